From an optimization exercise on the open Yosys and OpenROAD flow, aimed at small area; shortcuts taken in it are not production practice. RTL that was checked went through simulation tests only; none was proved equivalent to the original. Order is by start time. A run may have started before the one above it ended, and the first run may already hold edits. Some runs may be left out. An edit can pass the tests and still lose a function that they never use. Function not checked in run 1: the RTL went through the layout flow alone. No driver is modelled on the clock port, so clocking that relies on it looks cheaper here than on a real chip. Power figures rest on the tool's default switching activity, not on a simulated workload.

==> flow/design.v <==
module backup_buffer#(
 parameter WIDTH = 128,
 parameter WORD_WIDTH = 64
)
(
 input logic                      i_clk,
 input logic                      i_reset,
 input logic                      i_en,
 input logic  [WORD_WIDTH - 1:0]  i_word,
 output logic [WIDTH - 1:0]       o_backup_buffer
);
logic counter;
always_ff @(posedge i_clk, negedge i_reset) begin
 if(~i_reset) begin
    o_backup_buffer <= 128'd0;
    counter <= 1'b0;
 end else if (i_en) begin
    if(counter)  begin
     o_backup_buffer[WORD_WIDTH - 1:0] <= i_word;
     counter <= 1'b0; 
    end else begin 
     o_backup_buffer[WIDTH - 1 : WORD_WIDTH] <= i_word;
     counter <= 1'b1;
    end
 end
end
endmodule
module barrel_shifter_1 #(
    parameter WIDTH = 68,
    parameter SHIFT_BIT = 6 
)
(
    input  logic [WIDTH -1:0]     i_word,
    input  logic [SHIFT_BIT -1:0] i_amt,
    output logic [WIDTH -1:0]     o_word
);
    logic [WIDTH -1 :0] s0;
    logic [WIDTH -1 :0] s1;    
    logic [WIDTH -1 :0] s2;
    logic [WIDTH -1 :0] s3;
    logic [WIDTH -1 :0] s4;
    logic [WIDTH -1 :0] s5;
    assign s0 = i_amt[0]? {i_word[WIDTH - 2 : 0], 1'b0} :i_word ;
    assign s1 = i_amt[1]? {s0[WIDTH - 3 : 0], 2'b00} : s0 ;
    assign s2 = i_amt[2]? {s1[WIDTH - 5 : 0], 4'h0} : s1;
    assign s3 = i_amt[3]? {s2[WIDTH - 9 : 0], 8'h0} : s2;
    assign s4 = i_amt[4]? {s3[WIDTH - 17 : 0], 16'h0} :s3;
    assign o_word = i_amt[5]? {s4[WIDTH - 33 : 0], 32'h0} : s4;
endmodule
module barrel_shifter_2 #(
    parameter TOTAL_LENGTH = 7,
    parameter WIDTH = 136
) (
    input logic [WIDTH - 1 :0]        i_word,
    input logic [TOTAL_LENGTH - 1 :0] i_amt,
    output logic [WIDTH - 1 :0] o_word
);
    logic [WIDTH -1 :0] s0;
    logic [WIDTH -1 :0] s1;    
    logic [WIDTH -1 :0] s2;
    logic [WIDTH -1 :0] s3;
    logic [WIDTH -1 :0] s4;
    logic [WIDTH -1 :0] s5;
    assign s0 = i_amt[0]? {i_word[WIDTH - 2 : 0], 1'b0} :i_word ;
    assign s1 = i_amt[1]? {s0[WIDTH - 3 : 0], 2'b00} : s0 ;
    assign s2 = i_amt[2]? {s1[WIDTH - 5 : 0], 4'h0} : s1;
    assign s3 = i_amt[3]? {s2[WIDTH - 9 : 0], 8'h0} : s2;
    assign s4 = i_amt[4]? {s3[WIDTH - 17 : 0], 16'h0} :s3;
    assign s5 = i_amt[5]? {s4[WIDTH - 33 : 0], 32'h0} : s4;
    assign o_word = i_amt[6]? {s5[WIDTH - 65 : 0], 64'h0} : s5;
endmodule
module barrel_shifter_3 #(
    parameter TOTAL_LENGTH = 7,
    parameter WIDTH = 136,
    parameter O_WIDTH = 128
) (
    input  logic [WIDTH - 1 :0]       i_word,
    input  logic [TOTAL_LENGTH - 1 :0]i_amt,
    output logic [O_WIDTH - 1 :0]     o_word
);
    logic [WIDTH -1 :0] s0;
    logic [WIDTH -1 :0] s1;    
    logic [WIDTH -1 :0] s2;
    logic [WIDTH -1 :0] s3;
    logic [WIDTH -1 :0] s4;
    logic [WIDTH -1 :0] s5;
    logic [WIDTH -1 :0] s6;
    assign s0 = i_amt[0]? {i_word[WIDTH - 2 : 0], 1'b0} : i_word ;
    assign s1 = i_amt[1]? {s0[WIDTH - 3 : 0], 2'b00} : s0 ;
    assign s2 = i_amt[2]? {s1[WIDTH - 5 : 0], 4'h0} : s1;
    assign s3 = i_amt[3]? {s2[WIDTH - 9 : 0], 8'h0} : s2;
    assign s4 = i_amt[4]? {s3[WIDTH - 17 : 0], 16'h0} :s3;
    assign s5 = i_amt[5]? {s4[WIDTH - 33 : 0], 32'h0} : s4;
    assign s6 = i_amt[6]? {s5[WIDTH - 65 : 0], 64'h0} : s5;
    assign o_word = s6[O_WIDTH - 1 : 0];
endmodule
module barrel_shifter_d2 #(
  parameter WIDTH     = 196,
  parameter I_WIDTH   = 128,
  parameter SHIFT_BIT = 7
)(
  input  logic                     i_comp_flag,
  input  logic [I_WIDTH-1 : 0]     i_word,
  input  logic [SHIFT_BIT - 1 : 0] i_amt,
  output logic [WIDTH-1 : 0]       o_word
);
  logic [WIDTH-1:0] stage [$clog2(WIDTH):0];
  logic [WIDTH-1 : 0]       pre_word;
  assign stage[0] = { {(WIDTH-I_WIDTH){1'b0}}, i_word };
  genvar i;
  generate
    for (i = 0; i < SHIFT_BIT; i++) begin : gen_shift_stage
      assign stage[i+1] = i_amt[i] ? { stage[i][WIDTH - 2**i -1 : 0], {2**i{1'b0}} } : stage[i];
    end
  endgenerate
  assign pre_word = stage[SHIFT_BIT];
  assign o_word = i_comp_flag ? pre_word : '0;
endmodule
module barrel_shifter_right #(parameter WIDTH = 196)(
    input  logic [WIDTH-1:0] i_data,
    input  logic [6:0]       i_amt,        
    output logic [WIDTH-1:0] o_data
); 
 logic [WIDTH-1:0] s0;
 logic [WIDTH-1:0] s1;
 logic [WIDTH-1:0] s2;
 logic [WIDTH-1:0] s3;
 logic [WIDTH-1:0] s4;
 logic [WIDTH-1:0] s5;
 logic [WIDTH-1:0] s6;
 logic [WIDTH-1:0] s7;
    assign s0 = i_data;
    assign s1 = i_amt[0] ? {{1'b0}, s0[WIDTH-1:1]} : s0;
    assign s2 = i_amt[1] ? {{2{1'b0}}, s1[WIDTH-1:2]} : s1;
    assign s3 = i_amt[2] ? {{4{1'b0}}, s2[WIDTH-1:4]} : s2;
    assign s4 = i_amt[3] ? {{8{1'b0}}, s3[WIDTH-1:8]}: s3;
    assign s5 = i_amt[4] ? {{16{1'b0}}, s4[WIDTH-1:16]} : s4;
    assign s6 = i_amt[5] ? {{32{1'b0}}, s5[WIDTH-1:32]} : s5;
    assign s7 = i_amt[6] ? {{64{1'b0}}, s6[WIDTH-1:64]} : s6;
    assign o_data = s7;
endmodule
module code_concatenator #(
  parameter DATA_WIDTH = 32,
  parameter TOTAL_BITS = 34,
  parameter TOTAL_WORDS = 16
)(
  input  logic [3:0]                           i_dict_idx, 
  input  logic [2:0]                           i_code,     
  input  logic [DATA_WIDTH - 1:0]              i_word,     
  output logic [TOTAL_BITS-1:0]                o_compressed_word
);
logic [TOTAL_BITS-1:0] temp;
always_comb begin
case (i_code)
    3'b000: begin  
        temp =  32'd0;
    end
    3'b001: begin  
        temp = {{(TOTAL_BITS-6){1'b0}}, i_dict_idx, 2'b10};  
    end
    3'b010: begin  
        temp = {{(TOTAL_BITS-12){1'b0}}, i_word[7:0], 4'b0111};  
    end
    3'b011: begin  
        temp = {{(TOTAL_BITS-16){1'b0}},  i_word[7:0], i_dict_idx, 4'b1011};  
    end
    3'b100: begin  
        temp = {{(TOTAL_BITS-24){1'b0}},  i_word[15:0], i_dict_idx, 4'b0011 };
    end
    3'b101: begin  
        temp = {i_word, 2'b01}; 
    end
    default: begin
        temp = {TOTAL_BITS{1'b0}};
    end
endcase
end
assign o_compressed_word = temp;
endmodule
module comparator_array1 #(
    parameter WIDTH = 32
)(
    input  logic                         i_reset,
    input  logic [WIDTH -1:0]            i_word,
    output logic                         o_type_matched,
    output logic                         o_match_s,
    output logic [11:0]                  o_code   
);
 logic match_zzzz;
 logic MSB_24_match;
 assign match_zzzz = ~(|i_word);
 assign MSB_24_match = ~(|i_word[31:8]);
always_comb begin
    if(i_reset) begin
       if (match_zzzz) begin
           o_code = 12'b0000_00000000;
           o_match_s = 1'b1;
		   o_type_matched = 1'b1;
       end else if (MSB_24_match) begin
           o_code = {4'b1101, i_word[7:0]};
           o_match_s = 1'b1;
		   o_type_matched = 1'b0;
       end else begin
           o_code = 12'b0;
           o_match_s = 1'b0;
		   o_type_matched = 1'b0;
       end
    end else begin
        o_code = 12'b0000_00000000;
        o_match_s = 1'b1;
		o_type_matched = 1'b1;
    end
end
endmodule
module comparator_array2#(parameter INPUT_WORD = 32, DICT_ENTRY = 16, DICT_WORD = 32)(
    input  logic                                   i_reset,
    input  logic [INPUT_WORD - 1 : 0]              i_input,
    input  logic [INPUT_WORD * DICT_ENTRY - 1 : 0] i_dict,
    output logic [1:0]                             o_type_matched,  
    output logic                                   o_align,
    output logic [$clog2(DICT_ENTRY) - 1 : 0]      o_location
);
localparam WIDTH_MATCH_BYTE = 2;
logic [DICT_ENTRY * 2 - 1 : 0] no_match;
logic [DICT_ENTRY - 1: 0] align;
logic [1:0]               pre_type_matched;
generate
 genvar i;
  for (i = 0; i < 16; i = i + 1) begin : gen_compare
   word_comparator #(.INPUT_WORD(INPUT_WORD),
                .COMPARE_WORD(DICT_WORD)) comparator_inst (
                .i_input(i_input),
                .i_dict(i_dict[(i+1)*DICT_WORD - 1 : i*DICT_WORD]),
                .o_no_match(no_match[(i+1)*2 - 1: i*2]),
                .o_align(align[i])
               );
  end
endgenerate
  max_selector #(.WIDTH_MATCH_BYTE(WIDTH_MATCH_BYTE), .NO_WORD(DICT_ENTRY)) max_selector (
        .i_no_byte_matched(no_match),
        .i_align(align),
        .max_val(pre_type_matched),
        .max_idx(o_location),
        .max_align(o_align)
    );
always_comb begin
   if(~i_reset) o_type_matched = 2'b11;
   else o_type_matched = pre_type_matched;
end
endmodule
module comparator_array4#(parameter INPUT_WORD = 32, DICT_ENTRY = 16, DICT_WORD = 32)(
    input  logic                                   i_reset,
    input  logic [INPUT_WORD - 1 : 0]              i_input,
    input  logic [INPUT_WORD - 1 : 0]              i_first_word,
    input  logic [INPUT_WORD * DICT_ENTRY - 1 : 0] i_dict,
    input  logic                                   i_match_s1,
    output logic [1:0]                             o_type_matched,
    output logic                                   o_align,
    output logic [$clog2(DICT_ENTRY) - 1 : 0]      o_location
);
localparam WIDTH_MATCH_BYTE = 2;
logic [DICT_ENTRY * 2 - 1 : 0] no_match;
logic [DICT_ENTRY - 1: 0]      align;
logic [1:0]                    first_word_no_match;
logic                          first_word_align;
logic [1:0]                    pre_type_matched, pre_type_matched2;
logic [3:0]                    pre_location;
logic                          pre_align;
word_comparator #(.INPUT_WORD(INPUT_WORD),
                .COMPARE_WORD(DICT_WORD)) comparator_first_word (
                    .i_input(i_input),
                    .i_dict(i_first_word),
                    .o_no_match(first_word_no_match),
                    .o_align(first_word_align));
generate
 genvar i;
  for (i = 0; i < 16; i = i + 1) begin : gen_compare
   word_comparator #(.INPUT_WORD(INPUT_WORD),
                .COMPARE_WORD(DICT_WORD)) comparator_inst (
                .i_input(i_input),
                .i_dict(i_dict[(i+1)*DICT_WORD - 1 : i*DICT_WORD]),
                .o_no_match(no_match[(i+1)*2 - 1: i*2]),
                .o_align(align[i]));
  end
endgenerate
max_selector #(.WIDTH_MATCH_BYTE(WIDTH_MATCH_BYTE), .NO_WORD(DICT_ENTRY)) max_selector (
        .i_no_byte_matched(no_match),
        .i_align(align),
        .max_val(pre_type_matched),
        .max_idx(pre_location),
        .max_align(pre_align));
max2_with_index m_final (
        .i_a(first_word_no_match),
        .i_b(pre_type_matched),
        .idxA(4'd0),
        .idxB(pre_location),
        .alignA(first_word_align),
        .alignB(pre_align),
        .max_out(pre_type_matched2),
        .max_idx(o_location),
        .max_align(o_align)
    );
always_comb begin
 if (~i_reset) o_type_matched = 2'b11;
 else if((&first_word_no_match) & i_match_s1) o_type_matched = 2'b00; 
 else o_type_matched = pre_type_matched2;
end
endmodule
module comparator_compress#(parameter N = 32) (
    input  logic [N -1 : 0]  input_i,
    input  logic [N - 1 : 0] compare_value_i,
    output logic             match_o
);
assign match_o = &(input_i ~^ compare_value_i);
endmodule
module comparator_decompress (
 input logic [7:0] i_len_r,
 output logic o_comp_signal
);
assign o_comp_signal = (i_len_r < 7'd68) ? 1'b1 : 1'b0;
endmodule : comparator_decompress
module compare_value#(parameter WIDTH = 3)(
    input  logic [WIDTH - 1:0] i_a,
    input  logic [WIDTH - 1:0] i_b,
    output logic       o_a_gt_b,
    output logic       o_equal
);
    logic [WIDTH -1:0] eq;
    assign eq[1] = ~(i_a[1] ^ i_b[1]);
    assign eq[0] = ~(i_a[0] ^ i_b[0]);
    assign o_equal = &eq;
    assign o_a_gt_b = o_equal ? 1'b0 : (i_a[1] & ~i_b[1]) |
                                       (eq[1] & i_a[0] & ~i_b[0]);  
endmodule
module control_signal_generator_compress (
    input  logic [1:0] i_type_matched2,
    input  logic       i_match_s1,
    input  logic       i_match_s3,
    input  logic [1:0] i_type_matched4,
    output logic [1:0] o_wr_control 
);
assign o_wr_control[0] = (~(i_type_matched2[0] | i_type_matched2[1]) & ~i_match_s1);
assign o_wr_control[1] = (~(i_type_matched4[0] | i_type_matched4[1]) & ~i_match_s3);
endmodule
module control_signal_generator_decompress(
 input  logic [1:0] i_first_code,
 input  logic [1:0] i_first_code_bak,
 input  logic [1:0] i_second_code,
 input  logic [1:0] i_second_code_bak,
 output logic [1:0] ctrl_signal
);
logic test_first_code;
logic test_second_code;
logic test_first_code_bak;
logic test_second_code_bak;
assign test_second_code = &i_second_code;
assign test_first_code = &i_first_code;
assign test_first_code_bak = ~i_first_code_bak[1] &i_first_code_bak[0];
assign test_second_code_bak = ~i_second_code_bak[1] & i_second_code_bak[0];
always_comb begin: proc_first
 ctrl_signal[0] = 1'b0; 
 if(~test_first_code) begin
  ctrl_signal[0] = 1'b0;  
 end else begin
    if (test_first_code_bak) begin
        ctrl_signal[0] = 1'b0;  
        end else begin
        ctrl_signal[0] = 1'b1;  
        end
 end
end
always_comb begin: proc_second
 ctrl_signal[1] = 1'b0; 
 if(~test_second_code) begin
  ctrl_signal[1] = 1'b0;  
 end else begin
    if (test_second_code_bak) begin
        ctrl_signal[1] = 1'b0;  
        end else begin
        ctrl_signal[1] = 1'b1;  
        end
 end
end
endmodule
module decoder #(
    parameter CODES = 2,
    parameter WORD  = 16,
    parameter WIDTH = 32,
    parameter I_WORD = 196,
    parameter I_WORD2 = 34
)(
    input  logic [CODES - 1 : 0]        i_codes,
    input  logic [CODES - 1 : 0]        i_codes_bak,
    input  logic [I_WORD - 1 : 0]       i_word, 
    input  logic [$clog2(WORD) - 1: 0]  i_idx,
    input  logic [WORD * WIDTH - 1 : 0] i_dict,
    output logic [WIDTH - 1 : 0]        o_word
);
logic [WIDTH - 1 : 0] temp_data;
assign temp_data = i_dict[i_idx * WIDTH +: WIDTH];
always_comb begin
 case(i_codes)
  2'b00: o_word = 32'd0;  
  2'b01: o_word = i_word[33:2];  
  2'b10: o_word = temp_data;  
  2'b11: begin
    case(i_codes_bak)
     2'b00: o_word = {temp_data[31:16], i_word[23:8]};  
     2'b01: o_word = {24'd0, i_word[11:4]};  
     2'b10: o_word = {temp_data[WIDTH -  1 : 8], i_word[15:8]};  
     2'b11: o_word = i_word[31:0];
    endcase
  end
 endcase
end
endmodule
module decompressor #(
 parameter WIDTH_DATA_IN = 128,
 parameter INPUT_LENGTH = 9,
 parameter WORD  = 16,
 parameter WIDTH = 32,
 parameter I_WORD = 196,
 parameter I_WORD2 = 34,
 parameter LENGTH_CODE = 2,
 parameter LENGTH = 6,
 parameter REMAIN_LENGTH = 8,
 parameter RESULT_LENGTH = 7
) 
(
 input  logic                         i_clk,
 input  logic                         i_decompressor_en,
 input  logic                         i_reset,
 input  logic                         i_update,
 input  logic                         i_comp_flag,
 input  logic [WIDTH_DATA_IN - 1 : 0] i_data,
 output logic [WIDTH_DATA_IN - 1 : 0] o_data,
 output logic [LENGTH_CODE - 1 : 0]   ctrl_signal,
 output logic [WIDTH - 1 : 0]         first_word,
 output logic [WIDTH - 1 : 0]         second_word,
 input  logic [WORD * WIDTH - 1 :0]   dictionary_data
);
logic [LENGTH_CODE - 1 : 0]  o_first_code;
logic [LENGTH_CODE - 1 : 0]  o_first_code_bak;
logic [LENGTH_CODE - 1 : 0]  o_second_code;
logic [LENGTH_CODE - 1 : 0]  o_second_code_bak;
logic [I_WORD2 - 1 : 0]      i_compressed_word1, i_compressed_word2;
logic [$clog2(WORD) - 1 :0]  o_idx1, o_idx2;
logic [LENGTH - 1 : 0]       o_first_length, o_second_length;
logic [REMAIN_LENGTH - 1 : 0]o_remain_length;
logic [REMAIN_LENGTH - 1 : 0]o_remain_length_n;
logic [RESULT_LENGTH - 1 : 0]o_len_r;
logic [RESULT_LENGTH - 1 : 0]o_mux_1;
logic [I_WORD - 1 : 0]       o_barrel_shifter2; 
logic [I_WORD - 1 : 0]       o_barrel_shifter1; 
logic [I_WORD - 1 : 0]       o_or_gate; 
logic [I_WORD - 1 : 0]       reg_array1_out; 
logic [WIDTH_DATA_IN - 1 : 0]o_reg_array3;
logic [WIDTH_DATA_IN - 1 : 0]o_latch; 
logic [I_WORD - 1 : 0]       o_mux_2; 
logic                        o_comp_signal;
logic                        latch_en;
logic [$clog2(WIDTH_DATA_IN)-1:0]    o_total_length_n;
logic [I_WORD - 1 : 0]       i_decoder2;
logic mux2_sel;
assign i_decoder2 = reg_array1_out >> o_first_length;
logic o_comp_signal_r;
always_ff @(posedge i_clk or negedge i_reset) begin
   if (~i_reset) begin
     o_comp_signal_r <= '0;
   end else begin
     o_comp_signal_r <= o_comp_signal;
   end
 end
assign mux2_sel = i_update | o_comp_signal_r;
unpacker #(
 .WIDTH(WIDTH_DATA_IN),  
 .CODE(LENGTH_CODE),  
 .WORD(WORD),  
 .LENGTH(LENGTH))  
unpacker
(
 .i_clk(i_clk),
 .i_comp_flag(i_comp_flag),
 .i_decompressor_en(i_decompressor_en),
 .i_reset(i_reset),
 .i_update(o_comp_signal_r),
 .i_data(o_mux_2),
 .o_first_code(o_first_code),
 .o_first_code_bak(o_first_code_bak),
 .o_idx1(o_idx1),
 .o_second_code(o_second_code),
 .o_second_code_bak(o_second_code_bak),
 .o_idx2(o_idx2),
 .o_first_length(o_first_length),
 .o_second_length(o_second_length),
 .o_remain_length(o_remain_length),
 .o_total_length_n(o_total_length_n),
 .o_remain_length_n(o_remain_length_n)
);
control_signal_generator_decompress control_signal_gen (
 .i_first_code(o_first_code),
 .i_first_code_bak(o_first_code_bak),
 .i_second_code(o_second_code),
 .i_second_code_bak(o_second_code_bak),
 .ctrl_signal(ctrl_signal)
);  
decoder #(
 .CODES(LENGTH_CODE),  
 .WORD(WORD),  
 .WIDTH(WIDTH),  
 .I_WORD(I_WORD),  
 .I_WORD2(I_WORD2)  
) decoder1
(
 .i_codes(o_first_code),
 .i_codes_bak(o_first_code_bak),
 .i_word(reg_array1_out),  
 .i_idx(o_idx1),
 .i_dict(dictionary_data),
 .o_word(first_word)
);
decoder #(
 .CODES(LENGTH_CODE),  
 .WORD(WORD),  
 .WIDTH(WIDTH),  
 .I_WORD(I_WORD),  
 .I_WORD2(I_WORD2)  
) decoder2
(
 .i_codes(o_second_code),
 .i_codes_bak(o_second_code_bak),
 .i_word(i_decoder2), 
 .i_idx(o_idx2),
 .i_dict(dictionary_data),
 .o_word(second_word)
);
reg_out #(
 .WIDTH(WIDTH),  
 .O_WIDTH(WIDTH_DATA_IN)  
)register_array3(
 .i_clk(i_clk),
 .i_reset(i_reset),
 .i_word1(first_word),
 .i_word2(second_word),
 .o_word(o_reg_array3),
 .o_count(latch_en)
);
latch_module_decompress #(
 .WIDTH(WIDTH_DATA_IN)  
) latch_module
(
 .i_clk(i_clk),
 .i_reset(i_reset),
 .i_enable(latch_en),
 .i_word(o_reg_array3),
 .o_word(o_latch)
);
three_input_carry_save_adder #(
 .WORD_LENGTH(LENGTH),  
 .REMAIN_LENGTH(REMAIN_LENGTH),  
 .RESULT_LENGTH(RESULT_LENGTH)  
) carry_save_adder
(
 .i_first_len(o_first_length),
 .i_second_len(o_second_length),
 .i_remain_len(o_remain_length),  
 .o_len_r(o_len_r)
);
comparator_decompress substracter(
 .i_len_r(o_remain_length_n),
 .o_comp_signal(o_comp_signal)  
);
mux2_1 #(
 .N(RESULT_LENGTH))  
mux1 (
 .i_option(o_comp_signal_r),
 .i_a(7'd0),
 .i_b(o_remain_length),
 .o_word(o_mux_1)
);
barrel_shifter_d2 #(
 .WIDTH(I_WORD),  
 .I_WIDTH(WIDTH_DATA_IN),  
 .SHIFT_BIT(RESULT_LENGTH)  
) barrel_shifter2 (
 .i_comp_flag(i_comp_flag),
 .i_word(i_data),
 .i_amt(o_mux_1),
 .o_word(o_barrel_shifter2)
);
or_gate_d #(
 .WIDTH(I_WORD))  
 or_gate( 
 .i_first_word(o_barrel_shifter2),
 .i_second_word(o_barrel_shifter1), 
 .o_word(o_or_gate)
);
mux2_1 #(
 .N(I_WORD))
mux2 (   
 .i_option(mux2_sel),
 .i_a(o_barrel_shifter1),
 .i_b(o_or_gate),
 .o_word(o_mux_2)
);
barrel_shifter_right #(
 .WIDTH(I_WORD)
) barrel_shifter1
(
 .i_data(reg_array1_out),
 .i_amt(o_total_length_n),        
 .o_data(o_barrel_shifter1)
); 
register_array #(
 .TOTAL_WIDTH(I_WORD))
register_array1 (
 .i_clk(i_clk),
 .i_reset(i_reset),  
 .i_en(1'b1),
 .i_word(o_mux_2),
 .o_word(reg_array1_out)
);
mux2_1 #(
 .N(WIDTH_DATA_IN))  
mux_out (   
 .i_option(i_comp_flag),
 .i_a(i_data),
 .i_b(o_latch),
 .o_word(o_data)
);
endmodule
module fifo_dict #(
  parameter DATA_WIDTH = 32,
  parameter TOTAL_WORDS = 16,  
  parameter SIZE = 8           
)(
  input  logic i_clk,
  input  logic i_reset,  
  input  logic wr,     
  input  logic wr2,  
  input  logic wr3,     
  input  logic wr4,    
  input  logic [DATA_WIDTH-1:0] w_data,  
  input  logic [DATA_WIDTH-1:0] w_data2,  
  input  logic [DATA_WIDTH-1:0] w_data3,  
  input  logic [DATA_WIDTH-1:0] w_data4,  
  output logic [TOTAL_WORDS*DATA_WIDTH-1:0] o_data 
);
  logic [DATA_WIDTH - 1 :0] real_write2, real_write;
  logic [$clog2(SIZE)-1:0] wr_addr, wr_addr2;
  fifo_ptr_gen #(.SIZE(SIZE)) ptr_gen (
    .i_clk(i_clk),
    .i_reset(i_reset),
    .wr(wr),
    .wr2(wr2),
    .wr3(wr3),
    .wr4(wr4),
    .wr_addr(wr_addr),
    .wr_addr2(wr_addr2)
  );
  reg_file_dual #(.DATA_N(DATA_WIDTH), .SIZE(SIZE), .TOTAL_WORDS(TOTAL_WORDS))
    rf_dual (
      .clk_i(i_clk),
      .i_reset(i_reset),
      .wr(wr),
      .wr2(wr2),
      .wr3(wr3),
      .wr4(wr4),
      .wr_addr(wr_addr),
      .wr_addr2(wr_addr2),
      .w_data(w_data),
      .w_data2(w_data2),
      .w_data3(w_data3),
      .w_data4(w_data4),
      .o_data(o_data)
    );
endmodule
module fifo_ptr_gen #(
  parameter SIZE = 8
)(
  input  logic i_clk,
  input  logic i_reset, 
  input  logic wr,     
  input  logic wr2,  
  input  logic wr3,     
  input  logic wr4,   
  output logic [$clog2(SIZE)-1:0] wr_addr,
  output logic [$clog2(SIZE)-1:0] wr_addr2
);
  logic [$clog2(SIZE)-1:0] current_ptr;
  logic [$clog2(SIZE)-1:0] current_ptr2;
  always_ff @(posedge i_clk or negedge i_reset) begin
    if (!i_reset) begin
      current_ptr  <= 0;
      current_ptr2 <= 0;
    end else begin
      if (wr | wr3) begin
        if (current_ptr < SIZE - 1)
          current_ptr <= current_ptr + 1'b1;
        else
          current_ptr <= 0;
      end
      if (wr2 | wr4) begin
        if (current_ptr2 < SIZE - 1)
          current_ptr2 <= current_ptr2 + 1'b1;
        else
          current_ptr2 <= 0;
      end
    end
  end
  assign wr_addr  = current_ptr;
  assign wr_addr2 = current_ptr2;
endmodule
module reg_file_dual #(
    parameter DATA_N = 32,
    parameter SIZE = 8,
    parameter TOTAL_WORDS = 16
)(
    input  logic              clk_i,
    input  logic              i_reset,
    input  logic              wr,       
    input  logic              wr2,  
    input  logic              wr3,       
    input  logic              wr4,      
    input  logic [$clog2(SIZE)-1:0] wr_addr,
    input  logic [$clog2(SIZE)-1:0] wr_addr2,
    input  logic [DATA_N-1:0] w_data,     
    input  logic [DATA_N-1:0] w_data2,    
    input  logic [DATA_N-1:0] w_data3,  
    input  logic [DATA_N-1:0] w_data4,  
    output logic [TOTAL_WORDS * DATA_N -1:0] o_data
);
logic [DATA_N-1:0] regs1 [0:SIZE-1];
logic [DATA_N-1:0] regs2 [0:SIZE-1];
always_ff @(posedge clk_i) begin
if (~i_reset) begin
 for (integer i = 0; i < SIZE; i = i + 1) begin
  regs1[i] <= 32'd0;
  regs2[i] <= 32'd0;
end
end else begin
 if(wr & wr2) begin
  regs2[wr_addr2] <= w_data2;
  regs1[wr_addr] <= w_data;
 end else if (wr) regs1[wr_addr] <= w_data;
 else if (wr2) regs2[wr_addr2] <= w_data2;
 else if (wr3) regs1[wr_addr] <= w_data3;
 else if (wr4) regs1[wr_addr] <= w_data4;
 else begin
  regs2[wr_addr2] <=  regs2[wr_addr2];
  regs1[wr_addr] <=  regs1[wr_addr];
  end
end
end
always @(*) begin
   o_data = {regs2[SIZE-1], regs1[SIZE-1], regs2[SIZE-2], regs1[SIZE-2],
                 regs2[SIZE-3], regs1[SIZE-3], regs2[SIZE-4], regs1[SIZE-4],
                 regs2[SIZE-5], regs1[SIZE-5], regs2[SIZE-6], regs1[SIZE-6],
                 regs2[SIZE-7], regs1[SIZE-7], regs2[0], regs1[0]};
end
endmodule
module latch_module_compress #(
    parameter WIDTH = 128
)
(
    input  logic                i_clk,
    input  logic                i_reset,
    input  logic                i_enable,
    input  logic [WIDTH - 1 :0] i_word,
    output logic [WIDTH - 1 :0] o_word
);
logic [WIDTH - 1 :0] hold_q;
always_ff @(posedge i_clk, negedge i_reset) begin
    if(~i_reset) hold_q <= '0;
    else if (i_enable) hold_q <= i_word;
end
assign o_word = (~i_reset) ? '0 : (i_enable ? i_word : hold_q);
endmodule
module latch_module_decompress #(
    parameter WIDTH = 128
)
(
    input  logic                i_clk,
    input  logic                i_reset,
    input  logic                i_enable,
    input  logic [WIDTH - 1 :0] i_word,
    output logic [WIDTH - 1 :0] o_word
);
logic [WIDTH - 1 :0] hold_q;
always_ff @(posedge i_clk, negedge i_reset) begin
    if(~i_reset) hold_q <= '0;
    else if (i_enable) hold_q <= i_word;
end
assign o_word = (~i_reset) ? '0 : (i_enable ? i_word : hold_q);
endmodule
module length_accumulator #(
  parameter CACHE_LINE = 128,
  parameter WORD_SIZE  = 64    
)(
  input  logic         i_clk,
  input  logic         i_reset,      
  input  logic [6:0]   i_total_length, 
  output logic         o_store_flag,   
  output logic [7:0]   o_shift_amount,  
  output logic         o_fill_flag,    
  output logic         o_output_flag,  
  output logic         o_fill_ctrl,   
  output logic         o_stop_flag,     
  output logic         o_done_flag,
  output logic         o_finish_final,
  output logic         o_compressed_flag,
  output logic         o_push_flag
);
logic [7:0] sum_partial_reg;  
logic [7:0] sum_total_reg;  
logic [7:0] sum64_reg;
logic [7:0] next_sum64;
logic [7:0] next_sum_partial;
logic [7:0] next_sum_total;
logic o_full_flag, push_flag_n, push_flag_n2;
assign o_done_flag = o_full_flag || o_stop_flag;
always_comb begin
  if(~i_reset) begin
      next_sum_partial = 0;
      next_sum_total   = 0;
      next_sum64       = 0;
		push_flag_n = 1'b0;
  end else begin
    push_flag_n = 1'b0;
    next_sum_partial = sum_partial_reg + i_total_length;
    next_sum_total   = sum_total_reg   + i_total_length;
    next_sum64       = sum64_reg + i_total_length;
    if(i_total_length >= WORD_SIZE) begin
      if(sum_total_reg <= WORD_SIZE - 4) begin
      next_sum64 = next_sum_total;
      push_flag_n = 1'b1;
      end else begin
      push_flag_n = 1'b0;
      end
    end else begin
      next_sum_partial = sum_partial_reg + i_total_length;
      next_sum_total   = sum_total_reg   + i_total_length;
      if (push_flag_n2) next_sum64 = sum64_reg - 8'd64 + i_total_length;
      else next_sum64 = sum64_reg + i_total_length;
    end
  end
end
always_ff @(posedge i_clk or negedge i_reset) begin
  if (~i_reset) begin
    sum_partial_reg <= 0;
    sum_total_reg   <= 0;
    sum64_reg <=0;
    o_push_flag <= 1'b0;
    push_flag_n2 <= 1'b0;
  end else begin
    push_flag_n2 <= push_flag_n;
    o_push_flag  <= push_flag_n2;
    if (o_store_flag) begin
      sum_partial_reg <= next_sum_partial - next_sum_partial;
      if(push_flag_n2) 
        if (o_stop_flag)sum64_reg <= sum64_reg - sum64_reg + i_total_length;
        else sum64_reg <= sum64_reg - WORD_SIZE + i_total_length;
      else sum64_reg <= sum64_reg - sum64_reg + i_total_length;
    end
    else begin 
      sum_partial_reg <= next_sum_partial;
      sum64_reg <= next_sum64;
    end
    if (o_full_flag)  sum_total_reg <= next_sum_total - next_sum_total + i_total_length;
    else if (o_stop_flag)  sum_total_reg <= next_sum_total - next_sum_total;
    else sum_total_reg   <= next_sum_total;
  end
end
always_comb begin 
 o_store_flag   = (sum64_reg >= WORD_SIZE) ? 1'b1 : 1'b0;
 o_shift_amount = sum64_reg;
 o_output_flag = (sum_total_reg >= CACHE_LINE) ? 1'b1 : 1'b0;
 o_stop_flag  = o_full_flag ? 1'b0 : (next_sum_total > CACHE_LINE) ? 1'b1 : 1'b0;
 o_compressed_flag = o_stop_flag ? 1'b0 : 1'b1;
end
always_ff @(posedge i_clk) begin
 o_fill_flag <= (sum_partial_reg < WORD_SIZE) ? 1'b1 : 1'b0;
 o_fill_ctrl <= (sum_partial_reg < WORD_SIZE && sum_total_reg + sum_partial_reg >= CACHE_LINE) ? 1'b1 : 1'b0;
 o_full_flag <= (next_sum_total == CACHE_LINE) ? 1'b1 : 1'b0;
 o_finish_final <= o_done_flag ? 1'b1 : 1'b0;
end
endmodule
module length_generation #(parameter CACHE_LINE = 128, WORD_SIZE = 64)
(
 input  logic         i_clk,
 input  logic         i_reset,
 input  logic [3:0]   i_type_matched2,
 input  logic [1:0]   i_type_matched1,
 input  logic [1:0]   i_match_s,
 output logic         o_store_flag,  
 output logic [7:0]   o_shift_amount,
 output logic [2:0]   o_encoded1,
 output logic [2:0]   o_encoded2,
 output logic [5:0]   o_length1,
 output logic [5:0]   o_length2,
 output logic [6:0]   o_total_length,
 output logic         o_fill_flag,    
 output logic         o_output_flag,  
 output logic         o_fill_ctrl,   
 output logic         o_stop_flag,     
 output logic         o_done_flag,
 output logic         o_push_flag,   
 output logic         o_compressed_flag,
 output logic         o_finish_final
);
logic [1:0] i_type_matched21, i_type_matched22;
logic       i_type_matched11, i_type_matched12;
logic       i_match_s1, i_match_s2;
assign i_type_matched21 = i_type_matched2[1:0];
assign i_type_matched22 = i_type_matched2[3:2];
assign i_type_matched11 = i_type_matched1[0];
assign i_type_matched12 = i_type_matched1[1];
assign i_match_s1 = i_match_s[0];
assign i_match_s2 = i_match_s[1];
length_accumulator #(
.CACHE_LINE(CACHE_LINE),
.WORD_SIZE(WORD_SIZE)    
) length_accumulator (
.i_clk(i_clk),
.i_reset(i_reset),      
.i_total_length(o_total_length), 
.o_store_flag(o_store_flag),  
.o_shift_amount(o_shift_amount),
.o_fill_flag(o_fill_flag),    
.o_output_flag(o_output_flag),  
.o_fill_ctrl(o_fill_ctrl),   
.o_stop_flag(o_stop_flag),     
.o_done_flag(o_done_flag),
.o_push_flag(o_push_flag),
.o_compressed_flag(o_compressed_flag),
.o_finish_final(o_finish_final)
);
total_length_generator total_length_generator(
.i_word1_length(o_length1),
.i_word2_length(o_length2),
.o_total_length(o_total_length)
);
word_length_genetator word_length_generator1(
.i_reset(i_reset),
.i_type_matched1(i_type_matched11),
.i_match_s1(i_match_s1),
.i_type_matched2(i_type_matched21),
.o_length(o_length1),
.o_encoded(o_encoded1)
);
word_length_genetator word_length_generator2(
.i_reset(i_reset),
.i_type_matched1(i_type_matched12),
.i_match_s1(i_match_s2),
.i_type_matched2(i_type_matched22),
.o_length(o_length2),
.o_encoded(o_encoded2)
);
endmodule
module length_generator#(
 parameter CODE = 2,
 parameter LENGTH = 6
)(
 input  logic                i_reset,
 input  logic [CODE - 1 : 0] i_codes,
 input  logic [CODE - 1 : 0] i_codes_bak,
 output logic [LENGTH -  1 : 0] o_length1
);
always_comb begin : proc_length_1
if(~i_reset) o_length1 = '0;
else
 case(i_codes)
  2'b00: o_length1 = 6'd2;  
  2'b01: o_length1 = 6'd34;  
  2'b10: o_length1 = 6'd6;  
  2'b11: begin
    case(i_codes_bak)
     2'b00: o_length1 = 5'd24;  
     2'b01: o_length1 = 6'd12;  
     2'b10: o_length1 = 6'd16;  
     2'b11: o_length1 = 6'd32;  
    endcase
  end
 endcase
end
endmodule
module length_packing_reg#(
 parameter WIDTH = 64
)(
 input  logic               i_clk,
 input  logic               i_reset,
 input  logic               i_store_flag,
 input  logic               i_done_flag,  
 input  logic               i_finish_final,
 input  logic               i_compressed_flag,
 input  logic [7:0]         i_shift_amount,
 input  logic [2:0]         i_encoded1,
 input  logic [2:0]         i_encoded2,
 input  logic [5:0]         i_length1,
 input  logic [5:0]         i_length2,
 input  logic [3:0]         i_location2,
 input  logic [3:0]         i_location4,
 input  logic [6:0]         i_total_length,
 input  logic               i_fill_flag,    
 input  logic               i_output_flag,  
 input  logic               i_fill_ctrl,   
 input  logic               i_push_flag,
 input  logic               i_stop_flag,     
 input  logic [WIDTH - 1:0] i_word,
 output logic               o_store_flag,  
 output logic               o_compressed_flag,
 output logic               o_done_flag,
 output logic [7:0]         o_shift_amount,
 output logic [2:0]         o_encoded1,
 output logic [2:0]         o_encoded2,
 output logic [5:0]         o_length1,
 output logic [5:0]         o_length2,
 output logic [3:0]         o_location2,
 output logic [3:0]         o_location4,
 output logic [6:0]         o_total_length,
 output logic               o_fill_flag,    
 output logic               o_output_flag,  
 output logic               o_fill_ctrl,   
 output logic               o_push_flag,
 output logic               o_finish_final,
 output logic               o_stop_flag,     
 output logic [WIDTH - 1:0] o_word
);
always_ff @(posedge i_clk, negedge i_reset) begin
 if(~i_reset) begin
  o_store_flag   <= 1'b0;
  o_shift_amount <= 7'd0;
  o_encoded1     <= 3'd0;
  o_encoded2     <= 3'd0;
  o_length1      <= 6'd0;
  o_length2      <= 6'd0;
  o_total_length <= 7'd0;
  o_fill_flag    <= 1'b0;
  o_output_flag  <= 1'b0;
  o_fill_ctrl    <= 1'b0;
  o_stop_flag    <= 1'b0;
  o_word         <= 64'd0;
  o_location2    <= 4'd0;
  o_location4    <= 4'd0;
  o_finish_final  <= 1'b0;
  o_done_flag    <= 1'b0;
  o_push_flag    <= 1'b0; 
  o_compressed_flag <= 1'b0;
 end else begin
  o_compressed_flag <= i_compressed_flag;
  o_finish_final <= i_finish_final;
  o_push_flag    <= i_push_flag;
  o_done_flag    <= i_done_flag;
  o_store_flag   <= i_store_flag;
  o_shift_amount <= i_shift_amount;
  o_encoded1     <= i_encoded1;
  o_encoded2     <= i_encoded2;
  o_length1      <= i_length1;
  o_length2      <= i_length2;
  o_total_length <= i_total_length;
  o_fill_flag    <= i_fill_flag;
  o_output_flag  <= i_output_flag;
  o_fill_ctrl    <= i_fill_ctrl;
  o_stop_flag    <= i_stop_flag;
  o_word         <= i_word;
  o_location2    <= i_location2;
  o_location4    <= i_location4;
;
 end
end
endmodule
module matching_length_reg #(
 parameter WIDTH = 64
)(
 input  logic               i_clk,
 input  logic               i_reset,
 input  logic [WIDTH - 1:0] i_word,
 input  logic [3:0]         i_type_matched2,
 input  logic [1:0]         i_type_matched1,
 input  logic [3:0]         i_location2,
 input  logic [3:0]         i_location4,
 input  logic [1:0]         i_match_s,
 output logic [3:0]         o_type_matched2,
 output logic [1:0]         o_type_matched1,
 output logic [1:0]         o_match_s,
 output logic [WIDTH - 1:0] o_word,
 output logic [3:0]         o_location2,
 output logic [3:0]         o_location4
);
always_ff @(posedge i_clk, negedge i_reset) begin
 if(~i_reset) begin
  o_type_matched1 <= 2'b11;
  o_type_matched2 <= 4'b1111;
  o_match_s       <= 2'd0;
  o_location2     <= 4'd0;
  o_location4     <= 4'd0;
  o_word          <= 64'd0;
 end else begin
  o_type_matched1 <= i_type_matched1;
  o_type_matched2 <= i_type_matched2;
  o_match_s       <= i_match_s;
  o_word          <= i_word;
  o_location2     <= i_location2;
  o_location4     <= i_location4;
 end
end
endmodule
module matching_stage #(parameter WIDTH = 64, DICT_ENTRY = 16, DICT_WORD = 32, WORD = 32) (
 input  logic               i_clk,
 input  logic               i_reset,
 input  logic [WIDTH - 1:0] i_word,
 output logic [3:0]         o_location2,
 output logic [3:0]         o_location4,
 output logic [11:0]        o_codeded1,
 output logic [11:0]        o_codeded3,
 output logic               type_matched1,  
 output logic               type_matched3,  
 output logic               match_s1,  
 output logic               match_s3,  
 output logic [1:0]         type_matched2,  
 output logic [1:0]         type_matched4,  
 output logic [1:0]         fifo_wr_signal,
 output logic [31:0]        first_word,
 output logic [31:0]        second_word,
 input  logic [511:0]       dictionary_data
);
logic         align2;
logic         align4;
assign first_word  = i_word[31:0];
assign second_word = i_word[63:32];
comparator_array2 #(.INPUT_WORD(WORD), .DICT_ENTRY(DICT_ENTRY), .DICT_WORD(DICT_WORD)) comparator_array2(
                    .i_reset(i_reset),
                    .i_input(first_word),
                    .i_dict(dictionary_data),
                    .o_type_matched(type_matched2),
                    .o_align(align2),
                    .o_location(o_location2)
);
comparator_array1 #(.WIDTH(WORD)) comparator_array1 (
                    .i_reset(i_reset),
                    .i_word(first_word),
                    .o_type_matched(type_matched1),
                    .o_match_s(match_s1),
                    .o_code(o_codeded1)
);
comparator_array4 #(.INPUT_WORD(WORD), .DICT_ENTRY(DICT_ENTRY), .DICT_WORD(DICT_WORD)) comparator_array4(
                    .i_reset(i_reset),
                    .i_input(second_word),
                    .i_first_word(first_word),
                    .i_match_s1(match_s1),
                    .i_dict(dictionary_data),
                    .o_type_matched(type_matched4),
                    .o_align(align4),
                    .o_location(o_location4)
);
comparator_array1 #(.WIDTH(WORD)) comparator_array3 (
                    .i_reset(i_reset),
                    .i_word(second_word),
                    .o_type_matched(type_matched3),
                    .o_match_s(match_s3),
                    .o_code(o_codeded3)
);
control_signal_generator_compress control_signal_generator (
    .i_match_s1(match_s1),
    .i_match_s3(match_s3),
    .i_type_matched2(type_matched2),
    .i_type_matched4(type_matched4),
    .o_wr_control(fifo_wr_signal) 
);
endmodule
module max2_with_index#(parameter WIDTH = 2)(
    input  logic [WIDTH - 1 : 0] i_a,
    input  logic [WIDTH - 1 : 0] i_b,
    input  logic [3:0]           idxA,
    input  logic [3:0]           idxB,
    input  logic                 alignA,
    input  logic                 alignB,
    output logic [WIDTH - 1 : 0] max_out,
    output logic [3:0]           max_idx,
    output logic                 max_align
);
    wire a_gt_b, equal;
    compare_value #(.WIDTH(WIDTH)) comp (
        .i_a(i_a),
        .i_b(i_b),
        .o_a_gt_b(a_gt_b),
        .o_equal(equal)
    );
    always_comb begin
        if(a_gt_b) begin  
            max_out   = i_a;
            max_idx   = idxA;
            max_align = alignA;
        end else if(~a_gt_b && ~equal) begin  
            max_out   = i_b;
            max_idx   = idxB;
            max_align = alignB;
        end else begin  
            if(alignA && ~alignB) begin
                max_out   = i_a;
                max_idx   = idxA;
                max_align = alignA;
            end else if(alignB && ~alignA) begin
                max_out   = i_b;
                max_idx   = idxB;
                max_align = alignB;
            end else begin
                max_out   = i_a;
                max_idx   = idxA;
                max_align = alignA;
            end
        end
    end
endmodule
module max_selector #(parameter WIDTH_MATCH_BYTE = 2, parameter NO_WORD = 16)(
    input  logic [WIDTH_MATCH_BYTE * NO_WORD - 1 :0] i_no_byte_matched,      
    input  logic [NO_WORD - 1 :0]                    i_align,  
    output logic [WIDTH_MATCH_BYTE - 1 : 0]          max_val,
    output logic [$clog2(NO_WORD) - 1:0]             max_idx,
    output logic                                     max_align     
);
    wire [WIDTH_MATCH_BYTE - 1 : 0] v   [0: NO_WORD - 1];
    wire [$clog2(NO_WORD) -1 : 0]   idx [0: NO_WORD - 1]; 
    wire                            a   [0:15];
    genvar i;
    generate
        for(i = 0; i < 16; i = i + 1) begin : stage0
            assign v[i]   = i_no_byte_matched[(i+1)*WIDTH_MATCH_BYTE - 1 : i*WIDTH_MATCH_BYTE];  
            assign idx[i] = i[3:0];  
            assign a[i]   = i_align[i];               
        end
    endgenerate
    wire [WIDTH_MATCH_BYTE -1 : 0] s1_val  [0:7];
    wire [$clog2(NO_WORD) - 1 : 0] s1_idx  [0:7];
    wire                           s1_align[0:7];
    genvar j;
    generate
        for(j = 0; j < 8; j = j + 1) begin : stage1
            max2_with_index m_inst (
                .i_a(v[2*j]), 
                .i_b(v[2*j+1]),
                .idxA(idx[2*j]),
                .idxB(idx[2*j+1]),
                .alignA(a[2*j]),
                .alignB(a[2*j+1]),
                .max_out(s1_val[j]),
                .max_idx(s1_idx[j]),
                .max_align(s1_align[j])
            );
        end
    endgenerate
    wire [WIDTH_MATCH_BYTE - 1: 0] s2_val  [0:3];
    wire [$clog2(NO_WORD) - 1: 0]  s2_idx  [0:3];
    wire                           s2_align[0:3];
    genvar k;
    generate
        for(k = 0; k < 4; k = k + 1) begin : stage2
            max2_with_index m_inst (
                .i_a(s1_val[2*k]),
                .i_b(s1_val[2*k+1]),
                .idxA(s1_idx[2*k]),
                .idxB(s1_idx[2*k+1]),
                .alignA(s1_align[2*k]),
                .alignB(s1_align[2*k+1]),
                .max_out(s2_val[k]),
                .max_idx(s2_idx[k]),
                .max_align(s2_align[k])
            );
        end
    endgenerate
    wire [WIDTH_MATCH_BYTE - 1 : 0] s3_val  [0:1];
    wire [$clog2(NO_WORD) -1 : 0]   s3_idx  [0:1];
    wire                            s3_align[0:1];
    genvar m;
    generate
        for(m = 0; m < 2; m = m + 1) begin : stage3
            max2_with_index m_inst (
                .i_a(s2_val[2*m]),
                .i_b(s2_val[2*m+1]),
                .idxA(s2_idx[2*m]),
                .idxB(s2_idx[2*m+1]),
                .alignA(s2_align[2*m]),
                .alignB(s2_align[2*m+1]),
                .max_out(s3_val[m]),
                .max_idx(s3_idx[m]),
                .max_align(s3_align[m])
            );
        end
    endgenerate
    max2_with_index m_final (
        .i_a(s3_val[0]),
        .i_b(s3_val[1]),
        .idxA(s3_idx[0]),
        .idxB(s3_idx[1]),
        .alignA(s3_align[0]),
        .alignB(s3_align[1]),
        .max_out(max_val),
        .max_idx(max_idx),
        .max_align(max_align)
    );
endmodule
module mux2_1#(parameter N = 32)(
	input logic [N-1:0] i_a, i_b,
	input logic i_option,
	output logic [N-1:0] o_word
);
always_comb begin: Multiplexor_2_1
	if(i_option) begin 
		o_word = i_b;
		end
	else begin 
		o_word = i_a;
		end
	end
endmodule
module or_gate #(
 parameter I_WIDTH1 = 68,
 parameter I_WIDTH2 = 34,
 parameter TOTAL_WIDTH = 136
)
(
 input logic [I_WIDTH1 - 1 : 0] i_first_word,
 input logic [I_WIDTH2 - 1 : 0] i_second_word,
 input logic [TOTAL_WIDTH - 1 : 0] i_reg_array,
 output logic [TOTAL_WIDTH - 1 :0] o_word
);
assign o_word = {i_reg_array[TOTAL_WIDTH-1:68], 
                         ({i_first_word[67:34], i_second_word | i_first_word[33:0]} | i_reg_array[67:0])};
endmodule
module or_gate_d #(
 parameter WIDTH = 196
)
(
 input logic [WIDTH - 1 : 0] i_first_word,
 input logic [WIDTH - 1 : 0] i_second_word,
 output logic [WIDTH - 1 :0] o_word
);
assign o_word = i_first_word | i_second_word;
endmodule
module packing_and_shifting #(
    parameter TOTAL_WIDTH           = 136,
    parameter TOTAL_BITS_COMPRESSED = 34,
    parameter CACHE_LINE            = 64,
    parameter WORD_WIDTH            = 32,
    parameter SHIFT_WIDTH           = 68,
    parameter WORD2_LENGTH          = 6,
    parameter TOTAL_LENGTH          = 7,
    parameter DICT_WORD             = 16,
    parameter OUT_SHIFT_BIT         = 7
)
(
    input  logic                                 i_clk,
    input  logic                                 i_reset,
    input  logic                                 i_store_flag,
    input  logic                                 i_output_flag,
    input  logic                                 i_fill_flag,
    input  logic                                 i_push_flag,
    input  logic                                 i_stop_flag,  
    input  logic [2:0]                           i_code1,
    input  logic [2:0]                           i_code2,
    input  logic [TOTAL_LENGTH - 1 :  0]         i_total_length,
    input  logic [OUT_SHIFT_BIT - 1 : 0]         i_out_shift,
    input  logic [WORD2_LENGTH - 1 : 0]          i_word2_length,
    input  logic [WORD_WIDTH - 1 :0]             i_word1,
    input  logic [WORD_WIDTH - 1 :0]             i_word2,
    input  logic [CACHE_LINE * 2 - 1 :0]         i_backup_buffer,
    input  logic [$clog2(DICT_WORD) - 1 :0]      i_idx1,
    input  logic [$clog2(DICT_WORD) - 1 :0]      i_idx2,
    output logic [CACHE_LINE*2 - 1 :0]           o_mux_array2
);
logic [TOTAL_BITS_COMPRESSED - 1 :0]   o_compressed_word1;
logic [TOTAL_BITS_COMPRESSED - 1 :0]   o_compressed_word2;
logic [TOTAL_BITS_COMPRESSED*2 - 1 :0] o_shifted; 
logic [TOTAL_WIDTH - 1 :0]             o_or_gate;
logic [TOTAL_WIDTH - 1 :0]             o_reg_array1;
logic [TOTAL_WIDTH - 1 :0]             o_barrel2_shifted;
logic [CACHE_LINE*2 - 1 :0]            o_barrel3_shifted;
logic [CACHE_LINE*2 - 1 :0]            shifted_and_or;
logic [CACHE_LINE*2 - 1 :0]            o_reg_array2;
logic [CACHE_LINE*2 - 1 :0]            o_padding;
logic [CACHE_LINE*2 - 1 :0]            o_mux_array1;
logic [CACHE_LINE*2 - 1 :0]            o_mux_array3;
logic [CACHE_LINE*2 - 1 :0]            o_mux_reg_array2;
logic [CACHE_LINE*2 - 1 :0]            o_latch;
code_concatenator #(
.DATA_WIDTH(WORD_WIDTH),
.TOTAL_BITS(TOTAL_BITS_COMPRESSED),
.TOTAL_WORDS(DICT_WORD)
) code_concatenator1 (
.i_dict_idx(i_idx1), 
.i_code(i_code1),     
.i_word(i_word1),     
.o_compressed_word(o_compressed_word1)
);
code_concatenator #(
.DATA_WIDTH(WORD_WIDTH),
.TOTAL_BITS(TOTAL_BITS_COMPRESSED),
.TOTAL_WORDS(DICT_WORD)
) code_concatenator2 (
.i_dict_idx(i_idx2), 
.i_code(i_code2),     
.i_word(i_word2),     
.o_compressed_word(o_compressed_word2)
);
barrel_shifter_1 #(
.WIDTH(TOTAL_BITS_COMPRESSED * 2),
.SHIFT_BIT(WORD2_LENGTH) 
) barrel_shifter1 (
 .i_word({34'd0, o_compressed_word2}),
 .i_amt(i_word2_length),
 .o_word(o_shifted)
);
or_gate #(
.I_WIDTH1(SHIFT_WIDTH),
.I_WIDTH2(TOTAL_BITS_COMPRESSED),
.TOTAL_WIDTH(TOTAL_WIDTH)
) or_gate (
.i_first_word(o_shifted),
.i_second_word(o_compressed_word1),
.i_reg_array(o_barrel2_shifted),
.o_word(o_or_gate)
);
register_array #(
 .TOTAL_WIDTH(TOTAL_WIDTH)
) reg_array1
(
 .i_clk(i_clk),
 .i_reset(i_reset),
 .i_en(1'b1),
 .i_word(o_or_gate),  
 .o_word(o_reg_array1)
);
barrel_shifter_3 #(
 .TOTAL_LENGTH(OUT_SHIFT_BIT),
 .WIDTH(TOTAL_WIDTH),
 .O_WIDTH(CACHE_LINE * 2)
) barrel_shifter_3(
 .i_word(o_reg_array1),
 .i_amt(i_out_shift),
 .o_word(o_barrel3_shifted)
);
barrel_shifter_2 #(
 .TOTAL_LENGTH(TOTAL_LENGTH),
 .WIDTH(TOTAL_WIDTH)
) barrel_shifter_2 (
 .i_word(o_reg_array1),
 .i_amt(i_total_length),
 .o_word(o_barrel2_shifted)
);
assign shifted_and_or = o_barrel3_shifted | o_reg_array2;
mux2_1#(
 .N(CACHE_LINE * 2)
) multiplexer_array1
(
 .i_a(o_reg_array2),
 .i_b(shifted_and_or),
 .i_option(i_store_flag),  
 .o_word(o_mux_array1)
);
mux2_1#(
 .N(CACHE_LINE * 2)
) multiplexer_reg_array2
(
 .i_a(o_barrel3_shifted),
 .i_b(o_reg_array1[127:0]),  
 .i_option(i_push_flag),  
 .o_word(o_mux_reg_array2)
);
reg_array2 #(
    .TOTAL_WIDTH(CACHE_LINE * 2)
)reg_array2(
 .i_clk(i_clk),
 .i_reset(i_reset),
 .i_enable(i_store_flag),
 .i_push_flag(i_push_flag),
 .i_word(o_mux_reg_array2),
 .o_word(o_reg_array2)
);
latch_module_compress #(
 .WIDTH(CACHE_LINE * 2)
) latch_module
(
.i_clk(i_clk),
.i_reset(i_reset),
.i_enable(i_output_flag),
.i_word(o_reg_array2),
.o_word(o_latch)
);
padding_module padding_module
(
 .i_word(o_reg_array2),
 .i_reset(i_reset),
 .i_padd_amount(i_fill_flag),
 .o_word(o_padding)
);
mux2_1#(
 .N(CACHE_LINE * 2)
) multiplexer_array3
(
 .i_a(o_reg_array2),
 .i_b(128'd0),  
 .i_option(1'b0),  
 .o_word(o_mux_array3)
);
mux2_1#(
 .N(CACHE_LINE * 2)
) multiplexer_array2
(
 .i_a(o_mux_array3),
 .i_b(i_backup_buffer),  
 .i_option(i_stop_flag),  
 .o_word(o_mux_array2)
);
endmodule
module padding_module (
  input  logic [127:0] i_word,
  input  logic         i_reset,
  input  logic [7:0]   i_padd_amount,
  output logic [127:0] o_word
);
  logic [127:0] mask;
always_comb begin
 if (~i_reset) begin
	o_word = 128'd0;
	mask = 128'd0;
 end else begin
	if (i_padd_amount >= 128)
	  mask = 128'd0;   
	else
	  mask = (128'hFFFFFFFFFFFFFFFFFFFFFFFFFFFFFFFF) >> i_padd_amount;
	o_word = i_word & mask;
 end
end
endmodule
module reg_array2 #(
    parameter TOTAL_WIDTH = 128
)(
    input  logic i_clk,
    input  logic i_reset,
    input  logic i_enable,
    input  logic i_push_flag,
    input  logic [TOTAL_WIDTH-1:0] i_word,
    output logic [TOTAL_WIDTH-1:0] o_word
);
logic toggle_half;
always_ff @(posedge i_clk or negedge i_reset) begin
    if (~i_reset) begin
        o_word <= '0;
        toggle_half <= 1'b0;
    end else if (i_enable) begin
        if (!toggle_half)
            if(i_push_flag) begin
            o_word <= i_word;
            end else o_word[63:0] <= i_word[127:64];          
        else
            if(i_push_flag) begin
            o_word <= i_word;
            end else o_word[127:64] <= i_word[127:64];        
        toggle_half <= ~toggle_half;        
    end
end
endmodule
 module reg_out #(
  parameter WIDTH   = 32,
  parameter O_WIDTH = 128
)(
  input  logic                 i_clk,
  input  logic                 i_reset,
  input  logic [WIDTH - 1:0]   i_word1,
  input  logic [WIDTH - 1:0]   i_word2,
  output logic [O_WIDTH - 1:0] o_word,
  output logic                 o_count
);
logic [WIDTH-1:0] reg_array [3:0];
logic [O_WIDTH-1:0] o_word_temp;
logic               word_count_r, word_count_n;   
always_comb begin
 if(~i_reset) begin
  o_word_temp  = '0;
  o_count = '0;
  word_count_n = '0;
 end else begin
  o_count = 1'b0;
  o_word_temp  = {reg_array[3], reg_array[2], reg_array[1], reg_array[0]};
  word_count_n = ~word_count_r;
  if (word_count_r) begin
   o_count = 1'b1;
   word_count_n = '0;
  end else begin
   o_count = 1'b0;
   end
 end
end
always_ff @(posedge i_clk or negedge i_reset) begin
 if (~i_reset) begin
  reg_array[0] <= '0;
  reg_array[1] <= '0;
  reg_array[2] <= '0;
  reg_array[3] <= '0;
  word_count_r <= '0;
  end else begin
  reg_array[3] <= reg_array[1];
  reg_array[2] <= reg_array[0];
  reg_array[1] <= i_word2;
  reg_array[0] <= i_word1;
  word_count_r <= word_count_n;
  o_word <= o_word_temp;
 end
end
endmodule
module register_array #(
    parameter TOTAL_WIDTH = 128
)(
    input  logic i_clk,
    input  logic i_reset,
    input  logic i_en,
    input  logic [TOTAL_WIDTH - 1:0] i_word,
    output logic [TOTAL_WIDTH - 1:0] o_word
);
always_ff @(posedge i_clk, negedge i_reset) begin
 if(~i_reset) o_word <= '0;
 else if (i_en) o_word <= i_word;
end
endmodule
module stage1and2 #(
 parameter WIDTH = 64,
 parameter DICT_ENTRY = 16, 
 parameter DICT_WORD = 32, 
 parameter WORD = 32,
 parameter CACHE_LINE = 128
)
(
 input  logic               i_clk,
 input  logic               i_reset,
 input  logic [WIDTH - 1:0] i_word,
 output logic               o_store_flag,  
 output logic [7:0]         o_shift_amount,
 output logic [2:0]         o_encoded1,
 output logic [2:0]         o_encoded2,
 output logic [5:0]         o_length1,
 output logic [5:0]         o_length2,
 output logic [6:0]         o_total_length,
 output logic [3:0]         o_location2,
 output logic [3:0]         o_location4,
 output logic               o_fill_flag,    
 output logic               o_output_flag,  
 output logic               o_fill_ctrl,   
 output logic               o_stop_flag,     
 output logic               o_done_flag,
 output logic               o_push_flag,   
 output logic               o_finish_final,
 output logic               o_compressed_flag,
 output logic [WIDTH - 1:0] o_word,
 output logic [1:0]         fifo_wr_signal,
 output logic [31:0]        first_word,
 output logic [31:0]        second_word,
 input  logic [511:0]       dictionary_data
);
logic [3:0]         i_location2, i_location4;
logic [3:0]         i_type_matched2, o_type_matched2;
logic [11:0]        o_codeded1, o_codeded3;
logic [1:0]         i_type_matched1, o_type_matched1;
logic [1:0]         i_match_s, o_match_s;
logic               type_matched1;
logic               type_matched3;
logic               match_s1;
logic               match_s3;
logic [1:0]         type_matched2;
logic [1:0]         type_matched4;
assign i_type_matched2[1:0] = type_matched2;
assign i_type_matched2[3:2] = type_matched4;
assign i_type_matched1[0]   = type_matched1;
assign i_type_matched1[1]   = type_matched3;
assign i_match_s[0]         = match_s1;
assign i_match_s[1]         = match_s3;
matching_stage #(
 .WIDTH(WIDTH),
 .DICT_ENTRY(DICT_ENTRY), 
 .DICT_WORD(DICT_WORD),
 .WORD(WORD)) 
 stage1 (
 .i_clk(i_clk),
 .i_reset(i_reset),
 .i_word(i_word),
 .o_location2(i_location2),
 .o_location4(i_location4),
 .o_codeded1(o_codeded1),
 .o_codeded3(o_codeded3),
 .type_matched1(type_matched1),  
 .type_matched3(type_matched3),  
 .match_s1(match_s1),  
 .match_s3(match_s3),  
 .type_matched2(type_matched2),  
 .type_matched4(type_matched4),  
 .fifo_wr_signal(fifo_wr_signal),
 .first_word(first_word),
 .second_word(second_word),
 .dictionary_data(dictionary_data)
);
matching_length_reg #(
 .WIDTH(WIDTH)
) pipeline_reg(
 .i_clk(i_clk),
 .i_reset(i_reset),
 .i_word(i_word),
 .i_type_matched2(i_type_matched2),
 .i_type_matched1(i_type_matched1),
 .i_location2(i_location2),
 .i_location4(i_location4),
 .i_match_s(i_match_s),
 .o_type_matched2(o_type_matched2),
 .o_type_matched1(o_type_matched1),
 .o_match_s(o_match_s),
 .o_word(o_word),
 .o_location2(o_location2),
 .o_location4(o_location4)
);
length_generation #(
 .CACHE_LINE(CACHE_LINE),
 .WORD_SIZE(WIDTH)
)
 stage2 (
 .i_clk(i_clk),
 .i_reset(i_reset),
 .i_type_matched2(o_type_matched2),
 .i_type_matched1(o_type_matched1),
 .i_match_s(o_match_s),
 .o_store_flag(o_store_flag),  
 .o_shift_amount(o_shift_amount),
 .o_encoded1(o_encoded1),
 .o_encoded2(o_encoded2),
 .o_length1(o_length1),
 .o_length2(o_length2),
 .o_total_length(o_total_length),
 .o_fill_flag(o_fill_flag),    
 .o_output_flag(o_output_flag),  
 .o_fill_ctrl(o_fill_ctrl),   
 .o_stop_flag(o_stop_flag),     
 .o_done_flag(o_done_flag),
 .o_push_flag(o_push_flag),
 .o_compressed_flag(o_compressed_flag),
 .o_finish_final(o_finish_final)
);
endmodule
module stage1and2and3 #(
 parameter WIDTH                 = 64,
 parameter DICT_ENTRY            = 16, 
 parameter DICT_WORD             = 32, 
 parameter WORD                  = 32,
 parameter CACHE_LINE            = 128,
 parameter TOTAL_WIDTH           = 136,
 parameter TOTAL_BITS_COMPRESSED = 34,
 parameter WORD2_LENGTH          = 6,
 parameter TOTAL_LENGTH          = 7,
 parameter DICT_WORD2            = 16,
 parameter OUT_SHIFT_BIT         = 7
)
(
 input  logic                     i_clk,
 input  logic                     i_reset,
 input  logic                     i_compressor_en,
 input  logic [WIDTH - 1:0]       i_word,
 output logic [CACHE_LINE - 1 :0] o_mux_array2,
 output logic                     o_finish_final,
 output logic                     o_compressed_flag,
 output logic [1:0]               fifo_wr_signal,
 output logic [31:0]              first_word,
 output logic [31:0]              second_word,
 input  logic [512 - 1 :0]        dictionary_data
);
 logic               i_compressed_flag;
 logic               i_finish_final;
 logic               i_push_flag, o_push_flag;
 logic               o_done_flag, i_done_flag;
 logic               i_store_flag, o_store_flag; 
 logic [7:0]         i_shift_amount, o_shift_amount;
 logic [7:0]         i_push_amount, o_push_amount;
 logic [3:0]         i_location2, i_location4;
 logic [3:0]         o_location2, o_location4;
 logic               i_send_back,o_send_back;
 logic [2:0]         i_encoded1, o_encoded1;
 logic [2:0]         i_encoded2, o_encoded2;
 logic [5:0]         i_length1, o_length1;
 logic [5:0]         i_length2, o_length2;
 logic [6:0]         i_total_length, o_total_length;
 logic               i_fill_flag, o_fill_flag;    
 logic               i_output_flag, o_output_flag;  
 logic               i_fill_ctrl, o_fill_ctrl;   
 logic               i_stop_flag, o_stop_flag;     
 logic [WIDTH - 1:0] i_reg_word, o_word;
 logic [DICT_WORD - 1 : 0] i_word1, i_word2;
 logic [CACHE_LINE - 1 :0] o_backup_buffer3;
 logic [WIDTH - 1 :0] o_backup_buffer2;
 logic [WIDTH - 1 :0] o_backup_buffer;
 assign i_word1 = o_word[31:0];
 assign i_word2 = o_word[63:32];
register_array #(
 .TOTAL_WIDTH(WIDTH)
) pipeline_reg_for_backup_buffer1
(
 .i_clk(i_clk),
 .i_reset(i_reset),
 .i_en(i_compressor_en),
 .i_word(i_word),
 .o_word(o_backup_buffer)
);
register_array #(
 .TOTAL_WIDTH(WIDTH)
) pipeline_reg_for_backup_buffer2
(
 .i_clk(i_clk),
 .i_reset(i_reset),
 .i_en(i_compressor_en),
 .i_word(o_backup_buffer),
 .o_word(o_backup_buffer2)
);
backup_buffer #(
 .WIDTH(CACHE_LINE),
 .WORD_WIDTH(WIDTH)
) backup_buffer
(
 .i_clk(i_clk),
 .i_reset(i_reset),
 .i_en(i_compressor_en),
 .i_word(o_backup_buffer),
 .o_backup_buffer(o_backup_buffer3)
);
stage1and2#(
 .WIDTH(WIDTH),
 .DICT_ENTRY(DICT_ENTRY), 
 .DICT_WORD(DICT_WORD), 
 .WORD(WORD),
 .CACHE_LINE(CACHE_LINE)
) stage1and2
(
 .i_clk(i_clk),
 .i_reset(i_reset),
 .i_word(i_word),
 .o_store_flag(i_store_flag),  
 .o_shift_amount(i_shift_amount),
 .dictionary_data(dictionary_data),
 .o_encoded1(i_encoded1),
 .o_encoded2(i_encoded2),
 .o_length1(i_length1),
 .o_length2(i_length2),
 .o_total_length(i_total_length),
 .o_fill_flag(i_fill_flag),    
 .o_output_flag(i_output_flag),  
 .o_fill_ctrl(i_fill_ctrl),   
 .o_stop_flag(i_stop_flag),     
 .o_compressed_flag(i_compressed_flag),
 .o_word(i_reg_word),
 .o_done_flag(i_done_flag),
 .o_push_flag(i_push_flag),
 .o_finish_final(i_finish_final),
 .o_location2(i_location2),
 .o_location4(i_location4),
 .fifo_wr_signal(fifo_wr_signal),
 .first_word(first_word),
 .second_word(second_word)
);
length_packing_reg #(
 .WIDTH(WIDTH)
) pipeline_reg (
 .i_clk(i_clk),
 .i_reset(i_reset | i_compressor_en),
 .i_store_flag(i_store_flag),  
 .i_shift_amount(i_shift_amount),
 .i_done_flag(i_done_flag),
 .i_finish_final(i_finish_final),
 .i_compressed_flag(i_compressed_flag),
 .i_encoded1(i_encoded1),
 .i_encoded2(i_encoded2),
 .i_length1(i_length1),
 .i_length2(i_length2),
 .i_location2(i_location2),
 .i_location4(i_location4),
 .i_total_length(i_total_length),
 .i_fill_flag(i_fill_flag),    
 .i_output_flag(i_output_flag),  
 .i_fill_ctrl(i_fill_ctrl),   
 .i_push_flag(i_push_flag),
 .i_stop_flag(i_stop_flag),     
 .i_word(i_reg_word),
 .o_compressed_flag(o_compressed_flag),
 .o_store_flag(o_store_flag),  
 .o_shift_amount(o_shift_amount),
 .o_done_flag(o_done_flag),
 .o_encoded1(o_encoded1),
 .o_encoded2(o_encoded2),
 .o_length1(o_length1),
 .o_length2(o_length2),
 .o_location2(o_location2),
 .o_location4(o_location4),
 .o_total_length(o_total_length),
 .o_fill_flag(o_fill_flag),    
 .o_output_flag(o_output_flag),  
 .o_fill_ctrl(o_fill_ctrl),   
 .o_stop_flag(o_stop_flag),     
 .o_finish_final(o_finish_final),
 .o_push_flag(o_push_flag),
 .o_word(o_word)
);
packing_and_shifting #(
 .TOTAL_WIDTH(TOTAL_WIDTH) ,
 .TOTAL_BITS_COMPRESSED(TOTAL_BITS_COMPRESSED),
 .CACHE_LINE(WIDTH),
 .WORD_WIDTH(DICT_WORD),
 .SHIFT_WIDTH(TOTAL_BITS_COMPRESSED*2) ,
 .WORD2_LENGTH(WORD2_LENGTH),
 .TOTAL_LENGTH (TOTAL_LENGTH),
 .DICT_WORD(DICT_WORD2),
 .OUT_SHIFT_BIT(OUT_SHIFT_BIT)
) stage3
(
 .i_clk(i_clk),
 .i_reset(i_reset | i_compressor_en),
 .i_store_flag(o_store_flag),
 .i_output_flag(o_output_flag),
 .i_push_flag(o_push_flag),
 .i_fill_flag(o_fill_flag),
 .i_stop_flag(o_stop_flag),  
 .i_code1(o_encoded1),
 .i_code2(o_encoded2),
 .i_total_length(o_total_length),
 .i_out_shift(o_shift_amount),
 .i_word2_length(o_length1),
 .i_word1(i_word1),
 .i_word2(i_word2),
 .i_backup_buffer(o_backup_buffer3),
 .i_idx1(o_location2),
 .i_idx2(o_location4),
 .o_mux_array2(o_mux_array2)
);
endmodule
module three_input_carry_save_adder #(
    parameter WORD_LENGTH = 6,
    parameter REMAIN_LENGTH = 8,
    parameter RESULT_LENGTH = 7
)
(
 input logic [WORD_LENGTH - 1 : 0] i_first_len,
 input logic [WORD_LENGTH - 1 : 0] i_second_len,
 input logic [REMAIN_LENGTH - 1 : 0] i_remain_len,  
 output logic [RESULT_LENGTH - 1 :0] o_len_r
);
logic [REMAIN_LENGTH - 1 : 0] temp_value;
assign temp_value = i_remain_len - (i_first_len + i_second_len);
assign o_len_r = temp_value[6:0];
endmodule
module total_length_generator (
 input  logic [5:0] i_word1_length,
 input  logic [5:0] i_word2_length,
 output logic [6:0] o_total_length
);
assign o_total_length = i_word1_length + i_word2_length;
endmodule
module unpacker #(
  parameter WIDTH  = 128,
  parameter CODE   = 2,
  parameter WORD   = 16,
  parameter LENGTH = 6,
  parameter WIDTH196 = 196
)(
  input  logic                       i_clk,
  input  logic                       i_decompressor_en,
  input  logic                       i_comp_flag,
  input  logic                       i_reset,
  input  logic                       i_update,
  input  logic [WIDTH196 - 1 : 0]    i_data,
  output logic [CODE - 1 : 0]        o_first_code,
  output logic [CODE - 1 : 0]        o_first_code_bak,
  output logic [$clog2(WORD)-1 : 0]  o_idx1,
  output logic [CODE - 1 : 0]        o_second_code,
  output logic [CODE - 1 : 0]        o_second_code_bak,
  output logic [$clog2(WORD)-1 : 0]  o_idx2,
  output logic [LENGTH - 1 : 0]      o_first_length,
  output logic [LENGTH - 1 : 0]      o_second_length,
  output logic [$clog2(WIDTH) : 0]   o_remain_length,
  output logic [$clog2(WIDTH)-1:0]   o_total_length_n,
  output logic [$clog2(WIDTH) : 0]   o_remain_length_n
);
logic [WIDTH196-1:0] shifted_data_n, shifted_data_r;
logic [$clog2(WIDTH)-1:0] total_length_next;
logic [WIDTH196-1:0] second_shifted;
logic test_first_code;
logic test_second_code;
assign o_total_length_n = total_length_next;
always_comb begin
  if(~i_reset | ~i_comp_flag) begin
    shifted_data_n = '0;
    second_shifted = '0;
    total_length_next = '0;
    test_first_code = '0;
    test_second_code = '0;
    o_remain_length_n = 8'd0;
  end else begin
    if(i_decompressor_en) total_length_next = o_first_length + o_second_length;
    else total_length_next = '0;
    if(i_update) begin
    shifted_data_n = i_data;
    second_shifted = shifted_data_r >> o_first_length;
    test_first_code = &shifted_data_r[1:0];
    test_second_code = &second_shifted[1:0];
    o_remain_length_n = ~i_decompressor_en ? 1'b0 : o_remain_length - total_length_next + 8'd128;  
    end else begin
    shifted_data_n = shifted_data_r >> total_length_next;
    second_shifted = shifted_data_r >> o_first_length;
    test_first_code = &shifted_data_r[1:0];
    test_second_code = &second_shifted[1:0];
    o_remain_length_n = o_remain_length - total_length_next;
    end
  end
end
always_ff @(posedge i_clk or negedge i_reset) begin : proc_update
  if (~i_reset) begin
    shifted_data_r <= '0;
    o_remain_length <= '0;
  end else begin
    o_remain_length <= o_remain_length_n;
    shifted_data_r <= shifted_data_n;
  end
end
always_comb begin : proc_first
  if (~i_reset) begin
    o_first_code      = '0;
    o_first_code_bak  = '0;
    o_idx1            = '0;
  end else begin
    o_first_code = shifted_data_r[1:0];
    if (test_first_code) begin
      o_first_code_bak = shifted_data_r[3:2];
      o_idx1 = shifted_data_r[7:4];
    end else begin
      o_first_code_bak = '0;
      o_idx1 = shifted_data_r[5:2];
    end
  end
end
length_generator #(
  .CODE(CODE),
  .LENGTH(LENGTH)
) length_gen1 (
  .i_reset(i_reset & i_decompressor_en),
  .i_codes(o_first_code),
  .i_codes_bak(o_first_code_bak),
  .o_length1(o_first_length)
);
always_comb begin : proc_second
  if (~i_reset) begin
    o_second_code     = '0;
    o_second_code_bak = '0;
    o_idx2            = '0;
  end else begin
    o_second_code = second_shifted[1:0];
    if (test_second_code) begin
      o_second_code_bak = second_shifted[3:2];
      o_idx2 = second_shifted[7:4];
    end else begin
      o_second_code_bak = '0;
      o_idx2 = second_shifted[5:2];
    end
  end
end
length_generator #(
  .CODE(CODE),
  .LENGTH(LENGTH)
) length_gen2 (
  .i_reset(i_reset & i_decompressor_en),
  .i_codes(o_second_code),
  .i_codes_bak(o_second_code_bak),
  .o_length1(o_second_length)
);
endmodule
module word_comparator#(parameter INPUT_WORD = 32, COMPARE_WORD = 32, BYTE = 8)(
 input  logic [INPUT_WORD - 1:0]   i_input,
 input  logic [COMPARE_WORD - 1:0] i_dict,
 output logic [1:0]                o_no_match,
 output logic                      o_align
);
logic [3:0] compare_vec;
generate
 genvar i;
  for (i = 0; i < 4; i = i + 1) begin : gen_compare
   comparator_compress #(.N(BYTE)) comparator_inst (
                .input_i(i_input[(i+1)*BYTE - 1 : i*BYTE]),
                .compare_value_i(i_dict[(i+1)*BYTE - 1 : i*BYTE]),
                .match_o(compare_vec[i])
               );
  end
endgenerate
word_decoder word_decoder_inst(.i_compare_vec(compare_vec), 
                               .o_match_count(o_no_match),
                               .o_align(o_align));
endmodule
module word_decoder (
    input  logic [3:0] i_compare_vec,   
    output logic [1:0] o_match_count,   
    output logic       o_align        
);
    always_comb begin
        case (i_compare_vec)
            4'b0000: begin  
                o_match_count = 2'd0;
                o_align     = 1'b0;
            end
            4'b1100: begin  
                o_match_count = 2'd1;  
                o_align     = 1'b1;
            end
            4'b1110: begin
                o_match_count = 2'd2;  
                o_align     = 1'b1;
            end
            4'b1111: begin  
                o_match_count = 2'd3;  
                o_align     = 1'b1;
            end
            default: begin
                o_match_count = 2'd0;
                o_align     = 1'b0;
            end
        endcase
    end
endmodule
module word_length_genetator(
    input  logic        i_reset,
    input  logic        i_type_matched1,
    input  logic        i_match_s1,
    input  logic  [1:0] i_type_matched2,
    output logic  [5:0] o_length,
    output logic  [2:0] o_encoded
);
always_comb begin
    if(i_reset) begin
        o_encoded[0] = i_type_matched2[1]&i_type_matched2[0] | ~i_match_s1&(i_type_matched2[1] | ~i_type_matched2[0]);
        o_encoded[1] = ~i_match_s1 & i_type_matched2[1] & ~i_type_matched2[0] |
                        i_match_s1 & ~i_type_matched1&(~i_type_matched2[1] | ~i_type_matched2[0]) | 
                        i_match_s1 & i_type_matched1 & i_type_matched2[1] & i_type_matched2[1];
        o_encoded[2] = ~i_match_s1&~i_type_matched2[1] |  i_match_s1 & i_type_matched1 & i_type_matched2[1] & i_type_matched2[0];
    end else o_encoded =3'b111;
end
always_comb begin
 if(~i_reset) o_length = 6'd0;
 else
  case (o_encoded)
   3'b000: o_length = 6'd2;  
   3'b001: o_length = 6'd6;  
   3'b010: o_length = 6'd12;  
   3'b011: o_length = 6'd16;  
   3'b100: o_length = 6'd24;  
   3'b101: o_length = 6'd34;  
  default: o_length = 6'd0;
  endcase
end
endmodule
module compressor_decompressor #(
 parameter WIDTH                 = 64,
 parameter DICT_ENTRY            = 16, 
 parameter DICT_WORD             = 32, 
 parameter WORD                  = 32,
 parameter CACHE_LINE            = 128,
 parameter TOTAL_WIDTH           = 136,
 parameter TOTAL_BITS_COMPRESSED = 34,
 parameter WORD2_LENGTH          = 6,
 parameter TOTAL_LENGTH          = 7,
 parameter DICT_WORD2            = 16,
 parameter OUT_SHIFT_BIT         = 7,
 parameter INPUT_LENGTH          = 9,
 parameter I_WORD                = 196,
 parameter LENGTH_CODE           = 2,
 parameter REMAIN_LENGTH         = 8
) (
 input  logic i_clk,
 input  logic i_reset,
 input  logic i_update_d,
 input  logic i_decompressor_en,
 input  logic i_compressor_en,
 input  logic i_compressed_flag,
 input  logic [WIDTH - 1:0]       i_word_c,
 input  logic [CACHE_LINE - 1 : 0] i_word_d,
 output logic [CACHE_LINE - 1 : 0] o_compressed_word,
 output logic [CACHE_LINE - 1 : 0] o_decompressed_word,
 output logic                      o_compressed_flag,
 output logic                      o_finish_c_flag
);
logic [1:0]   fifo_wr_signal, fifo_wr_signal_d;
logic [31:0]  first_word, second_word, third_word, fourth_word;
logic [511:0] dictionary_data;
stage1and2and3 #(
 .WIDTH(WIDTH),
 .DICT_ENTRY(DICT_ENTRY), 
 .DICT_WORD(DICT_WORD), 
 .WORD(WORD),
 .CACHE_LINE(CACHE_LINE),
 .TOTAL_WIDTH(TOTAL_WIDTH),
 .TOTAL_BITS_COMPRESSED(TOTAL_BITS_COMPRESSED),
 .WORD2_LENGTH(WORD2_LENGTH),
 .TOTAL_LENGTH(TOTAL_LENGTH),
 .DICT_WORD2(DICT_WORD2),
 .OUT_SHIFT_BIT(OUT_SHIFT_BIT)       
) compressor
(
 .i_clk(i_clk),
 .i_reset(i_reset),
 .i_word(i_word_c),
 .i_compressor_en(i_compressor_en),
 .o_mux_array2(o_compressed_word),
 .o_finish_final(o_finish_c_flag),
 .o_compressed_flag(o_compressed_flag),
 .fifo_wr_signal(fifo_wr_signal),
 .first_word(first_word),
 .second_word(second_word),
 .dictionary_data(dictionary_data)
);
decompressor #(
  .WIDTH_DATA_IN(CACHE_LINE),
  .INPUT_LENGTH(INPUT_LENGTH),
  .WORD(DICT_ENTRY),
  .WIDTH(WORD),
  .I_WORD(I_WORD),
  .I_WORD2(TOTAL_BITS_COMPRESSED),
  .LENGTH_CODE(LENGTH_CODE),
  .LENGTH(WORD2_LENGTH),
  .REMAIN_LENGTH(REMAIN_LENGTH),
  .RESULT_LENGTH(OUT_SHIFT_BIT) 
) decompressor
(
 .i_clk(i_clk),
 .i_decompressor_en(i_decompressor_en),
 .i_reset(i_reset),
 .i_update(i_update_d),
 .i_comp_flag(i_compressed_flag),
 .i_data(i_word_d),
 .o_data(o_decompressed_word),
 .ctrl_signal(fifo_wr_signal_d),
 .first_word(third_word),
 .second_word(fourth_word),
 .dictionary_data(dictionary_data)
);
fifo_dict #(.DATA_WIDTH(WORD), .TOTAL_WORDS(DICT_ENTRY)) dictionary (
            .i_clk(i_clk),
            .i_reset(i_reset),
            .wr(fifo_wr_signal[0]),
            .wr2(fifo_wr_signal[1]),
            .wr3(fifo_wr_signal_d[0]),
            .wr4(fifo_wr_signal_d[1]),
            .w_data(first_word),
            .w_data2(second_word),
            .w_data3(third_word),
            .w_data4(fourth_word),
            .o_data(dictionary_data)
);
endmodule
==> flow/run.sh <==
#!/bin/bash
# synth_recipe.tcl (not shown) runs the flow's synth.tcl, then flattens the netlist and writes it again
# the make line also repeats each setting of config.mk as NAME=value (left out here)
make -C /OpenROAD-flow-scripts/flow DESIGN_CONFIG=/design/flow/config.mk WORK_HOME=/design/flow/orfs CLKGATE_MAP_FILE= SYNTH_SCRIPT=/design/flow/synth_recipe.tcl finish
==> flow/config.mk <==
export PLATFORM = sky130hd
export DESIGN_NAME = compressor_decompressor
export DESIGN_NICKNAME = compressor_decompressor
export VERILOG_FILES = /design/flow/design.v
export SDC_FILE = /design/flow/constraint.sdc
export NUM_CORES = 4
export LEC_CHECK = 0
export CAP_MARGIN = 20
export CORE_MARGIN = 2
export CORE_UTILIZATION = 40
export SLEW_MARGIN = 20
==> flow/constraint.sdc <==
create_clock -name core_clock -period 20.0 [get_ports {i_clk}]
set_input_delay 4.0000 -clock core_clock [delete_from_list [all_inputs] [get_ports {i_clk}]]
set_output_delay 4.0000 -clock core_clock [all_outputs]
set_load 0.01 [all_outputs]
==> report_table.html, run 1 <==
<table>
<tr><th>Metric</th><th>Value</th></tr>
<tr><th colspan="2">CTS</th></tr>
<tr><td>Clock net sink count</td><td>slightly below 2k</td></tr>
<tr><td>TritonCTS clock tree</td><td>yes</td></tr>
<tr><td>Number of gates given a new drive strength after cts</td><td>0</td></tr>
<tr><td>Clock-pin slew on the worst setup and hold paths</td><td>50 ps</td></tr>
<tr><td>H-Tree Depth</td><td>4</td></tr>
<tr><td>Count of hold-fix buffers inserted at cts</td><td>0</td></tr>
<tr><td>Clock root buffer master</td><td>clkbuf_16</td></tr>
<tr><td>Clock latency of the later-clocked register in the worst-skew pair</td><td>between 1000 and 1500 ps</td></tr>
<tr><td>Post-CTS Repair Setup Buffers</td><td>0</td></tr>
<tr><td>Maximum number of buffers from clock root to sink</td><td>4</td></tr>
<tr><td>CTS buffer count</td><td>approximately 230</td></tr>
<tr><th colspan="2">Placed design</th></tr>
<tr><td>HPWL after detailed placement</td><td>602 mm</td></tr>
<tr><td>Placer Congestion</td><td>about 1.1</td></tr>
<tr><td>Placed Cells incl. Taps</td><td>between 20k and 25k</td></tr>
<tr><td>Total of buffers placed on input and output ports</td><td>455</td></tr>
<tr><td>Dpl ws</td><td>between 3000 and 4000 ps</td></tr>
<tr><th colspan="2">Floorplan</th></tr>
<tr><td>Die Ht</td><td>about 620 um</td></tr>
<tr><td>Core Area</td><td>roughly 0.38 sq mm</td></tr>
<tr><td>Die area</td><td>0.384 sq mm</td></tr>
<tr><td>Starting density of the core</td><td>40.1%</td></tr>
<tr><td>Number of top-level pins</td><td>456</td></tr>
<tr><td>Chip width</td><td>~620 um</td></tr>
<tr><td>Number of rows created at floorplan</td><td>approximately 230</td></tr>
<tr><th colspan="2">Routing</th></tr>
<tr><td>Via/cell ratio</td><td>just under 7</td></tr>
<tr><td>Aggregate routed wire length</td><td>797 mm</td></tr>
<tr><td>Number of detailed-routing iterations run before antenna repair</td><td>10</td></tr>
<tr><td>DR DRC count</td><td>0</td></tr>
<tr><td>Vias after detailed routing</td><td>144k</td></tr>
<tr><td>Routed WL per cell</td><td>around 37 um</td></tr>
<tr><td>Iteration-0 DRC Markers</td><td>24.3k</td></tr>
<tr><td>Remaining number of nets flagged by the antenna check after routing</td><td>0</td></tr>
<tr><th colspan="2">GRT</th></tr>
<tr><td>Number of global-route vias before repair</td><td>between 100k and 150k</td></tr>
<tr><td>Routing usage on met1</td><td>about half</td></tr>
<tr><td>Wire length of the first global-routing pass</td><td>about 1100 mm</td></tr>
<tr><td>Final global-route overflow total</td><td>0</td></tr>
<tr><td>Grt peak-use layer</td><td>met2</td></tr>
<tr><td>Met3 Use GR</td><td>between 10% and 20%</td></tr>
<tr><td>Met2 Resource Use GR</td><td>~56%</td></tr>
<tr><td>Maximum number of pins on one net before global-route repair</td><td>178</td></tr>
<tr><td>Number of antenna violations at the first check in global routing</td><td>between 90 and 100</td></tr>
<tr><td>GRT Overall Usage</td><td>around two fifths</td></tr>
<tr><th colspan="2">STA</th></tr>
<tr><td>Worst hold slack across all endpoints</td><td>roughly 330 ps</td></tr>
<tr><td>Worst Skew</td><td>between 90 and 100 ps</td></tr>
<tr><td>Actual transition at the worst max-transition pin</td><td>between 1000 and 1500 ps</td></tr>
<tr><td>Share of the cycle needed by the critical path after routing</td><td>around three quarters</td></tr>
<tr><td>RSZ-0062 raised after global routing</td><td>false</td></tr>
<tr><td>Normalized max-slew margin</td><td>a little over a tenth</td></tr>
<tr><td>Post-route setup slack</td><td>between 4000 and 5000 ps</td></tr>
<tr><td>TNS Setup</td><td>0 ps</td></tr>
<tr><td>Total setup violations reported at the end of the flow</td><td>0</td></tr>
<tr><td>Final Max Slew Viols</td><td>0</td></tr>
<tr><td>F_max</td><td>~0.065 GHz</td></tr>
<tr><td>Count of final hold-check violations</td><td>0</td></tr>
<tr><td>Time the worst path needs with I/O delays and setup</td><td>15,370 ps</td></tr>
<tr><th colspan="2">Min path</th></tr>
<tr><td>Class of the most critical hold timing path</td><td>reg2reg</td></tr>
<tr><td>Cell depth of the worst hold path</td><td>0</td></tr>
<tr><th colspan="2">Logic synthesis</th></tr>
<tr><td>Most numerous cell types in the synthesized netlist</td><td>nand2_1 (2,339), mux2i_1 (2,247), nor2_1 (1,436)</td></tr>
<tr><td>Number of flops mapped to enable cells by yosys</td><td>640</td></tr>
<tr><td>Post-synth net total</td><td>16.8k</td></tr>
<tr><td>Share of Yosys cell area claimed by the top area cell type</td><td>21.6%</td></tr>
<tr><td>Gate count of the mapped netlist</td><td>~16k</td></tr>
<tr><td>Yosys warnings</td><td>36</td></tr>
<tr><td>Primary FF master, synth</td><td>dfrtp_1</td></tr>
<tr><td>Flop and latch count out of synthesis</td><td>1,954</td></tr>
<tr><td>Cell area after synthesis</td><td>0.152 sq mm</td></tr>
<tr><td>Seq/Total Area, Yosys</td><td>between 30% and 40%</td></tr>
<tr><td>Dominant cells by area after synthesis</td><td>dfrtp_1 (22%), mux2i_1 (15%), edfxtp_1 (13%), mux4_2 (5.9%), nand2_1 (5.8%)</td></tr>
<tr><td>Mean instance size in the synthesized netlist</td><td>between 9 and 10 sq um</td></tr>
<tr><td>Number of distinct standard cells referenced by the synthesized netlist</td><td>~110</td></tr>
<tr><td>Cell type with the highest aggregate area in the netlist</td><td>dfrtp_1</td></tr>
<tr><td>Most common cell in the netlist</td><td>nand2_1</td></tr>
<tr><td>Proportion of register bits with asynchronous set or reset after synthesis</td><td>about 67%</td></tr>
<tr><th colspan="2">Setup path</th></tr>
<tr><td>Category of the worst setup path capture point</td><td>flip-flop</td></tr>
<tr><td>Worst r2r path cells</td><td>34</td></tr>
<tr><td>Reg-to-reg startpoint</td><td>dictionary.rf_dual.regs2[7][21]</td></tr>
<tr><td>Arrival time reported for the critical path endpoint</td><td>roughly 16,000 ps</td></tr>
<tr><td>Reg-to-reg slack, setup</td><td>approximately 7700 ps</td></tr>
<tr><td>CP Launch Type</td><td>input port</td></tr>
<tr><td>Origin of the worst setup path</td><td>i_word_c[51]</td></tr>
<tr><td>Cell repeated most along the worst path</td><td>ha_1</td></tr>
<tr><td>Capture point of the critical path</td><td>dictionary.rf_dual.regs2[0][4]</td></tr>
<tr><td>Worst reg2reg path endpoint</td><td>dictionary.rf_dual.regs2[0][4]</td></tr>
<tr><td>Largest stage delay on the critical path</td><td>approximately 950 ps</td></tr>
<tr><td>Setup Crit Path Kind</td><td>in2reg</td></tr>
<tr><td>Largest fanout on the critical path</td><td>50</td></tr>
<tr><td>Worst endpoint required time</td><td>20,580 ps</td></tr>
<tr><td>Cell with the largest stage delay on the worst path</td><td>a211oi_4</td></tr>
<tr><th colspan="2">Final layout</th></tr>
<tr><td>Multi-input gate area</td><td>0.0936 sq mm</td></tr>
<tr><td>Count of non-filler cells in the finished layout</td><td>~21k</td></tr>
<tr><td>Final core area utilization</td><td>around 44%</td></tr>
<tr><td>NumNets Final</td><td>16.4k</td></tr>
<tr><td>Fillers</td><td>36.7k</td></tr>
<tr><td>Sequential cell area</td><td>approximately 0.052 sq mm</td></tr>
<tr><td>Layout overhead on the synthesized area</td><td>11.0%</td></tr>
<tr><td>Share of cells above drive strength 1</td><td>about an eighth</td></tr>
<tr><td>Registers with the most flip-flops</td><td>dictionary.rf_dual.regs1: 256 flops, dictionary.rf_dual.regs2: 256 flops</td></tr>
<tr><th colspan="2">Power</th></tr>
<tr><td>IR drop worst, VDD</td><td>104 uV</td></tr>
<tr><td>Total power per unit cell area</td><td>between 100 and 150 mW/mm^2</td></tr>
<tr><td>Total leakage power</td><td>roughly 73 nW</td></tr>
<tr><th colspan="2">Run</th></tr>
<tr><td>Maxcap violations</td><td>0</td></tr>
<tr><th colspan="2">Outcome</th></tr>
<tr><td>Status</td><td>no timing/DRC/antenna violations</td></tr>
</table>
[kinds of logic after synthesis]
kind of cell / count (synthesis) / share of synthesized area [%]
compound gates: 3207 / 14.1
simple gates: 5341 / 15.5
mux: 3160 / 24.6
xor+xnor: 1115 / 6.44
flops: 1954 / 34.4
buf+inv: 1631 / 4.27
fa+ha+maj: 91 / 0.806
[through the flow]
stage / power (mW) / cell area, sq um
final: 19.9 / 168000
after global routing: 20.4 / 168000
after CTS: 19.4 / 168000
after detailed placement: 14.8 / 160000
after global placement: 14.8 / 160000
after floorplan: 11.0 / 152000
[critical path, delay by kind of cell]
kind                     cells  cell delay, ps
AO/OA/AOI/OAI               10            3550
AND/OR/NAND/NOR             10            3330
buffers and inverters        7            2200
adder cells (fa/ha/maj)      5            1860
multiplexers                 2             670
XOR/XNOR                     1             150
[routing by layer]
| layer | share of wire [%] | vias up |
|---|---|---|
| li1 | - | 59500 |
| met2 | 40 | 10600 |
| met3 | 14 | 2310 |
| met1 | 38 | 71600 |
| met5 | 0.10 | - |
| met4 | 8.1 | 54 |
[report_power, final]
part / leakage, nW / internal (mW) / switching (mW)
registers: 22.3 / 5.05 / 1.73
clock network: 3.89 / 2.62 / 1.95
logic: 47.0 / 3.15 / 5.39
total: 73.2 / 10.8 / 9.07
[cells in the final DEF, fill, tap and decap left out, types with 37 or more instances in the layout]
master,Yosys,routed
a21oi_1,746,739
clkbuf_16,0,238
a211oi_1,329,328
a21o_1,47,47
clkinv_2,0,37
a22o_1,175,175
edfxtp_1,640,640
mux4_2,394,394
mux2i_1,2247,2226
xnor2_1,361,361
and3_1,191,191
nor4_1,204,198
o22ai_1,211,211
ha_1,80,80
nor2_1,1436,1423
a31oi_1,173,173
nor2b_1,170,167
a22oi_1,143,143
clkdlybuf4s50_1,0,388
o21ai_0,632,619
nand2b_1,46,45
dfrtp_1,1306,1287
a221o_1,90,90
xor2_1,754,754
o221ai_1,76,75
mux2_2,517,517
a32oi_1,38,38
inv_1,168,161
nand3_1,275,274
o211ai_1,113,113
nor3_1,294,292
buf_4,21,370
nand2_1,2339,2324
diode_2,0,72
buf_2,194,65
nand4_1,130,130
and2_1,111,102
o22a_1,47,47
a311oi_1,65,65
[final cells by class]
type | count | share of cell area [%]
Sequential cell | 1954 | 31.0
Timing Repair Buffer | 835 | 4.28
Tap cell | 5016 | 3.73
Clock inverter | 129 | 0.959
Multi-Input combinational cell | 12900 | 55.6
Inverter | 188 | 0.438
Clock buffer | 299 | 3.83
Antenna cell | 72 | 0.107
[worst min path at each step]
stage,slack [ps],endpoint,startpoint
after floorplan,320,compressor.pipeline_reg.o_finish_final,flip-flop
after global placement,320,compressor.pipeline_reg.o_finish_final,flip-flop
after detailed placement,320,compressor.pipeline_reg.o_finish_final,flip-flop
after CTS,330,compressor.pipeline_reg.o_finish_final,flip-flop
after global routing,340,compressor.pipeline_reg.o_finish_final,flip-flop
final,330,compressor.pipeline_reg.o_finish_final,flip-flop
==> run 2: changes to the inputs <==
==> flow/design.v (replaced) <==
module compressor_decompressor #(
 parameter WIDTH                 = 64,
 parameter DICT_ENTRY            = 16,
 parameter DICT_WORD             = 32,
 parameter WORD                  = 32,
 parameter CACHE_LINE            = 128,
 parameter TOTAL_WIDTH           = 136,
 parameter TOTAL_BITS_COMPRESSED = 34,
 parameter WORD2_LENGTH          = 6,
 parameter TOTAL_LENGTH          = 7,
 parameter DICT_WORD2            = 16,
 parameter OUT_SHIFT_BIT         = 7,
 parameter INPUT_LENGTH          = 9,
 parameter I_WORD                = 196,
 parameter LENGTH_CODE           = 2,
 parameter REMAIN_LENGTH         = 8
) (
 input  logic i_clk,
 input  logic i_reset,
 input  logic i_update_d,
 input  logic i_decompressor_en,
 input  logic i_compressor_en,
 input  logic i_compressed_flag,
 input  logic [WIDTH - 1:0]       i_word_c,
 input  logic [CACHE_LINE - 1 : 0] i_word_d,
 output logic [CACHE_LINE - 1 : 0] o_compressed_word,
 output logic [CACHE_LINE - 1 : 0] o_decompressed_word,
 output logic                      o_compressed_flag,
 output logic                      o_finish_c_flag
);
function automatic [1:0] match_class(input logic [31:0] a, input logic [31:0] b);
  logic [3:0] v;
  for (int k = 0; k < 4; k++) v[k] = (a[8*k +: 8] == b[8*k +: 8]);
  case (v)
    4'b1111: match_class = 2'd3;
    4'b1110: match_class = 2'd2;
    4'b1100: match_class = 2'd1;
    default: match_class = 2'd0;
  endcase
endfunction
function automatic [5:0] clen(input logic [2:0] e);
  case (e)
    3'b000: clen = 6'd2;
    3'b001: clen = 6'd6;
    3'b010: clen = 6'd12;
    3'b011: clen = 6'd16;
    3'b100: clen = 6'd24;
    3'b101: clen = 6'd34;
    default: clen = 6'd0;
  endcase
endfunction
function automatic [2:0] cenc(input logic z, input logic ms, input logic [1:0] t);
  if (!ms) begin
    case (t)
      2'd0: cenc = 3'b101;
      2'd1: cenc = 3'b100;
      2'd2: cenc = 3'b011;
      default: cenc = 3'b001;
    endcase
  end else if (!z) begin
    cenc = (t == 2'd3) ? 3'b001 : 3'b010;
  end else begin
    case (t)
      2'd2: cenc = 3'b010;
      2'd3: cenc = 3'b111;
      default: cenc = 3'b000;
    endcase
  end
endfunction
function automatic [33:0] ccode(input logic [2:0] e, input logic [3:0] idx, input logic [31:0] w);
  case (e)
    3'b001: ccode = {28'd0, idx, 2'b10};
    3'b010: ccode = {22'd0, w[7:0], 4'b0111};
    3'b011: ccode = {18'd0, w[7:0], idx, 4'b1011};
    3'b100: ccode = {10'd0, w[15:0], idx, 4'b0011};
    3'b101: ccode = {w, 2'b01};
    default: ccode = 34'd0;
  endcase
endfunction
function automatic [5:0] dlen(input logic [1:0] c, input logic [1:0] cb);
  case (c)
    2'b00: dlen = 6'd2;
    2'b01: dlen = 6'd34;
    2'b10: dlen = 6'd6;
    default:
      case (cb)
        2'b00: dlen = 6'd24;
        2'b01: dlen = 6'd12;
        2'b10: dlen = 6'd16;
        default: dlen = 6'd32;
      endcase
  endcase
endfunction
logic [31:0] bank1 [0:7];
logic [31:0] bank2 [0:7];
logic [2:0]  ptr1, ptr2;
logic [31:0] dict [0:15];
always_comb
  for (int k = 0; k < 8; k++) begin
    dict[2*k]   = bank1[k];
    dict[2*k+1] = bank2[k];
  end
logic wr, wr2, wr3, wr4;               
logic [31:0] dw1, dw2;                 
logic [31:0] cw1_in, cw2_in;
assign cw1_in = i_word_c[31:0];
assign cw2_in = i_word_c[63:32];
logic [15:0] f1_3, f1_2, f1_1, f2_3, f2_2, f2_1;
always_comb
  for (int e = 0; e < 16; e++) begin
    f1_3[e] = (match_class(cw1_in, dict[e]) == 2'd3);
    f1_2[e] = (match_class(cw1_in, dict[e]) == 2'd2);
    f1_1[e] = (match_class(cw1_in, dict[e]) == 2'd1);
    f2_3[e] = (match_class(cw2_in, dict[e]) == 2'd3);
    f2_2[e] = (match_class(cw2_in, dict[e]) == 2'd2);
    f2_1[e] = (match_class(cw2_in, dict[e]) == 2'd1);
  end
logic [1:0]  t1, pv2;
logic [3:0]  loc1, ploc2;
logic [15:0] sel1, sel2;
always_comb begin
  t1   = (|f1_3) ? 2'd3 : (|f1_2) ? 2'd2 : (|f1_1) ? 2'd1 : 2'd0;
  sel1 = (|f1_3) ? f1_3 : (|f1_2) ? f1_2 : f1_1;
  pv2  = (|f2_3) ? 2'd3 : (|f2_2) ? 2'd2 : (|f2_1) ? 2'd1 : 2'd0;
  sel2 = (|f2_3) ? f2_3 : (|f2_2) ? f2_2 : f2_1;
  loc1 = 4'd0;
  for (int e = 15; e >= 0; e--) if (sel1[e]) loc1 = e;
  ploc2 = 4'd0;
  for (int e = 15; e >= 0; e--) if (sel2[e]) ploc2 = e;
end
logic       z1, z2, ms1, ms2;
logic [1:0] fv2, t2;
logic [3:0] loc2;
always_comb begin
  z1  = ~|cw1_in;
  z2  = ~|cw2_in;
  ms1 = ~|cw1_in[31:8];
  ms2 = ~|cw2_in[31:8];
  fv2 = match_class(cw2_in, cw1_in);
  if (fv2 >= pv2) begin
    t2   = fv2;
    loc2 = 4'd0;
  end else begin
    t2   = pv2;
    loc2 = ploc2;
  end
  if (fv2 == 2'd3 && ms1) t2 = 2'd0;
  wr  = i_reset & (t1 == 2'd0) & ~ms1;
  wr2 = i_reset & (t2 == 2'd0) & ~ms2;
end
logic [2:0]  e1_s1, e2_s1;
logic [67:0] p_s1;
always_comb begin
  e1_s1 = cenc(z1, ms1, t1);
  e2_s1 = cenc(z2, ms2, t2);
  p_s1  = {34'd0, ccode(e1_s1, loc1, cw1_in)} |
          ({34'd0, ccode(e2_s1, loc2, cw2_in)} << clen(e1_s1));
end
logic [2:0]  e1_s2, e2_s2;
logic [67:0] p_s2;
always_ff @(posedge i_clk, negedge i_reset) begin
  if (~i_reset) begin
    e1_s2 <= 3'b001;
    e2_s2 <= 3'b001;
    p_s2  <= 68'h82;
  end else begin
    e1_s2 <= e1_s1;
    e2_s2 <= e2_s1;
    p_s2  <= p_s1;
  end
end
logic [6:0] tl2;
assign tl2 = clen(e1_s2) + clen(e2_s2);
logic [7:1] st, s64;
logic       pf2, opf, full, fin;
logic [7:0] st8, s648, nst, ns64, s64_nx, st_nx;
logic       pfn, store2, stop2;
always_comb begin
  st8  = {st, 1'b0};
  s648 = {s64, 1'b0};
  nst  = st8 + tl2;
  pfn  = 1'b0;
  if (tl2 >= 7'd64) begin
    if (st8 <= 8'd60) begin
      ns64 = nst;
      pfn  = 1'b1;
    end else ns64 = s648 + tl2;
  end else if (pf2) ns64 = s648 - 8'd64 + tl2;
  else ns64 = s648 + tl2;
  store2 = s648 >= 8'd64;
  stop2  = ~full & (nst > 8'd128);
  if (store2) begin
    if (pf2 & ~stop2) s64_nx = s648 - 8'd64 + tl2;
    else s64_nx = {1'b0, tl2};
  end else s64_nx = ns64;
  if (full) st_nx = {1'b0, tl2};
  else if (stop2) st_nx = 8'd0;
  else st_nx = nst;
end
logic [67:0] p_s3;
logic [6:1]  tl3;
logic [7:1]  sh3;
logic        push3, stop3, fin3;
always_ff @(posedge i_clk, negedge i_reset) begin
  if (~i_reset) begin
    st    <= '0;
    s64   <= '0;
    p_s3  <= '0;
    push3 <= 1'b0;
    fin3  <= 1'b0;
  end else begin
    st    <= st_nx[7:1];
    s64   <= s64_nx[7:1];
    p_s3  <= p_s2;
    push3 <= opf;
    fin3  <= fin;
  end
end
always_ff @(posedge i_clk) begin
  pf2   <= pfn;
  opf   <= pf2;
  full  <= (nst == 8'd128);
  fin   <= full | stop2;
  tl3   <= tl2[6:1];
  sh3   <= s64;
  stop3 <= stop2;
end
logic [127:0] ra1, ra2, bk;
logic [63:0]  bk1;
logic         tog, bk_cnt;
logic         store3;
logic [127:0] ra1_nx;
logic [63:0]  b3hi;
assign store3 = sh3[7] | sh3[6];
assign ra1_nx = (ra1 << {tl3, 1'b0}) | {60'd0, p_s3};
logic [127:0] b3;
assign b3     = ra1 << {sh3[6:1], 1'b0};
assign b3hi   = b3[127:64];
always_ff @(posedge i_clk, negedge i_reset) begin
  if (~i_reset) begin
    ra1 <= '0;
    ra2 <= '0;
    tog <= 1'b0;
  end else begin
    ra1 <= ra1_nx;
    if (store3) begin
      tog <= ~tog;
      if (push3) ra2 <= ra1;
      else if (!tog) ra2[63:0] <= b3hi;
      else ra2[127:64] <= b3hi;
    end
  end
end
always_ff @(posedge i_clk, negedge i_reset) begin
  if (~i_reset) begin
    bk1    <= '0;
    bk     <= '0;
    bk_cnt <= 1'b0;
  end else if (i_compressor_en) begin
    bk1    <= i_word_c;
    bk_cnt <= ~bk_cnt;
    if (bk_cnt) bk[63:0] <= bk1;
    else bk[127:64] <= bk1;
  end
end
assign o_compressed_word = stop3 ? bk : ra2;
assign o_compressed_flag = ~stop3;
assign o_finish_c_flag   = fin3;
logic [193:0] sreg, areg;    
logic [7:1]   rl;
logic         crl;
logic         cf, den;
assign cf  = i_compressed_flag;
assign den = i_decompressor_en;
logic [1:0]  fc, fcb, sc, scb;
logic [3:0]  idx1, idx2;
logic [5:0]  l1, l2;
logic [6:0]  tl;
logic [7:0]  ss;
logic [33:0] aw2;
always_comb begin
  fc   = sreg[1:0];
  fcb  = (cf & (&sreg[1:0])) ? sreg[3:2] : 2'b00;
  idx1 = (cf & (&sreg[1:0])) ? sreg[7:4] : sreg[5:2];
  l1   = den ? dlen(fc, fcb) : 6'd0;
  ss   = cf ? 8'(sreg >> l1) : 8'd0;
  sc   = ss[1:0];
  scb  = (&ss[1:0]) ? ss[3:2] : 2'b00;
  idx2 = (&ss[1:0]) ? ss[7:4] : ss[5:2];
  l2   = den ? dlen(sc, scb) : 6'd0;
  tl   = cf ? ({1'b0, l1} + {1'b0, l2}) : 7'd0;
  aw2  = 34'(areg >> l1);
  wr3  = i_reset & (&fc) & (fcb != 2'b01);
  wr4  = i_reset & (&sc) & (scb != 2'b01);
end
function automatic [31:0] ddec(input logic [1:0] c, input logic [1:0] cb,
                               input logic [33:0] w, input logic [31:0] d);
  case (c)
    2'b00: ddec = 32'd0;
    2'b01: ddec = w[33:2];
    2'b10: ddec = d;
    default:
      case (cb)
        2'b00: ddec = {d[31:16], w[23:8]};
        2'b01: ddec = {24'd0, w[11:4]};
        2'b10: ddec = {d[31:8], w[15:8]};
        default: ddec = w[31:0];
      endcase
  endcase
endfunction
assign dw1 = ddec(fc, fcb, areg[33:0], dict[idx1]);
assign dw2 = ddec(sc, scb, aw2, dict[idx2]);
logic [193:0] b1a, b1s, b2, mrg;
logic [7:0]   rl8, rln;
always_comb begin
  rl8 = {rl, 1'b0};
  b1a = areg >> tl;
  b1s = sreg >> tl;
  b2  = cf ? ({66'd0, i_word_d} << (crl ? rl8[6:0] : 7'd0)) : 194'd0;
  mrg = (i_update_d | crl) ? (b2 | b1a) : b1a;
  if (!cf) rln = 8'd0;
  else if (crl) rln = den ? (rl8 - {1'b0, tl} + 8'd128) : 8'd0;
  else rln = rl8 - {1'b0, tl};
end
always_ff @(posedge i_clk, negedge i_reset) begin
  if (~i_reset) begin
    areg <= '0;
    rl   <= '0;
    crl  <= 1'b0;
  end else begin
    areg <= mrg;
    rl   <= rln[7:1];
    crl  <= rln < 8'd68;
  end
end
always_ff @(posedge i_clk)
  sreg <= (cf & i_reset) ? (crl ? mrg : b1s) : 194'd0;
logic [127:0] stg, dout;
logic         wc;
always_ff @(posedge i_clk, negedge i_reset) begin
  if (~i_reset) begin
    wc         <= 1'b0;
    stg[63:0]  <= '0;
  end else begin
    wc         <= ~wc;
    stg[63:0]  <= {dw2, dw1};
  end
end
always_ff @(posedge i_clk)
  stg[127:64] <= stg[63:0];
always_ff @(posedge i_clk)
  if (~wc) dout <= stg;
assign o_decompressed_word = cf ? dout : i_word_d;
logic        we1;
logic [31:0] wd1, wd2;
always_comb begin
  we1 = wr | (~wr2 & (wr3 | wr4));
  wd1 = ~i_reset ? 32'd0 : wr ? cw1_in : wr3 ? dw1 : dw2;
  wd2 = ~i_reset ? 32'd0 : cw2_in;
end
always_ff @(posedge i_clk, negedge i_reset) begin
  if (~i_reset) begin
    ptr1 <= '0;
    ptr2 <= '0;
  end else begin
    if (wr | wr3) ptr1 <= ptr1 + 3'd1;
    if (wr2 | wr4) ptr2 <= ptr2 + 3'd1;
  end
end
always_ff @(posedge i_clk)
  for (int k = 0; k < 8; k++) begin
    if (~i_reset | (we1 & (ptr1 == k))) bank1[k] <= wd1;
    if (~i_reset | (wr2 & (ptr2 == k))) bank2[k] <= wd2;
  end
endmodule
==> flow/flow/run.sh (new file) <==
#!/bin/bash
# Layout flow: the standard flow (standard.sh: floorplan, power grid and
# tap cells as standard) with
#  - the standard synthesis but an area-oriented ABC script (flow/area.abc) (flow/synth.tcl),
#  - buf_1 port buffers instead of the default port buffer cell,
#  - CTS with clkbuf_8 buffers, larger sink clusters and no dummy loads,
#  - a power-recovery (downsizing) pass after CTS on paths with slack.
# Each tool's output stays in the ORFS logs standard.sh writes; this
# script's own output goes to run_flow.log.
exec > run_flow.log 2>&1
export AREA_ABC_SCRIPT="$PWD/flow/area.abc"
export BUFFER_PORTS_ARGS="-buffer_cell sky130_fd_sc_hd__buf_1"
export CTS_ARGS="-sink_clustering_enable -repair_clock_nets -dont_use_dummy_load -buf_list sky130_fd_sc_hd__clkbuf_8 -sink_clustering_size 20 -sink_clustering_max_diameter 80"
export POST_CTS_TCL="$PWD/flow/post_cts.tcl"
# standard.sh with its synthesis script swapped for flow/synth.tcl
sed "s#SYNTH_SCRIPT=[^ ]*#SYNTH_SCRIPT=$PWD/flow/synth.tcl#" standard.sh > standard_area_synth.sh
grep -q "SYNTH_SCRIPT=$PWD/flow/synth.tcl" standard_area_synth.sh || exit 1
bash standard_area_synth.sh finish
==> flow/flow/area.abc (new file) <==
strash
&get -n
&fraig -x
&put
dc2
strash
&get -n
&st
&syn2
&dch -f
&nf -p -R 1000
&st
&syn2
&dch -f
&nf -p -R 1000
&st
&syn2
&dch -f
&nf -p -R 1000
&st
&syn2
&dch -f
&nf -p -R 1000
&st
&syn2
&dch -f
&nf -p -R 1000
&st
&syn2
&dch -f
&nf -p -R 1000
&st
&dch -f
&nf -p -R 2000 -F 6 -A 6
&put
==> flow/flow/post_cts.tcl (new file) <==
# Downsize cells on paths with positive setup slack, then re-legalize.
estimate_parasitics -placement
repair_timing -recover_power 100 -verbose
detailed_placement
check_placement -verbose
==> flow/flow/synth.tcl (new file) <==
# The standard flow's synthesis script (synth_recipe.tcl) with one change: ORFS's abc call
# uses the area-oriented script flow/area.abc instead of ORFS's speed script.
# Everything else (yosys synth -nofsm -noshare, flip-flop mapping, flatten,
# renaming) is the standard synthesis, so the registers are the same.
proc synth {args} { yosys synth -nofsm -noshare {*}$args }
proc abc {args} {
  set i [lsearch -exact $args -script]
  if {$i >= 0} { lset args [expr {$i + 1}] $::env(AREA_ABC_SCRIPT) }
  yosys abc {*}$args
}
source $::env(SCRIPTS_DIR)/synth.tcl
# left out here: clear keep_hierarchy, flatten, clean up, hide names made inside functions, write 1_2_yosys.v
==> flow/standard.sh (new file) <==
#!/bin/bash
# synth_recipe.tcl (not shown) runs the flow's synth.tcl, then flattens the netlist and writes it again
# the make line also repeats each setting of config.mk as NAME=value (left out here)
make -C /OpenROAD-flow-scripts/flow DESIGN_CONFIG=/design/flow/config.mk WORK_HOME=/design/flow/orfs CLKGATE_MAP_FILE= SYNTH_SCRIPT=/design/flow/synth_recipe.tcl "${@:-finish}"
--- a/flow/config.mk
+++ b/flow/config.mk
@@ -5,7 +5,7 @@
 export SDC_FILE = /design/flow/constraint.sdc
 export NUM_CORES = 4
 export LEC_CHECK = 0
-export CAP_MARGIN = 20
+export CAP_MARGIN = 10
 export CORE_MARGIN = 2
-export CORE_UTILIZATION = 40
-export SLEW_MARGIN = 20
+export CORE_UTILIZATION = 60
+export SLEW_MARGIN = 10
removed: flow/run.sh
==> report_table.html, run 2 <==
<table>
<tr><th>Metric</th><th>Value</th></tr>
<tr><th colspan="2">Logic synthesis</th></tr>
<tr><td>Number of flops mapped to enable cells by yosys</td><td>640</td></tr>
<tr><td>Yosys warnings</td><td>4</td></tr>
<tr><td>Cell type with the highest aggregate area in the netlist</td><td>dfrtp_1</td></tr>
<tr><td>Flop and latch count out of synthesis</td><td>1,797</td></tr>
<tr><td>Cell area after synthesis</td><td>between 0.1 and 0.15 sq mm</td></tr>
<tr><td>Post-synth net total</td><td>between 10k and 15k</td></tr>
<tr><td>Gate count of the mapped netlist</td><td>13.6k</td></tr>
<tr><td>Most common cell in the netlist</td><td>nand2_1</td></tr>
<tr><td>Dominant cells by area after synthesis</td><td>dfrtp_1 (18%), edfxtp_1 (15%), mux2i_1 (13%), mux2_1 (5.2%), nand2_1 (5.1%)</td></tr>
<tr><td>Most numerous cell types in the synthesized netlist</td><td>nand2_1 (1,694), mux2i_1 (1,656), nor2_1 (1,614)</td></tr>
<tr><td>Primary FF master, synth</td><td>dfrtp_1</td></tr>
<tr><td>Proportion of register bits with asynchronous set or reset after synthesis</td><td>49.0%</td></tr>
<tr><td>Share of Yosys cell area claimed by the top area cell type</td><td>between 15 and 20%</td></tr>
<tr><td>Number of distinct standard cells referenced by the synthesized netlist</td><td>71</td></tr>
<tr><td>Mean instance size in the synthesized netlist</td><td>approximately 9.1 sq um</td></tr>
<tr><td>Seq/Total Area, Yosys</td><td>between 30% and 40%</td></tr>
<tr><th colspan="2">GRT</th></tr>
<tr><td>Final global-route overflow total</td><td>1</td></tr>
<tr><td>Maximum number of pins on one net before global-route repair</td><td>between 150 and 200</td></tr>
<tr><td>Number of global-route vias before repair</td><td>between 100k and 150k</td></tr>
<tr><td>Wire length of the first global-routing pass</td><td>~1000 mm</td></tr>
<tr><td>GRT Overall Usage</td><td>66.1%</td></tr>
<tr><th colspan="2">Placed design</th></tr>
<tr><td>HPWL after detailed placement</td><td>between 500 and 600 mm</td></tr>
<tr><td>Placer Congestion</td><td>about 1.3</td></tr>
<tr><td>Total of buffers placed on input and output ports</td><td>455</td></tr>
<tr><th colspan="2">Outcome</th></tr>
<tr><td>Status</td><td>stopped before the end</td></tr>
<tr><td>Failing step</td><td>5_1_grt</td></tr>
<tr><td>Run-stopping error</td><td>[ERROR GRT-0116] Global routing finished with congestion. Check the congestion regions in the DRC Viewer.</td></tr>
<tr><th colspan="2">Floorplan</th></tr>
<tr><td>Chip width</td><td>~460 um</td></tr>
<tr><td>Number of top-level pins</td><td>456</td></tr>
<tr><td>Starting density of the core</td><td>60.2%</td></tr>
<tr><td>Number of rows created at floorplan</td><td>167</td></tr>
<tr><td>Die Ht</td><td>between 400 and 500 um</td></tr>
<tr><th colspan="2">CTS</th></tr>
<tr><td>Clock net sink count</td><td>between 1.5k and 2k</td></tr>
</table>
==> run 2: per-stage QoR <==
| step | hold slack, ps | cells | cell area, sq um | power (mW) | worst slack (ps) |
|---|---|---|---|---|---|
| 3_5_place_dp | 324 | 17200 | 133000 | 14.8 | 6700 |
| 3_3_place_gp | 317 | 17200 | 133000 | 14.7 | 6880 |
| 2_1_floorplan | 316 | 13600 | 125000 | 11.0 | -2210 |
==> run 2: power by group through the flow <==
stage,clock (mW),sequential (mW),combinational (mW)
after detailed placement,0,6.17,8.65
after floorplan,0,5.56,5.48
after global placement,0,6.14,8.55
==> run 2: worst max path at each step <==
stage / start / end / slack (ps) / depth (start not counted)
2_1_floorplan: i_compressed_flag / sreg[73] / -2210 / 28
3_3_place_gp: i_compressed_flag / sreg[55] / 6880 / 26
3_5_place_dp: i_compressed_flag / sreg[66] / 6700 / 29
==> run 2: logic make-up after synthesis <==
| group | after synthesis | synth area share, % |
|---|---|---|
| fa+ha+maj | 58 | 0.644 |
| compound gates | 4238 | 21.8 |
| xor+xnor | 883 | 6.22 |
| buf+inv | 199 | 0.601 |
| mux | 2239 | 18.7 |
| flops | 1797 | 37.6 |
| simple gates | 4225 | 14.4 |
==> run 2: metal layers <==
metal | GRT overflow | global-route usage [%]
met1 | 0 | 73.0
met2 | 0 | 81.4
met3 | 0 | 48.2
met4 | 1 | 54.9
met5 | 0 | 20.5
==> run 3: changes to the inputs <==
--- a/flow/design.v
+++ b/flow/design.v
@@ -108,12 +108,19 @@
 logic [15:0] f1_3, f1_2, f1_1, f2_3, f2_2, f2_1;
 always_comb
   for (int e = 0; e < 16; e++) begin
-    f1_3[e] = (match_class(cw1_in, dict[e]) == 2'd3);
-    f1_2[e] = (match_class(cw1_in, dict[e]) == 2'd2);
-    f1_1[e] = (match_class(cw1_in, dict[e]) == 2'd1);
-    f2_3[e] = (match_class(cw2_in, dict[e]) == 2'd3);
-    f2_2[e] = (match_class(cw2_in, dict[e]) == 2'd2);
-    f2_1[e] = (match_class(cw2_in, dict[e]) == 2'd1);
+    logic h1, m1, l1e, h2, m2, l2e;
+    h1  = (cw1_in[31:16] == dict[e][31:16]);
+    m1  = (cw1_in[15:8]  == dict[e][15:8]);
+    l1e = (cw1_in[7:0]   == dict[e][7:0]);
+    h2  = (cw2_in[31:16] == dict[e][31:16]);
+    m2  = (cw2_in[15:8]  == dict[e][15:8]);
+    l2e = (cw2_in[7:0]   == dict[e][7:0]);
+    f1_3[e] = h1 & m1 & l1e;
+    f1_2[e] = h1 & m1 & ~l1e;
+    f1_1[e] = h1 & ~m1 & ~l1e;
+    f2_3[e] = h2 & m2 & l2e;
+    f2_2[e] = h2 & m2 & ~l2e;
+    f2_1[e] = h2 & ~m2 & ~l2e;
   end
 logic [1:0]  t1, pv2;
 logic [3:0]  loc1, ploc2;
@@ -243,12 +250,9 @@
     tog <= 1'b0;
   end else begin
     ra1 <= ra1_nx;
-    if (store3) begin
-      tog <= ~tog;
-      if (push3) ra2 <= ra1;
-      else if (!tog) ra2[63:0] <= b3hi;
-      else ra2[127:64] <= b3hi;
-    end
+    if (store3) tog <= ~tog;
+    if (store3 & (push3 | ~tog)) ra2[63:0]   <= push3 ? ra1[63:0]   : b3hi;
+    if (store3 & (push3 | tog))  ra2[127:64] <= push3 ? ra1[127:64] : b3hi;
   end
 end
 always_ff @(posedge i_clk, negedge i_reset) begin
@@ -308,16 +312,25 @@
       endcase
   endcase
 endfunction
-assign dw1 = ddec(fc, fcb, areg[33:0], dict[idx1]);
-assign dw2 = ddec(sc, scb, aw2, dict[idx2]);
+logic [31:0] dsel1, dsel2;
+always_comb begin
+  dsel1 = 32'd0;
+  dsel2 = 32'd0;
+  for (int e = 0; e < 16; e++) begin
+    dsel1 = dsel1 | ({32{idx1 == e}} & dict[e]);
+    dsel2 = dsel2 | ({32{idx2 == e}} & dict[e]);
+  end
+end
+assign dw1 = ddec(fc, fcb, areg[33:0], dsel1);
+assign dw2 = ddec(sc, scb, aw2, dsel2);
 logic [193:0] b1a, b1s, b2, mrg;
 logic [7:0]   rl8, rln;
 always_comb begin
   rl8 = {rl, 1'b0};
   b1a = areg >> tl;
   b1s = sreg >> tl;
-  b2  = cf ? ({66'd0, i_word_d} << (crl ? rl8[6:0] : 7'd0)) : 194'd0;
-  mrg = (i_update_d | crl) ? (b2 | b1a) : b1a;
+  b2  = {66'd0, (cf & (i_update_d | crl)) ? i_word_d : 128'd0} << (crl ? rl8[6:0] : 7'd0);
+  mrg = b2 | b1a;
   if (!cf) rln = 8'd0;
   else if (crl) rln = den ? (rl8 - {1'b0, tl} + 8'd128) : 8'd0;
   else rln = rl8 - {1'b0, tl};
==> flow/flow/run.sh (replaced) <==
#!/bin/bash
# Layout flow: the standard flow (standard.sh: floorplan, power grid and
# tap cells as standard) with
#  - the standard synthesis but an area-oriented ABC script (flow/area.abc) (flow/synth.tcl),
#  - buf_1 port buffers instead of the default port buffer cell,
#  - CTS with clkbuf_8 buffers in small sink clusters and no dummy loads,
#  - a power-recovery (downsizing) pass after CTS on paths with slack.
# Each tool's output stays in the ORFS logs standard.sh writes; this
# script's own output goes to run_flow.log.
exec > run_flow.log 2>&1
export AREA_ABC_SCRIPT="$PWD/flow/area.abc"
export BUFFER_PORTS_ARGS="-buffer_cell sky130_fd_sc_hd__buf_1"
export CTS_ARGS="-sink_clustering_enable -repair_clock_nets -dont_use_dummy_load -buf_list sky130_fd_sc_hd__clkbuf_8 -sink_clustering_size 10 -sink_clustering_max_diameter 40"
export POST_CTS_TCL="$PWD/flow/post_cts.tcl"
# standard.sh with its synthesis script swapped for flow/synth.tcl
sed "s#SYNTH_SCRIPT=[^ ]*#SYNTH_SCRIPT=$PWD/flow/synth.tcl#" standard.sh > standard_area_synth.sh
grep -q "SYNTH_SCRIPT=$PWD/flow/synth.tcl" standard_area_synth.sh || exit 1
bash standard_area_synth.sh finish
--- a/flow/config.mk
+++ b/flow/config.mk
@@ -5,7 +5,7 @@
 export SDC_FILE = /design/flow/constraint.sdc
 export NUM_CORES = 4
 export LEC_CHECK = 0
-export CAP_MARGIN = 10
+export CAP_MARGIN = 20
 export CORE_MARGIN = 2
-export CORE_UTILIZATION = 60
-export SLEW_MARGIN = 10
+export CORE_UTILIZATION = 45
+export SLEW_MARGIN = 20
==> report_table.html, run 3 <==
<table>
<tr><th>Metric</th><th>Value</th></tr>
<tr><th colspan="2">Outcome</th></tr>
<tr><td>Status</td><td>no timing/DRC/antenna violations</td></tr>
<tr><th colspan="2">Power</th></tr>
<tr><td>IR drop worst, VDD</td><td>approximately 130 uV</td></tr>
<tr><td>Total leakage power</td><td>between 50 and 60 nW</td></tr>
<tr><td>Total power per unit cell area</td><td>around 130 mW/mm^2</td></tr>
<tr><th colspan="2">Routing</th></tr>
<tr><td>Remaining number of nets flagged by the antenna check after routing</td><td>0</td></tr>
<tr><td>Via/cell ratio</td><td>~7.4</td></tr>
<tr><td>Vias after detailed routing</td><td>roughly 140k</td></tr>
<tr><td>DR DRC count</td><td>0</td></tr>
<tr><td>Routed WL per cell</td><td>about 41 um</td></tr>
<tr><td>Number of detailed-routing iterations run before antenna repair</td><td>17</td></tr>
<tr><td>Aggregate routed wire length</td><td>just under 800 mm</td></tr>
<tr><td>Iteration-0 DRC Markers</td><td>approximately 26k</td></tr>
<tr><th colspan="2">Setup path</th></tr>
<tr><td>Category of the worst setup path capture point</td><td>flip-flop</td></tr>
<tr><td>Reg-to-reg slack, setup</td><td>~9000 ps</td></tr>
<tr><td>Largest fanout on the critical path</td><td>69</td></tr>
<tr><td>Origin of the worst setup path</td><td>i_compressed_flag</td></tr>
<tr><td>Crit path buf inv count</td><td>6</td></tr>
<tr><td>Largest stage delay on the critical path</td><td>around 890 ps</td></tr>
<tr><td>CP Launch Type</td><td>input port</td></tr>
<tr><td>Setup Crit Path Kind</td><td>in2reg</td></tr>
<tr><td>Kind of cell with the highest combined delay on the critical path</td><td>buffers and inverters</td></tr>
<tr><td>Arrival time reported for the critical path endpoint</td><td>~15,000 ps</td></tr>
<tr><td>Worst endpoint required time</td><td>approximately 21,000 ps</td></tr>
<tr><td>Cell with the largest stage delay on the worst path</td><td>buf_4</td></tr>
<tr><td>Reg-to-reg startpoint</td><td>sreg[0]</td></tr>
<tr><td>Cell repeated most along the worst path</td><td>buf_4</td></tr>
<tr><th colspan="2">Final layout</th></tr>
<tr><td>Registers with the most flip-flops</td><td>bank1: 256 flops, bank2: 256 flops</td></tr>
<tr><td>Design area</td><td>about 0.14 sq mm</td></tr>
<tr><td>Sequential cell area</td><td>0.0468 sq mm</td></tr>
<tr><td>NumNets Final</td><td>~15k</td></tr>
<tr><td>Layout overhead on the synthesized area</td><td>13.2%</td></tr>
<tr><td>Leading cell type in the layout, fill and taps excluded</td><td>nand2_1</td></tr>
<tr><td>Fillers</td><td>26.3k</td></tr>
<tr><td>Commonest cells after routing, fill and taps aside</td><td>nand2_1 (1,756), nor2_1 (1,500), mux2i_1 (1,418)</td></tr>
<tr><td>Share of cells above drive strength 1</td><td>6.86%</td></tr>
<tr><td>Multi-input gate area</td><td>0.0770 sq mm</td></tr>
<tr><th colspan="2">GRT</th></tr>
<tr><td>Final global-route overflow total</td><td>0</td></tr>
<tr><td>Number of global-route vias before repair</td><td>125k</td></tr>
<tr><td>Routing usage on met1</td><td>between 60% and 70%</td></tr>
<tr><td>GRT Overall Usage</td><td>between 50% and 60%</td></tr>
<tr><td>Grt peak-use layer</td><td>met2</td></tr>
<tr><td>Wire length of the first global-routing pass</td><td>1030 mm</td></tr>
<tr><td>Number of antenna violations at the first check in global routing</td><td>78</td></tr>
<tr><td>Met3 Use GR</td><td>between 20% and 30%</td></tr>
<tr><td>Met2 Resource Use GR</td><td>69.2%</td></tr>
<tr><td>Maximum number of pins on one net before global-route repair</td><td>approximately 160</td></tr>
<tr><th colspan="2">STA</th></tr>
<tr><td>Final Max Slew Viols</td><td>0</td></tr>
<tr><td>Share of the cycle needed by the critical path after routing</td><td>roughly 70%</td></tr>
<tr><td>RSZ-0062 raised after global routing</td><td>false</td></tr>
<tr><td>Worst Skew</td><td>129 ps</td></tr>
<tr><td>F_max</td><td>0.0711 GHz</td></tr>
<tr><td>Normalized max-slew margin</td><td>6.25%</td></tr>
<tr><td>Time the worst path needs with I/O delays and setup</td><td>around 14,000 ps</td></tr>
<tr><td>Count of final hold-check violations</td><td>0</td></tr>
<tr><td>TNS Setup</td><td>0 ps</td></tr>
<tr><td>Actual transition at the worst max-transition pin</td><td>around 1400 ps</td></tr>
<tr><td>Total setup violations reported at the end of the flow</td><td>0</td></tr>
<tr><th colspan="2">Run</th></tr>
<tr><td>Maxcap violations</td><td>0</td></tr>
<tr><th colspan="2">Placed design</th></tr>
<tr><td>Total of buffers placed on input and output ports</td><td>~460</td></tr>
<tr><td>HPWL after detailed placement</td><td>562 mm</td></tr>
<tr><td>Post-DP Area</td><td>0.134 sq mm</td></tr>
<tr><td>Placer Congestion</td><td>between 1 and 1.5</td></tr>
<tr><th colspan="2">Logic synthesis</th></tr>
<tr><td>Mean instance size in the synthesized netlist</td><td>9.05 sq um</td></tr>
<tr><td>Flop and latch count out of synthesis</td><td>about 1.8k</td></tr>
<tr><td>Dominant cells by area after synthesis</td><td>dfrtp_1 (18%), edfxtp_1 (16%), mux2i_1 (11%), nand2_1 (5.4%), mux2_1 (5.3%)</td></tr>
<tr><td>Most common cell in the netlist</td><td>nand2_1</td></tr>
<tr><td>Number of distinct standard cells referenced by the synthesized netlist</td><td>63</td></tr>
<tr><td>Gate count of the mapped netlist</td><td>13.7k</td></tr>
<tr><td>Cell type with the highest aggregate area in the netlist</td><td>dfrtp_1</td></tr>
<tr><td>Share of Yosys cell area claimed by the top area cell type</td><td>between 10% and 20%</td></tr>
<tr><td>Proportion of register bits with asynchronous set or reset after synthesis</td><td>49.0%</td></tr>
<tr><td>Seq/Total Area, Yosys</td><td>roughly 38%</td></tr>
<tr><td>Cell area after synthesis</td><td>about 0.12 sq mm</td></tr>
<tr><td>Primary FF master, synth</td><td>dfrtp_1</td></tr>
<tr><td>Post-synth net total</td><td>between 10k and 15k</td></tr>
<tr><td>Yosys warnings</td><td>4</td></tr>
<tr><td>Number of flops mapped to enable cells by yosys</td><td>640</td></tr>
<tr><td>Most numerous cell types in the synthesized netlist</td><td>nand2_1 (1,781), nor2_1 (1,555), mux2i_1 (1,420)</td></tr>
<tr><th colspan="2">CTS</th></tr>
<tr><td>Clock net sink count</td><td>about 1.8k</td></tr>
<tr><td>TritonCTS clock tree</td><td>yes</td></tr>
<tr><td>Clock-pin slew on the worst setup and hold paths</td><td>60 ps</td></tr>
<tr><td>Clock latency of the later-clocked register in the worst-skew pair</td><td>approximately 1200 ps</td></tr>
<tr><th colspan="2">Min path</th></tr>
<tr><td>Worst hold path startpoint</td><td>opf</td></tr>
<tr><td>Class of the most critical hold timing path</td><td>reg2reg</td></tr>
<tr><th colspan="2">Floorplan</th></tr>
<tr><td>Number of rows created at floorplan</td><td>~190</td></tr>
<tr><td>Die area</td><td>approximately 0.28 sq mm</td></tr>
<tr><td>Number of top-level pins</td><td>about 460</td></tr>
<tr><td>Core Area</td><td>~0.27 sq mm</td></tr>
<tr><td>Die Ht</td><td>around 530 um</td></tr>
<tr><td>Starting density of the core</td><td>roughly 45%</td></tr>
<tr><td>Chip width</td><td>roughly 530 um</td></tr>
</table>
run 3: final cells by class:
cell class	instances	share of cell area [%]
Antenna cell	63	0.113
Clock buffer	330	3.24
Inverter	193	0.548
Multi-Input combinational cell	11700	55.0
Sequential cell	1797	33.4
Tap cell	3589	3.21
Timing Repair Buffer	940	4.47
run 3: per-layer routing:
metal	share of wire [%]	vias to the layer above
met5	0.14	-
li1	-	54800
met4	8.3	58
met1	37	66000
met2	38	12600
met3	17	3177
run 3: stage by stage:
step | setup WS, ps | power (mW) | hold slack (ps) | utilization, % | std cells
floorplan | -4900 | 10.9 | 316 | - | 13700
global placement | 6430 | 15.1 | 314 | 49.0 | 18100
detailed placement | 6310 | 15.1 | 322 | 49.0 | 18100
global route | 5750 | 19.2 | 323 | 51.1 | 18500
finish | 5940 | 18.8 | 309 | 51.2 | 18600
run 3: final timing paths:
path,endpoint,cells past startpoint
setup / recovery,sreg[26],25
hold / removal,push3,0
setup reg to reg,sreg[26],27
hold reg to reg,push3,0
max in group asynchronous,areg[180],7
min in group asynchronous,bk1[37],2
run 3: cells by family after synthesis:
kind of cell	after synthesis	share of synthesized area, %
buffers and inverters	193	0.586
xor gates and xnor gates	910	6.44
AOI/OAI and AO/OA	4383	22.6
DFF	1797	37.8
adders and majority gates	58	0.647
muxes	2020	17.1
and+or+nand+nor	4304	14.7
run 3: where the power goes:
group | switching [mW] | internal [mW] | leakage, nW
sequential | 1.56 | 4.86 | 19.1
clock | 1.54 | 1.44 | 2.37
combinational | 6.58 | 2.87 | 35.2

## what the ideal ports hide
No port has a modelled driver above. Below, the same layouts with a new extraction and two added sets of constraints. Step 1: set_driving_cell puts a clkbuf_16 on i_clk and a buf_2 on each other input, an assumption about the parent block. Step 2 times the ports against the registers' clock, not the clock port: input delays grow and output delays shrink by t, the midpoint of the rising clock arrivals with the driver on. a / b / c = ideal ports / drivers / drivers and shift; a / b = the first two.
run | shift t [ns] | setup slack, ns | hold slack, ns | worst data-port slew with drivers (ns)
run 1 | 1.081 | 4.626 / 4.722 / 3.641 | 0.330 / 0.330 / 0.330 | 0.13
run 3 | 1.191 | 5.941 / 6.021 / 4.830 | 0.309 / 0.309 / 0.309 | 0.16
After both steps every run listed still meets setup and hold. The setup slack of run 3, which loses most, moves by +0.080 ns with the drivers and by -1.111 ns with both steps.
